Context: an optimization exercise on an open-source flow, tuned for a short achievable clock period and few clock cycles. The choices shown serve that exercise and are no tape-out recipe.
At most, simulation tests tie the RTL to the original design; equivalence was not proved.
The runs stand in the order in which they began. Some may have run side by side, so a run need not build on the results above it, and the first need not be the original design.
Some runs may be left out. An edit can pass the tests and still lose a function that they never use.
No functional check of the RTL was part of runs 3 and 5.
No activity file was given, so power comes from the tool's default toggle rates.

**run.sh**
```bash
#!/bin/bash
# synth_recipe.tcl (not shown) runs the flow's synth.tcl, then flattens the netlist and writes it again
# the make line also repeats each setting of config.mk as NAME=value (left out here)
make -C /OpenROAD-flow-scripts/flow DESIGN_CONFIG=/design/flow/config.mk WORK_HOME=/design/flow/orfs CLKGATE_MAP_FILE= SYNTH_SCRIPT=/design/flow/synth_recipe.tcl finish
```
**config.mk**
```make
export PLATFORM = sky130hd
export DESIGN_NAME = mips_cpu
export DESIGN_NICKNAME = mips_cpu
export VERILOG_FILES = /design/flow/design.v
export SDC_FILE = /design/flow/constraint.sdc
export NUM_CORES = 4
export LEC_CHECK = 0
export ABC_CLOCK_PERIOD_IN_PS = 4000
export CAP_MARGIN = 20
export CORE_MARGIN = 2
export CORE_UTILIZATION = 40
export PLACE_DENSITY = 0.6
export SETUP_SLACK_MARGIN = 5
export SLEW_MARGIN = 20
```
**constraint.sdc**
```tcl
create_clock -name core_clock -period 15.0 [get_ports {clk}]
set_input_delay 3.0000 -clock core_clock [delete_from_list [all_inputs] [get_ports {clk}]]
set_output_delay 3.0000 -clock core_clock [all_outputs]
set_load 0.01 [all_outputs]
```
**design.v**
```verilog
module Registers_file (
		input clk,
		input rst,
		input [4:0] src1,
		input [4:0] src2,
		input [4:0] dest,
		input [31:0] Write_Val,
		input Write_EN,           
		output [31:0] reg1,
		output [31:0] reg2
);
	reg [31:0] regs [1:31];
	integer i;
	always @(posedge clk, posedge rst) begin
		if (rst) begin
			for (i = 1; i < 32; i = i + 1)
				regs[i] <= i;
		end else if (Write_EN)
			regs[dest] <= Write_Val;
	end
	wire [31:0] r1 = (src1 == 5'd0) ? 32'd0 : regs[src1];
	wire [31:0] r2 = (src2 == 5'd0) ? 32'd0 : regs[src2];
	assign reg1 = (Write_EN && dest == src1) ? Write_Val : r1;
	assign reg2 = (Write_EN && dest == src2) ? Write_Val : r2;
endmodule
module mips_cpu(
	input clk,
	input rst,
	output [31:0] imem_addr,
	input  [31:0] imem_data,
	output [17:0] sram_addr,
	output [15:0] sram_dq_out,
	input  [15:0] sram_dq_in,
	output sram_we_n
);
	localparam QD = 4;           
	localparam QB = 3;           
	localparam [5:0] OP_ADD = 6'b000001, OP_SUB = 6'b000011, OP_AND = 6'b000101,
		OP_OR = 6'b000110, OP_NOR = 6'b000111, OP_XOR = 6'b001000, OP_SLA = 6'b001001,
		OP_SLL = 6'b001010, OP_SRA = 6'b001011, OP_SRL = 6'b001100, OP_ADDI = 6'b100000,
		OP_SUBI = 6'b100001, OP_LD = 6'b100100, OP_ST = 6'b100101, OP_BEZ = 6'b101000,
		OP_BNE = 6'b101001, OP_JMP = 6'b101010;
	reg  [31:0] pc;
	reg  [31:0] d_ins;           
	reg  [31:0] d_pc4;
	reg         e_wen, e_load, e_store, e_bez, e_bne, e_jmp, e_brnz, e_pred;
	reg  [4:0]  e_dst;
	reg         e_sub, e_add, e_and, e_or, e_nor, e_xor, e_sll, e_srl, e_sra;
	reg  [31:0] e_a, e_b, e_rt, e_pc4, e_tgt;
	reg  [3:0]  e_fa, e_fb, e_ft;    
	reg         m1_wen, m1_load;
	reg  [4:0]  m1_dst;
	reg  [31:0] m1_res;
	reg         m2_wen, m2_load, m2_usedq;
	reg  [4:0]  m2_dst;
	reg  [31:0] m2_res;
	reg         w_wen;
	reg  [4:0]  w_dst;
	reg  [31:0] w_val;
	reg  [7:0]  q_w [0:QD-1];
	reg  [31:0] q_d [0:QD-1];
	reg  [QB-1:0] q_cnt;
	reg         q_ph;            
	reg  [8:0]  s_addr;
	reg  [15:0] s_dq;
	reg         s_we_n;
	assign imem_addr   = pc;
	assign sram_addr   = {9'd0, s_addr};
	assign sram_dq_out = s_dq;
	assign sram_we_n   = s_we_n;
	wire [5:0]  op  = d_ins[31:26];
	wire [4:0]  rs  = d_ins[25:21];
	wire [4:0]  rt  = d_ins[20:16];
	wire [4:0]  rd  = d_ins[15:11];
	wire [31:0] imm = {{16{d_ins[15]}}, d_ins[15:0]};
	wire        imm_nz = |d_ins[15:0];
	wire i_add  = op == OP_ADD,  i_sub  = op == OP_SUB,  i_and = op == OP_AND;
	wire i_or   = op == OP_OR,   i_nor  = op == OP_NOR,  i_xor = op == OP_XOR;
	wire i_sll  = op == OP_SLA || op == OP_SLL;
	wire i_sra  = op == OP_SRA,  i_srl  = op == OP_SRL;
	wire i_addi = op == OP_ADDI, i_subi = op == OP_SUBI;
	wire i_ld   = op == OP_LD,   i_st   = op == OP_ST;
	wire i_bez  = op == OP_BEZ,  i_bne  = op == OP_BNE,  i_jmp = op == OP_JMP;
	wire i_rtype = i_add | i_sub | i_and | i_or | i_nor | i_xor | i_sll | i_sra | i_srl;
	wire i_itype = i_addi | i_subi | i_ld;
	wire use_rs  = i_rtype | i_itype | i_st | i_bez | i_bne;
	wire use_rt  = i_rtype | i_st | i_bne;
	wire [4:0] dst = i_rtype ? rd : rt;
	wire wen = (i_rtype | i_itype) && dst != 5'd0;
	wire pred = (i_jmp | i_bne | (i_bez & d_ins[15])) & imm_nz;
	wire [31:0] rf_a, rf_b;
	Registers_file rf(.clk(clk), .rst(rst), .src1(rs), .src2(rt), .dest(w_dst),
		.Write_Val(w_val), .Write_EN(w_wen), .reg1(rf_a), .reg2(rf_b));
	wire rs_e  = e_wen  && e_dst  == rs;
	wire rs_m1 = m1_wen && m1_dst == rs;
	wire rs_m2 = m2_wen && m2_dst == rs;
	wire rt_e  = e_wen  && e_dst  == rt;
	wire rt_m1 = m1_wen && m1_dst == rt;
	wire rt_m2 = m2_wen && m2_dst == rt;
	wire [3:0] fa = rs_e ? 4'b0001 : rs_m1 ? 4'b0010 : rs_m2 ? 4'b0100 : 4'b1000;
	wire [3:0] ft = rt_e ? 4'b0001 : rt_m1 ? 4'b0010 : rt_m2 ? 4'b0100 : 4'b1000;
	wire ld_haz = (use_rs && ((rs_e && e_load) || (rs_m1 && m1_load))) ||
	              (use_rt && ((rt_e && e_load) || (rt_m1 && m1_load)));
	wire ld_ld  = i_ld && e_load;
	wire q_full = ({1'b0, q_cnt} + {{QB{1'b0}}, e_store}) >= QD;
	wire id_stall = ld_haz || ld_ld || (i_st && q_full);
	wire [31:0] d_tgt = d_pc4 + {imm[29:0], 2'b00};
	wire [31:0] fwd_a = ({32{e_fa[0]}} & m1_res) | ({32{e_fa[1]}} & m2_res) |
	                    ({32{e_fa[2]}} & w_val)  | ({32{e_fa[3]}} & e_a);
	wire [31:0] fwd_b = ({32{e_fb[0]}} & m1_res) | ({32{e_fb[1]}} & m2_res) |
	                    ({32{e_fb[2]}} & w_val)  | ({32{e_fb[3]}} & e_b);
	wire [31:0] fwd_t = ({32{e_ft[0]}} & m1_res) | ({32{e_ft[1]}} & m2_res) |
	                    ({32{e_ft[2]}} & w_val)  | ({32{e_ft[3]}} & e_rt);
	wire [31:0] sum = fwd_a + (e_sub ? ~fwd_b : fwd_b) + {31'd0, e_sub};
	wire        big = |fwd_b[31:5];
	wire [4:0]  sh  = fwd_b[4:0];
	wire [31:0] r_sll = big ? 32'd0 : (fwd_a << sh);
	wire [31:0] r_srl = big ? 32'd0 : (fwd_a >> sh);
	wire signed [31:0] sra_v = $signed(fwd_a) >>> sh;
	wire [31:0] r_sra = big ? {32{fwd_a[31]}} : sra_v;
	wire [31:0] alu = ({32{e_add}} & sum) |
	                  ({32{e_and}} & (fwd_a & fwd_b)) |
	                  ({32{e_or }} & (fwd_a | fwd_b)) |
	                  ({32{e_nor}} & ~(fwd_a | fwd_b)) |
	                  ({32{e_xor}} & (fwd_a ^ fwd_b)) |
	                  ({32{e_sll}} & r_sll) |
	                  ({32{e_srl}} & r_srl) |
	                  ({32{e_sra}} & r_sra);
	wire taken = e_jmp | (e_bez & (fwd_a == 32'd0)) | (e_bne & (fwd_a != fwd_t));
	wire mispredict = e_brnz & (taken != e_pred);
	wire [31:0] redirect = taken ? e_tgt : e_pc4;
	wire id_redirect = pred & ~id_stall;
	reg        qhit;
	reg [31:0] qdat;
	integer k;
	always @(*) begin
		qhit = 1'b0;
		qdat = 32'd0;
		for (k = 0; k < QD; k = k + 1)
			if (k < q_cnt && q_w[k] == m1_res[9:2]) begin
				qhit = 1'b1;
				qdat = q_d[k];
			end
	end
	wire q_push = e_store;
	wire q_wr   = !m1_load && !e_load && q_cnt != 0;
	wire q_pop  = q_wr && q_ph;
	integer j;
	always @(posedge clk or posedge rst) begin
		if (rst) begin
			s_addr <= 9'd0;
			s_dq   <= 16'd0;
			s_we_n <= 1'b1;
			q_cnt  <= {QB{1'b0}};
			q_ph   <= 1'b0;
		end else begin
			if (m1_load) begin
				s_addr <= {m1_res[9:2], 1'b0};
				s_we_n <= 1'b1;
			end else if (e_load) begin
				s_addr <= {sum[9:2], 1'b1};
				s_we_n <= 1'b1;
			end else if (q_cnt != 0) begin
				s_addr <= {q_w[0], q_ph};
				s_dq   <= q_ph ? q_d[0][31:16] : q_d[0][15:0];
				s_we_n <= 1'b0;
			end else
				s_we_n <= 1'b1;
			if (q_wr) q_ph <= ~q_ph;
			q_cnt <= q_cnt + {{QB-1{1'b0}}, q_push} - {{QB-1{1'b0}}, q_pop};
		end
	end
	always @(posedge clk) begin
		for (j = 0; j < QD; j = j + 1) begin
			if (q_push && j == q_cnt - {{QB-1{1'b0}}, q_pop}) begin
				q_w[j] <= sum[9:2];
				q_d[j] <= fwd_t;
			end else if (q_pop) begin
				if (j < QD - 1) begin
					q_w[j] <= q_w[j+1];
					q_d[j] <= q_d[j+1];
				end
			end
		end
	end
	always @(posedge clk or posedge rst) begin
		if (rst) begin
			pc <= 32'd0;
			d_ins <= 32'd0;
			{e_wen, e_load, e_store, e_bez, e_bne, e_jmp, e_brnz, e_pred} <= 8'd0;
			{m1_wen, m1_load} <= 2'b0;
			{m2_wen, m2_load, m2_usedq} <= 3'b0;
			w_wen <= 1'b0;
		end else begin
			if (mispredict)
				pc <= redirect;
			else if (id_redirect)
				pc <= d_tgt;
			else if (!id_stall)
				pc <= pc + 32'd4;
			if (mispredict || id_redirect)
				d_ins <= 32'd0;
			else if (!id_stall)
				d_ins <= imem_data;
			if (mispredict || id_stall)
				{e_wen, e_load, e_store, e_bez, e_bne, e_jmp, e_brnz, e_pred} <= 8'd0;
			else begin
				e_wen <= wen;
				e_load <= i_ld;
				e_store <= i_st;
				e_bez <= i_bez;
				e_bne <= i_bne;
				e_jmp <= i_jmp;
				e_brnz <= (i_bez | i_bne | i_jmp) & imm_nz;
				e_pred <= pred;
			end
			m1_wen <= e_wen;
			m1_load <= e_load;
			m2_wen <= m1_wen;
			m2_load <= m1_load;
			m2_usedq <= m1_load & ~qhit;
			w_wen <= m2_wen;
		end
	end
	always @(posedge clk) begin
		if (!mispredict && !id_redirect && !id_stall)
			d_pc4 <= pc + 32'd4;
		e_dst <= dst;
		e_sub <= i_sub | i_subi;
		e_add <= i_add | i_sub | i_addi | i_subi | i_ld | i_st;
		e_and <= i_and;
		e_or  <= i_or;
		e_nor <= i_nor;
		e_xor <= i_xor;
		e_sll <= i_sll;
		e_srl <= i_srl;
		e_sra <= i_sra;
		e_a   <= rf_a;
		e_b   <= (i_itype | i_st) ? imm : rf_b;
		e_rt  <= rf_b;
		e_fa  <= fa;
		e_fb  <= (i_itype | i_st) ? 4'b1000 : ft;
		e_ft  <= ft;
		e_pc4 <= d_pc4;
		e_tgt <= d_tgt;
		m1_dst <= e_dst;
		m1_res <= alu;
		m2_dst <= m1_dst;
		m2_res <= m1_load ? (qhit ? qdat : {sram_dq_in, 16'd0}) : m1_res;
		w_dst <= m2_dst;
		w_val <= {m2_res[31:16], m2_usedq ? sram_dq_in : m2_res[15:0]};
	end
endmodule
```
==> flow_summary.toml, run 1 <==
[synthesis]
yosys_register_bits = 1586
synthTopCellsByArea = "dfrtp_1 (31%), mux2_2 (15%), dfxtp_1 (7.1%)"
ys_types = 87
ys_warn_count = 5
synth.top_cell.area_share_pct = 30.6
seq_area_frac_synth_pct = 47.2
synth_edf_count = 192
syn-cell-area_um2 = 83200
synth_top_area_cell = "dfrtp_1"
postSynth.asyncResetShare_pct = 69.3
ys.flop_type = "dfrtp_1"
synth_cells = 7653
avgSynthCellArea_um2 = 10.9

[floorplanning]
die_height_um = 460
core_area_um2 = 207000
die_x_um = 460
design.portCount = 117
start_util_pct = 40.2
die_area_um2 = 212000
rows = 167

[cells_and_area]
mostFrequentLayoutCell = "mux2_2"
final_nets = 7625
area_delta_synth_final_pct = 12.4
largest_reg_flops = 992
top_register = "rf.regs"
fin_util_pct = 45.2
drive_gt1_share_pct = 24.8
fin_cells = 10309
final_cell_mix = "mux2_2 (1095), dfrtp_1 (1014), a22oi_1 (633), nand2_1 (423), a21oi_1 (295)"
reg_top3 = "rf.regs x992, q_d x128"
final_cell_area_um2 = 93500

[route]
first_pass_iters = 13
routed_via_density = 7.09
vias = 73051
ant_nets = 0
route.detailed.drc = 0
drt_iter0_markers = 13449
wl_um = 389000
wl_per_cell_um = 37.8

[sta]
tightestPinTransition_ps = 1350
fmax_mhz = 177
slew_violations = 0
max_slew_margin_pct = 9.35
period_minus_slack_ps = 5650
final.period_utilization_pct = 37.6
finalSetupViolCount = 0
rsz0062_at_grt = "false"
finalHoldViolCount = 0
fin_skew_ps = 57.2

[critical_path]
path_max_fanout = 62
end_kind = "register"
cp_slowest_cell = "dfxtp_2"
r2r_start = "w_val[3]"
critPathLaunchType = "register"
cp-startpoint = "w_val[3]"
critPathRequiredTime_ps = 15700
critical_path.cell_chain = "a22oi_1, nand2_2, buf_4, inv_1, buf_4, xnor2_1, ha_1, inv_1, a311oi_1, a311o_1, o211ai_1, nand3b_1, a31oi_1, a2111oi_0, or3_1"
rrSetupSlack_ps = 9350
worst-setup-path-type = "register to register"
max_stage_delay_ps = 810
cp.arrival_ps = 6340

[global_routing]
track_usage_pct = 35.7
first_global_vias = 69220
grt-ovfl-total = 0
grt_max_degree = 187
grt_antenna_before_repair = 25
grt_pass1_wl_um = 540000

[clock_network]
post_cts_resized = 0
clk_pin_slew_worst_paths_ps = 60
hold_buffers = 0
cts.sinks = 1586
cts_setup_buffers = 0
worstSkewPairLatency_ps = 870
clockRootBuffer = "clkbuf_16"
htreeDepth = 4
cts_made_buffers = 175
clock_path_buffers = 3
cts_tree = "yes"

[place]
port-buffer-count = 107
place.detailed.hpwl_um = 235000
postPlaceCellArea_um2 = 87400
place.gp.congestion = 0.995
place_inst = 9965

[outcome]
status = "no timing/DRC/antenna violations"

[power_and_ir_drop]
ir_worst_vdd_mv = 0.177
p_leak_nw = 40.3
cellPowerDensity_nw_per_um2 = 134

[worst_hold_path]
hp-class = "register to register"
min_from = "d_pc4[25]"

[run]
drv_cap = 0
==> report_power, final <==
part	total [mW]	switching, mW	internal (mW)
Clock	4.55	1.92	2.63
Combinational	2.46	1.54	0.914
Sequential	5.53	0.503	5.02
Total	12.5	3.97	8.57
==> metal layers <==
metal	GRT usage [%]	vias up	share of wire (%)
li1	-	28806	-
met1	44.2	36415	37
met2	50.6	6016	41
met3	14.3	1793	14
met4	24.4	21	8.6
met5	0	-	0.065
==> path summary, 6_finish.rpt <==
kind	depth (start not counted)	endpoint
setup / recovery	15	m1_res[29]
hold reg to reg	0	e_pc4[25]
min in group asynchronous	3	s_dq[12]
setup reg to reg	15	m1_res[29]
max in group asynchronous	6	rf.regs[14][29]
hold / removal	0	e_pc4[25]
==> kinds of logic after synthesis <==
family	Yosys count	synth area share [%]
AOI/OAI and AO/OA	2141	18.9
xor gates and xnor gates	174	1.83
adders and majority gates	135	2.06
buffers and inverters	890	4.13
DFF	1586	47.2
muxes	1332	17.7
other	1	0.00451
and+or+nand+nor	1394	8.15
==> stage by stage <==
stage | hold WS, ps | setup slack, ps | TNS (ps) | total power, mW
5_1_grt | 379 | 9140 | 0 | 12.9
3_5_place_dp | 356 | 8830 | 0 | 7.97
3_3_place_gp | 357 | 8880 | 0 | 7.91
2_1_floorplan | 348 | -3100 | -3152600 | 6.91
4_1_cts | 377 | 9250 | 0 | 12.5
6_report | 378 | 9350 | 0 | 12.5
==> worst max-delay path, delay by kind of cell, from the launching register on <==
family	cells	cell delay, ps
AO/OA/AOI/OAI	6	2050
XOR/XNOR	1	220
adder cells (fa/ha/maj)	1	350
buffers and inverters	4	1140
flip-flops	1	810
AND/OR/NAND/NOR	3	870
==> cell usage after synthesis, types with 68 or more instances <==
library cell  number
dfstp_2           81
a22o_1           280
nand3_1          138
ha_1             132
o21ai_0          237
mux2i_1          235
a222oi_1          68
o31ai_1           71
xor2_1            83
nand2_1          441
edfxtp_1         192
mux2_2          1095
nand4_1          192
nor2_1           262
a221oi_1         230
a21oi_1          295
xnor2_1           91
dfrtp_1         1018
a22oi_1          633
dfxtp_1          295
nor3_1            84
clkbuf_1         609
inv_1            149
buf_1             95
==> layout make-up <==
| cell class | count | area [um2] |
|---|---|---|
| Multi-Input combinational cell | 5185 | 41300 |
| Clock inverter | 71 | 932 |
| Clock buffer | 257 | 5090 |
| Fill cell | 19163 | 113000 |
| Sequential cell | 1586 | 39300 |
| Tap cell | 2704 | 3380 |
| Inverter | 152 | 574 |
| Antenna cell | 14 | 35.0 |
| Timing Repair Buffer | 340 | 2930 |
Testbench counts, summed over its fixed seeds: cycles 26,935.
==> inputs of run 2 (changes only) <==
==> flow/run.sh (new file) <==
#!/bin/bash
# Standard ORFS layout; timing repair aims at a margin below the clock period so that the
# achieved period (clock period less setup slack) is as short as the logic allows.
set -euo pipefail
bash standard.sh SETUP_SLACK_MARGIN=10.5 finish > orfs_finish.log 2>&1
==> standard.sh (new file) <==
#!/bin/bash
# synth_recipe.tcl (not shown) runs the flow's synth.tcl, then flattens the netlist and writes it again
# the make line also repeats each setting of config.mk as NAME=value (left out here)
make -C /OpenROAD-flow-scripts/flow DESIGN_CONFIG=/design/flow/config.mk WORK_HOME=/design/flow/orfs CLKGATE_MAP_FILE= SYNTH_SCRIPT=/design/flow/synth_recipe.tcl "${@:-finish}"
--- a/config.mk
+++ b/config.mk
@@ -10,5 +10,4 @@
 export CORE_MARGIN = 2
 export CORE_UTILIZATION = 40
 export PLACE_DENSITY = 0.6
-export SETUP_SLACK_MARGIN = 5
 export SLEW_MARGIN = 20
removed: run.sh
==> run 2 against run 1 <==
Compared with the run above: cell count rose by 0.50%; global-route usage shrank 0.12 points; register-to-register slack better by 930 ps; wire length fell by 0.30%; hold slack worse by 34 ps; final area rose by 0.92%; highest routed layer unchanged.
==> flow_summary.toml, run 2 <==
[critical_path]
worst-setup-path-type = "register to register"
path_max_fanout = 17
cp.arrival_ps = 5350
end_kind = "register"
cp_slowest_cell = "o31ai_1"
critPathRequiredTime_ps = 15630
r2r_start = "d_ins[25]"
max_stage_delay_ps = 970
critPathLaunchType = "register"
cp-startpoint = "d_ins[25]"
critical_path.cell_chain = "nand2b_1, nor2_4, buf_4, a222oi_1, nand3_1, nor4_1, o31ai_1"

[synthesis]
yosysMostFrequentCell = "mux2_2"
ys_warn_count = 5
synth_top_area_cell = "dfrtp_1"
yosys_register_bits = 1586
ys.flop_type = "dfrtp_1"
ys_types = 87
seq_area_frac_synth_pct = 47.2
synth.top_cell.area_share_pct = 30.6
synth_cells = 7653
synth_edf_count = 192
synthTopCellsByArea = "dfrtp_1 (31%), mux2_2 (15%), dfxtp_1 (7.1%)"
postSynth.asyncResetShare_pct = 69.3
synth_common_cells = "mux2_2 (1095), dfrtp_1 (1018), a22oi_1 (633), clkbuf_1 (609), nand2_1 (441)"
syn-cell-area_um2 = 83200
avgSynthCellArea_um2 = 10.9

[route]
drt_iter0_markers = 13360
routed_via_density = 7.05
route.detailed.drc = 0
first_pass_iters = 14
vias = 73033
wl_um = 388000
wl_per_cell_um = 37.5
ant_nets = 0

[floorplanning]
core_area_um2 = 207000
die_area_um2 = 212000
start_util_pct = 40.2
design.portCount = 117
die_height_um = 460
rows = 167
die_x_um = 460

[global_routing]
grtUsageMet3_pct = 14.0
met2_usage_pct = 50.6
grt_antenna_before_repair = 25
track_usage_pct = 35.5
first_global_vias = 69274
grt-ovfl-total = 0
gr-usage-met1_pct = 43.8
grt_max_degree = 91
busiest_layer = "met2"
grt_pass1_wl_um = 537000

[clock_network]
hold_buffers = 0
clk_pin_slew_worst_paths_ps = 60
htreeDepth = 4
clockRootBuffer = "clkbuf_16"
cts_tree = "yes"
cts_made_buffers = 173
clock_path_buffers = 3
cts.sinks = 1586
worstSkewPairLatency_ps = 880

[cells_and_area]
final_nets = 7682
final-seq-area_um2 = 39300
final_cell_mix = "mux2_2 (1095), dfrtp_1 (996), a22oi_1 (630), nand2_1 (420), a21oi_1 (293)"
drive_gt1_share_pct = 26.4
mostFrequentLayoutCell = "mux2_2"
fin_util_pct = 45.6
largest_reg_flops = 992
area_delta_synth_final_pct = 13.4
reg_top3 = "rf.regs x992, q_d x128"
top_register = "rf.regs"
multi_input_area_um2 = 41500
num-fill-cells = 19027

[place]
place.detailed.hpwl_um = 236000
place.gp.congestion = 0.998
port-buffer-count = 107

[sta]
finalSetupViolCount = 0
finalHoldViolCount = 0
rsz0062_at_grt = "true"
max_slew_margin_pct = 16.6
fin_skew_ps = 94.2
fmax_mhz = 212
slew_violations = 0
final.period_utilization_pct = 31.5
tightestPinTransition_ps = 1250
period_minus_slack_ps = 4720

[power_and_ir_drop]
p_leak_nw = 40.8
cellPowerDensity_nw_per_um2 = 133
ir_worst_vdd_mv = 0.149
total_power_mw = 12.6

[worst_hold_path]
hp-class = "register to register"
min_from = "m2_res[23]"

[outcome]
status = "no timing/DRC/antenna violations"

[run]
drv_cap = 0
==> run 2: cell types whose count changed in the layout (fill, tap and decap cells not counted), sizes merged <==
cell,before,now
bufbuf,0,3
clkdlybuf4s15,0,26
clkdlybuf4s50,107,49
clkbuf,257,266
buf,233,309
diode,14,12
bufinv,15,13
==> run 2: what timing repair did <==
action,4_1_cts,5_1_grt
buffers inserted,43,6
resized for setup,253,49
setup endpoints to repair,1296,404
pin swaps,7,6
cloned,8,2
==> run 2: critical path, delay by kind of cell (launching register included) <==
family,cells,cell delay (ps)
AO/OA/AOI/OAI,2,1200
buffers and inverters,1,670
flip-flops,1,780
AND/OR/NAND/NOR,4,1810
==> run 2: cell families (layout without fill, tap and decap cells) <==
family                   Yosys count  in the layout  synth area share (%)
adder cells (fa/ha/maj)          135            135                  2.06
other                              1             21               0.00451
flip-flops                      1586           1586                  47.2
AO/OA/AOI/OAI                   2141           2141                  18.9
multiplexers                    1332           1332                  17.7
AND/OR/NAND/NOR                 1394           1394                  8.15
XOR/XNOR                         174            174                  1.83
buffers and inverters            890            874                  4.13
==> run 2: path summary, 6_finish.rpt <==
check / to / slack, ps / cells after the start
min reg2reg: w_val[23] / 340 / 0
max: e_a[8] / 10280 / 7
min in group asynchronous: s_addr[0] / 2990 / 2
min: w_val[23] / 340 / 0
max in group asynchronous: rf.regs[20][27] / 10630 / 5
max reg2reg: e_a[8] / 10280 / 7
==> run 2: report_power, final <==
part / switching [mW] / internal [mW] / leakage [nW]
Sequential: 0.461 / 5.03 / 19.1
Combinational: 1.61 / 0.939 / 18.8
Clock: 1.94 / 2.58 / 2.91
Total: 4.01 / 8.55 / 40.8
==> run 2: metal layers <==
layer  vias to the layer above  share of wire [%]
met5                         -              0.050
met4                        14                8.6
met3                      1861                 13
met2                      6063                 41
met1                     36190                 37
li1                      28905                  -
==> run 2: layout make-up <==
type	instances	share of cell area, %
Multi-Input combinational cell	5185	43.9
Inverter	152	0.612
Clock inverter	68	1.01
Antenna cell	12	0.0318
Tap cell	2704	3.58
Timing Repair inverter	1	0.00530
Timing Repair Buffer	398	3.82
Clock buffer	255	5.34
Sequential cell	1586	41.7
==> run 2: per-stage QoR <==
| step | setup slack (ps) | std cells | hold WS [ps] | TNS [ps] | instance area, um2 |
|---|---|---|---|---|---|
| detailed placement | 8200 | 9965 | 365 | 0 | 87400 |
| CTS | 10480 | 10339 | 352 | 0 | 94100 |
| global placement | 8250 | 9965 | 357 | 0 | 87400 |
| floorplan | -3100 | 7661 | 348 | -3152600 | 83300 |
| finish | 10280 | 10361 | 344 | 0 | 94400 |
| global route | 10410 | 10353 | 364 | 0 | 94400 |
==> inputs of run 3 (changes only) <==
--- a/design.v
+++ b/design.v
@@ -1,3 +1,29 @@
+module ALU(
+    input  [31:0] a,
+    input  [31:0] b,
+    input         cin,
+    output [31:0] s
+);
+    wire [191:0] G, P;
+    wire [31:0] p0 = a ^ b;
+    assign G[31:0] = {a[31:1] & b[31:1], (a[0] & b[0]) | (p0[0] & cin)};
+    assign P[31:0] = p0;
+    genvar l, i;
+    generate
+        for (l = 1; l <= 5; l = l + 1) begin : lvl
+            for (i = 0; i < 32; i = i + 1) begin : col
+                if (i >= (1 << (l - 1))) begin : merge
+                    assign G[32*l+i] = G[32*(l-1)+i] | (P[32*(l-1)+i] & G[32*(l-1)+i-(1<<(l-1))]);
+                    assign P[32*l+i] = P[32*(l-1)+i] & P[32*(l-1)+i-(1<<(l-1))];
+                end else begin : pass
+                    assign G[32*l+i] = G[32*(l-1)+i];
+                    assign P[32*l+i] = P[32*(l-1)+i];
+                end
+            end
+        end
+    endgenerate
+    assign s = p0 ^ {G[32*5 +: 31], cin};
+endmodule
 module Registers_file (
 		input clk,
 		input rst,
@@ -35,6 +61,7 @@
 );
 	localparam QD = 4;           
 	localparam QB = 3;           
+	localparam BN = 8;           
 	localparam [5:0] OP_ADD = 6'b000001, OP_SUB = 6'b000011, OP_AND = 6'b000101,
 		OP_OR = 6'b000110, OP_NOR = 6'b000111, OP_XOR = 6'b001000, OP_SLA = 6'b001001,
 		OP_SLL = 6'b001010, OP_SRA = 6'b001011, OP_SRL = 6'b001100, OP_ADDI = 6'b100000,
@@ -43,6 +70,12 @@
 	reg  [31:0] pc;
 	reg  [31:0] d_ins;           
 	reg  [31:0] d_pc4;
+	reg  [29:0] d_pc;            
+	reg         d_btb;           
+	reg         bt_v  [0:BN-1];
+	reg  [29:0] bt_pc [0:BN-1];
+	reg  [29:0] bt_tg [0:BN-1];
+	reg  [2:0]  bt_ptr;
 	reg         e_wen, e_load, e_store, e_bez, e_bne, e_jmp, e_brnz, e_pred;
 	reg  [4:0]  e_dst;
 	reg         e_sub, e_add, e_and, e_or, e_nor, e_xor, e_sll, e_srl, e_sra;
@@ -111,7 +144,8 @@
 	                    ({32{e_fb[2]}} & w_val)  | ({32{e_fb[3]}} & e_b);
 	wire [31:0] fwd_t = ({32{e_ft[0]}} & m1_res) | ({32{e_ft[1]}} & m2_res) |
 	                    ({32{e_ft[2]}} & w_val)  | ({32{e_ft[3]}} & e_rt);
-	wire [31:0] sum = fwd_a + (e_sub ? ~fwd_b : fwd_b) + {31'd0, e_sub};
+	wire [31:0] sum;
+	ALU adder(.a(fwd_a), .b(e_sub ? ~fwd_b : fwd_b), .cin(e_sub), .s(sum));
 	wire        big = |fwd_b[31:5];
 	wire [4:0]  sh  = fwd_b[4:0];
 	wire [31:0] r_sll = big ? 32'd0 : (fwd_a << sh);
@@ -129,7 +163,37 @@
 	wire taken = e_jmp | (e_bez & (fwd_a == 32'd0)) | (e_bne & (fwd_a != fwd_t));
 	wire mispredict = e_brnz & (taken != e_pred);
 	wire [31:0] redirect = taken ? e_tgt : e_pc4;
-	wire id_redirect = pred & ~id_stall;
+	wire id_redirect = (pred != d_btb) & ~id_stall;
+	wire [31:0] id_target = pred ? d_tgt : d_pc4;
+	wire bt_install = pred & ~d_btb & ~id_stall;
+	reg        bt_hit;
+	reg [29:0] bt_nxt;
+	integer b;
+	always @(*) begin
+		bt_hit = 1'b0;
+		bt_nxt = 30'd0;
+		for (b = 0; b < BN; b = b + 1)
+			if (bt_v[b] && bt_pc[b] == pc[31:2]) begin
+				bt_hit = 1'b1;
+				bt_nxt = bt_tg[b];
+			end
+	end
+	integer bi;
+	always @(posedge clk or posedge rst) begin
+		if (rst) begin
+			for (bi = 0; bi < BN; bi = bi + 1)
+				bt_v[bi] <= 1'b0;
+			bt_ptr <= 3'd0;
+		end else if (bt_install) begin
+			bt_v[bt_ptr] <= 1'b1;
+			bt_ptr <= bt_ptr + 3'd1;
+		end
+	end
+	always @(posedge clk)
+		if (bt_install) begin
+			bt_pc[bt_ptr] <= d_pc;
+			bt_tg[bt_ptr] <= d_tgt[31:2];
+		end
 	reg        qhit;
 	reg [31:0] qdat;
 	integer k;
@@ -187,6 +251,7 @@
 		if (rst) begin
 			pc <= 32'd0;
 			d_ins <= 32'd0;
+			d_btb <= 1'b0;
 			{e_wen, e_load, e_store, e_bez, e_bne, e_jmp, e_brnz, e_pred} <= 8'd0;
 			{m1_wen, m1_load} <= 2'b0;
 			{m2_wen, m2_load, m2_usedq} <= 3'b0;
@@ -195,13 +260,16 @@
 			if (mispredict)
 				pc <= redirect;
 			else if (id_redirect)
-				pc <= d_tgt;
+				pc <= id_target;
 			else if (!id_stall)
-				pc <= pc + 32'd4;
-			if (mispredict || id_redirect)
+				pc <= bt_hit ? {bt_nxt, 2'b00} : pc + 32'd4;
+			if (mispredict || id_redirect) begin
 				d_ins <= 32'd0;
-			else if (!id_stall)
+				d_btb <= 1'b0;
+			end else if (!id_stall) begin
 				d_ins <= imem_data;
+				d_btb <= bt_hit;
+			end
 			if (mispredict || id_stall)
 				{e_wen, e_load, e_store, e_bez, e_bne, e_jmp, e_brnz, e_pred} <= 8'd0;
 			else begin
@@ -223,8 +291,10 @@
 		end
 	end
 	always @(posedge clk) begin
-		if (!mispredict && !id_redirect && !id_stall)
+		if (!mispredict && !id_redirect && !id_stall) begin
 			d_pc4 <= pc + 32'd4;
+			d_pc  <= pc[31:2];
+		end
 		e_dst <= dst;
 		e_sub <= i_sub | i_subi;
 		e_add <= i_add | i_sub | i_addi | i_subi | i_ld | i_st;
==> run 3 against run 2 <==
Compared with the run above: critical path type unchanged; critical endpoint is now e_b[14]; clock-buffer cell count increased by 78; wire length is 22% higher; still clean; fmax about the same.
==> flow_summary.toml, run 3 <==
[worst_hold_path]
hold_path_depth = 0
hp-class = "register to register"

[critical_path]
worst-setup-path-type = "register to register"
path_max_fanout = 23
end_kind = "register"
critPathLaunchType = "register"
reg2reg_depth = 12
cp.arrival_ps = 5510
critPathRequiredTime_ps = 15790

[cells_and_area]
final_cell_mix = "mux2_2 (1112), dfrtp_1 (1023), edfxtp_1 (702), a22oi_1 (692), nand2_1 (528)"
largest_reg_flops = 992
reg_top3 = "rf.regs x992, bt_pc x240, bt_tg x240"
drive_gt1_share_pct = 24.1
top_register = "rf.regs"
fin_cells = 12824
area_delta_synth_final_pct = 13.9
final_nets = 9294
mostFrequentLayoutCell = "mux2_2"

[power_and_ir_drop]
ir_worst_vdd_mv = 0.204
p_leak_nw = 48.8
cellPowerDensity_nw_per_um2 = 147
total_power_mw = 17.6

[synthesis]
ys_warn_count = 6
synthTopCellsByArea = "dfrtp_1 (25%), edfxtp_1 (20%), mux2_2 (12%)"
synth_common_cells = "mux2_2 (1112), dfrtp_1 (1030), edfxtp_1 (702), a22oi_1 (694), clkbuf_1 (612)"
postSynth.asyncResetShare_pct = 52.7
synth_edf_count = 702
yosys_register_bits = 2108
seq_area_frac_synth_pct = 52.2
synth_top_area_cell = "dfrtp_1"
yosysMostFrequentCell = "mux2_2"
synth.top_cell.area_share_pct = 24.5
avgSynthCellArea_um2 = 11.4
ys_types = 92
synth_cells = 9190
ys.flop_type = "dfrtp_1"
syn-cell-area_um2 = 105000

[clock_network]
htreeDepth = 4
worstSkewPairLatency_ps = 920
cts_tree = "yes"
clockRootBuffer = "clkbuf_16"
cts.sinks = 2108
cts_made_buffers = 226
clock_path_buffers = 4
clk_pin_slew_worst_paths_ps = 60
hold_buffers = 0

[global_routing]
grt_pass1_wl_um = 654000
grt_max_degree = 183
track_usage_pct = 34.4
grtUsageMet3_pct = 11.3
grt-ovfl-total = 0
gr-usage-met1_pct = 44.4
busiest_layer = "met2"
grt_antenna_before_repair = 33
met2_usage_pct = 49.7
first_global_vias = 83469

[route]
route.detailed.drc = 0
routed_via_density = 6.88
wl_per_cell_um = 37.0
vias = 88179
drt_iter0_markers = 16169
wl_um = 474000
ant_nets = 0
first_pass_iters = 14

[floorplanning]
core_area_um2 = 262000
die_area_um2 = 267000
die_height_um = 517
die_x_um = 517
design.portCount = 117
rows = 188
start_util_pct = 40.2

[sta]
fin_skew_ps = 113
final.period_utilization_pct = 31.5
whs_ps = 337
fin_ws_ps = 10280
slew_violations = 0
rsz0062_at_grt = "true"
tightestPinTransition_ps = 1290
period_minus_slack_ps = 4720
finalHoldViolCount = 0
finalSetupViolCount = 0
max_slew_margin_pct = 13.0
fmax_mhz = 212

[place]
place_inst = 12304
place.gp.congestion = 0.983
place.detailed.hpwl_um = 275000
port-buffer-count = 107
dpl_worst_slack_ps = 8080

[outcome]
status = "no timing/DRC/antenna violations"

[run]
drv_cap = 0
[run 3: area by class of cell]
class / instances / area (um2)
diodes: 21 / 52.6
clock buffers: 333 / 6610
clock inverters: 81 / 953
fillers: 23914 / 142000
inverters: 170 / 653
multi-input cells: 6102 / 47400
flip-flops and latches: 2108 / 54900
well taps: 3515 / 4400
repair buffers: 492 / 4750
repair inverters: 2 / 11.3
[run 3: kinds of logic (layout without fill, tap and decap cells)]
kind of cell / count (synthesis) / after routing / synth area share (%)
and+or+nand+nor: 1867 / 1869 / 8.75
muxes: 1338 / 1338 / 14.1
other: 1 / 30 / 0.00357
xor gates and xnor gates: 421 / 421 / 3.53
AOI/OAI and AO/OA: 2323 / 2323 / 16.0
adders and majority gates: 142 / 142 / 1.71
buffers and inverters: 990 / 1078 / 3.78
DFF: 2108 / 2108 / 52.2
[run 3: power by group]
part,switching [mW],internal [mW]
registers,0.687,7.03
logic,2.73,1.40
clock network,2.44,3.37
total,5.85,11.8
[run 3: repair_timing]
item	4_1_cts	5_1_grt
gates cloned	9	3
pin swaps	10	4
buffers inserted	71	2
gates resized for setup	460	60
setup endpoints to repair	1357	416
[run 3: critical path, cell delays in order, from the launching register on]
cell      delay (ps)
dfrtp_2          440
buf_4            370
buf_4            540
nand3b_1         430
nor2_4           170
buf_4            470
buf_4            580
a22oi_1          180
nand3_1          180
nor4_1            90
a21oi_1          480
mux2_2           420
mux2_2           190
[run 3: through the flow]
step	TNS [ps]	cell area, um2	utilization, %
after floorplan	-3362650	105000	-
after global placement	0	110000	42.2
after detailed placement	0	110000	42.2
after CTS	0	119000	45.6
after global routing	0	120000	45.7
final	0	120000	45.7
[run 3: final timing paths]
check	from	endpoint	slack, ps
max	d_ins[16]	e_b[14]	10280
min	m2_res[20]	w_val[20]	340
max reg2reg	d_ins[16]	e_b[14]	10280
min reg2reg	m2_res[20]	w_val[20]	340
max in group asynchronous	rst	rf.regs[17][30]	10590
min in group asynchronous	rst	rf.regs[28][10]	2720
[run 3: metal layers]
layer  vias up  wire, um
met4        31     36600
met5         -       483
met3      2049     63300
li1      34799         -
met1     44002    176000
met2      7298    198000
==> inputs of run 4 (changes only) <==
--- a/design.v
+++ b/design.v
@@ -29,6 +29,8 @@
 		input rst,
 		input [4:0] src1,
 		input [4:0] src2,
+		input [31:0] src1_oh,
+		input [31:0] src2_oh,
 		input [4:0] dest,
 		input [31:0] Write_Val,
 		input Write_EN,           
@@ -44,8 +46,16 @@
 		end else if (Write_EN)
 			regs[dest] <= Write_Val;
 	end
-	wire [31:0] r1 = (src1 == 5'd0) ? 32'd0 : regs[src1];
-	wire [31:0] r2 = (src2 == 5'd0) ? 32'd0 : regs[src2];
+	reg [31:0] r1, r2;
+	integer k;
+	always @(*) begin
+		r1 = 32'd0;
+		r2 = 32'd0;
+		for (k = 1; k < 32; k = k + 1) begin
+			r1 = r1 | ({32{src1_oh[k]}} & regs[k]);
+			r2 = r2 | ({32{src2_oh[k]}} & regs[k]);
+		end
+	end
 	assign reg1 = (Write_EN && dest == src1) ? Write_Val : r1;
 	assign reg2 = (Write_EN && dest == src2) ? Write_Val : r2;
 endmodule
@@ -72,6 +82,7 @@
 	reg  [31:0] d_pc4;
 	reg  [29:0] d_pc;            
 	reg         d_btb;           
+	reg  [31:0] d_rs_oh, d_rt_oh;    
 	reg         bt_v  [0:BN-1];
 	reg  [29:0] bt_pc [0:BN-1];
 	reg  [29:0] bt_tg [0:BN-1];
@@ -122,7 +133,8 @@
 	wire wen = (i_rtype | i_itype) && dst != 5'd0;
 	wire pred = (i_jmp | i_bne | (i_bez & d_ins[15])) & imm_nz;
 	wire [31:0] rf_a, rf_b;
-	Registers_file rf(.clk(clk), .rst(rst), .src1(rs), .src2(rt), .dest(w_dst),
+	Registers_file rf(.clk(clk), .rst(rst), .src1(rs), .src2(rt),
+		.src1_oh(d_rs_oh), .src2_oh(d_rt_oh), .dest(w_dst),
 		.Write_Val(w_val), .Write_EN(w_wen), .reg1(rf_a), .reg2(rf_b));
 	wire rs_e  = e_wen  && e_dst  == rs;
 	wire rs_m1 = m1_wen && m1_dst == rs;
@@ -252,6 +264,8 @@
 			pc <= 32'd0;
 			d_ins <= 32'd0;
 			d_btb <= 1'b0;
+			d_rs_oh <= 32'd1;
+			d_rt_oh <= 32'd1;
 			{e_wen, e_load, e_store, e_bez, e_bne, e_jmp, e_brnz, e_pred} <= 8'd0;
 			{m1_wen, m1_load} <= 2'b0;
 			{m2_wen, m2_load, m2_usedq} <= 3'b0;
@@ -266,9 +280,13 @@
 			if (mispredict || id_redirect) begin
 				d_ins <= 32'd0;
 				d_btb <= 1'b0;
+				d_rs_oh <= 32'd1;
+				d_rt_oh <= 32'd1;
 			end else if (!id_stall) begin
 				d_ins <= imem_data;
 				d_btb <= bt_hit;
+				d_rs_oh <= 32'd1 << imem_data[25:21];
+				d_rt_oh <= 32'd1 << imem_data[20:16];
 			end
 			if (mispredict || id_stall)
 				{e_wen, e_load, e_store, e_bez, e_bne, e_jmp, e_brnz, e_pred} <= 8'd0;
==> run 4 against run 3 <==
Compared with the run above: still clean on timing, DRC and antenna; sequential cell count increased by 62; critical path depth decreased by 10; non-clock buffer count decreased by 51; clock-buffer cell count decreased by 5; clock power increased by 3.6%; first-iteration DRC count decreased by 3.9%; hold slack improved by 32 ps; synthesized cell count decreased by 1.3%; critical path type is now register to primary output; largest cell class unchanged; largest power group unchanged.
==> flow_summary.toml, run 4 <==
[outcome]
status = "no timing/DRC/antenna violations"

[sta]
finalHoldViolCount = 0
final.period_utilization_pct = 30.6
period_minus_slack_ps = 4590
whs_ps = 370
tightestPinTransition_ps = 1310
tns_ps = 0
max_slew_margin_pct = 11.7
fmax_mhz = 218
finalSetupViolCount = 0
slew_violations = 0
fin_skew_ps = 139
fin_ws_ps = 10410
rsz0062_at_grt = "true"

[floorplanning]
rows = 188
die_area_um2 = 268000
core_area_um2 = 263000
die_height_um = 518
start_util_pct = 40.2
design.portCount = 117
die_x_um = 518

[global_routing]
first_global_vias = 82369
track_usage_pct = 33.0
grt_antenna_before_repair = 32
grt_max_degree = 183
grt-ovfl-total = 0
grt_pass1_wl_um = 640000

[synthesis]
synth_top_area_cell = "dfrtp_1"
synth_edf_count = 702
ys_types = 88
syn-cell-area_um2 = 106000
ys_warn_count = 6
synth.top_cell.area_share_pct = 25.8
ys.flop_type = "dfrtp_1"
yosysMostFrequentCell = "dfrtp_1"
yosys_register_bits = 2170
synth_common_cells = "dfrtp_1 (1092), mux2_2 (1056), edfxtp_1 (702), clkbuf_1 (609), nand2_1 (574)"
synth_cells = 9067
postSynth.asyncResetShare_pct = 54.1
avgSynthCellArea_um2 = 11.7
synthTopCellsByArea = "dfrtp_1 (26%), edfxtp_1 (20%), mux2_2 (11%)"
seq_area_frac_synth_pct = 53.4

[cells_and_area]
drive_gt1_share_pct = 23.6
top_register = "rf.regs"
final_cell_area_um2 = 120000
final_cell_mix = "mux2_2 (1055), dfrtp_1 (1017), edfxtp_1 (702), nand2_1 (552), a22oi_1 (538)"
area_delta_synth_final_pct = 13.7
largest_reg_flops = 992
reg_top3 = "rf.regs x992, bt_pc x240, bt_tg x240"
final_nets = 9154
mostFrequentLayoutCell = "mux2_2"
num-fill-cells = 23802

[critical_path]
worst-setup-path-type = "register to primary output"
reg2reg_depth = 16
end_kind = "primary output"
cp.arrival_ps = 1590
critPathLaunchType = "register"
rrSetupSlack_ps = 10470
r2r_start = "e_fa[2]"
critPathRequiredTime_ps = 12000
r2r_end = "pc[24]"
crit_path_end = "imem_addr[21]"
path_max_fanout = 2
cp-startpoint = "pc[21]"

[clock_network]
clk_pin_slew_worst_paths_ps = 60
htreeDepth = 4
cts_made_buffers = 234
hold_buffers = 0
cts.sinks = 2170
cts_tree = "yes"
clock_path_buffers = 4
worstSkewPairLatency_ps = 940
clockRootBuffer = "clkbuf_16"

[power_and_ir_drop]
cellPowerDensity_nw_per_um2 = 142
total_power_mw = 17.0
ir_worst_vdd_mv = 0.123
p_leak_nw = 50.2

[place]
port-buffer-count = 107
place.detailed.hpwl_um = 272000
dpl_worst_slack_ps = 8190
place.gp.congestion = 0.965
postPlaceCellArea_um2 = 111000

[worst_hold_path]
hp-class = "register to register"

[route]
ant_nets = 0
vias = 86408
wl_um = 463000
first_pass_iters = 13
routed_via_density = 6.81
route.detailed.drc = 0
wl_per_cell_um = 36.5
drt_iter0_markers = 15531

[run]
drv_cap = 0
-- run 4: where the power goes --
group / switching (mW) / total [mW] / internal (mW)
clock network: 2.51 / 6.01 / 3.50
registers: 0.595 / 7.72 / 7.12
logic: 2.14 / 3.29 / 1.15
-- run 4: kinds of logic (layout without fill, tap and decap cells) --
kind of cell	after synthesis	in the layout	synth area share [%]
AO/OA/AOI/OAI	2300	2300	16.3
multiplexers	1298	1298	13.5
other	1	27	0.00355
buffers and inverters	966	1044	3.56
adder cells (fa/ha/maj)	143	143	1.71
XOR/XNOR	426	426	3.53
flip-flops	2170	2170	53.4
AND/OR/NAND/NOR	1763	1769	7.99
-- run 4: timing repair --
item	4_1_cts	5_1_grt
endpoints found under the setup margin	1032	776
gates cloned	11	5
hold endpoints to repair	0	0
gates resized for setup	466	52
pin swaps	13	7
buffers inserted	45	10
-- run 4: how the worst min path moves through the flow --
stage / endpoint / from / cells after the start
detailed placement: e_tgt[1] / d_pc4[1] / 0
global route: w_val[23] / m2_res[23] / 0
global placement: e_tgt[0] / d_pc4[0] / 0
CTS: w_val[27] / m2_res[27] / 0
floorplan: e_tgt[0] / d_pc4[0] / 0
finish: w_val[23] / m2_res[23] / 0
-- run 4: per-layer routing --
metal | track usage [%] | share of wire (%)
met3 | 10.9 | 13
met5 | 0.142 | 0.045
met4 | 20.5 | 7.7
met1 | 42.7 | 37
met2 | 47.6 | 42
-- run 4: worst max-delay path, stage by stage, from the launching register on --
cell,delay (ps)
dfrtp_2,430
buf_12,140
buf_6,110
-- run 4: metrics by stage --
stage / utilization (%) / instances
floorplan: - / 9075
global placement: 42.1 / 12164
detailed placement: 42.1 / 12167
CTS: 45.6 / 12657
global route: 45.7 / 12681
finish: 45.8 / 12692
-- run 4: cell type report --
cell class	instances	area, um2	share of cell area [%]
antenna	18	45.0	0.0375
clock buffer	328	6730	5.59
clock inverter	106	1200	1.00
inverter	167	674	0.561
multi-input combinational	5945	46200	38.4
sequential	2170	56600	47.1
tap	3515	4400	3.66
timing repair buffer	441	4340	3.61
timing repair inverter	2	17.5	0.0146
Testbench counts for the RTL of run 4, summed over its fixed seeds: cycles 26,673.
==> inputs of run 5 (changes only) <==
--- a/design.v
+++ b/design.v
@@ -71,26 +71,25 @@
 );
 	localparam QD = 4;           
 	localparam QB = 3;           
-	localparam BN = 8;           
 	localparam [5:0] OP_ADD = 6'b000001, OP_SUB = 6'b000011, OP_AND = 6'b000101,
 		OP_OR = 6'b000110, OP_NOR = 6'b000111, OP_XOR = 6'b001000, OP_SLA = 6'b001001,
 		OP_SLL = 6'b001010, OP_SRA = 6'b001011, OP_SRL = 6'b001100, OP_ADDI = 6'b100000,
 		OP_SUBI = 6'b100001, OP_LD = 6'b100100, OP_ST = 6'b100101, OP_BEZ = 6'b101000,
 		OP_BNE = 6'b101001, OP_JMP = 6'b101010;
-	reg  [31:0] pc;
-	reg  [31:0] d_ins;           
+	reg  [31:0] pc;              
+	reg  [31:0] pcn;             
+	reg  [5:0]  d_op;            
+	reg  [25:0] d_fld;           
+	wire [31:0] d_ins = {d_op, d_fld};
 	reg  [31:0] d_pc4;
-	reg  [29:0] d_pc;            
-	reg         d_btb;           
+	reg  [31:0] d_pc8;           
+	reg         d_pred;          
 	reg  [31:0] d_rs_oh, d_rt_oh;    
-	reg         bt_v  [0:BN-1];
-	reg  [29:0] bt_pc [0:BN-1];
-	reg  [29:0] bt_tg [0:BN-1];
-	reg  [2:0]  bt_ptr;
 	reg         e_wen, e_load, e_store, e_bez, e_bne, e_jmp, e_brnz, e_pred;
 	reg  [4:0]  e_dst;
 	reg         e_sub, e_add, e_and, e_or, e_nor, e_xor, e_sll, e_srl, e_sra;
-	reg  [31:0] e_a, e_b, e_rt, e_pc4, e_tgt;
+	reg  [31:0] e_a, e_b, e_rt;
+	reg  [31:0] e_alt, e_alt4;
 	reg  [3:0]  e_fa, e_fb, e_ft;    
 	reg         m1_wen, m1_load;
 	reg  [4:0]  m1_dst;
@@ -107,11 +106,11 @@
 	reg         q_ph;            
 	reg  [8:0]  s_addr;
 	reg  [15:0] s_dq;
-	reg         s_we_n;
+	reg         s_we;            
 	assign imem_addr   = pc;
 	assign sram_addr   = {9'd0, s_addr};
 	assign sram_dq_out = s_dq;
-	assign sram_we_n   = s_we_n;
+	assign sram_we_n   = ~s_we;
 	wire [5:0]  op  = d_ins[31:26];
 	wire [4:0]  rs  = d_ins[25:21];
 	wire [4:0]  rt  = d_ins[20:16];
@@ -131,7 +130,6 @@
 	wire use_rt  = i_rtype | i_st | i_bne;
 	wire [4:0] dst = i_rtype ? rd : rt;
 	wire wen = (i_rtype | i_itype) && dst != 5'd0;
-	wire pred = (i_jmp | i_bne | (i_bez & d_ins[15])) & imm_nz;
 	wire [31:0] rf_a, rf_b;
 	Registers_file rf(.clk(clk), .rst(rst), .src1(rs), .src2(rt),
 		.src1_oh(d_rs_oh), .src2_oh(d_rt_oh), .dest(w_dst),
@@ -149,7 +147,6 @@
 	wire ld_ld  = i_ld && e_load;
 	wire q_full = ({1'b0, q_cnt} + {{QB{1'b0}}, e_store}) >= QD;
 	wire id_stall = ld_haz || ld_ld || (i_st && q_full);
-	wire [31:0] d_tgt = d_pc4 + {imm[29:0], 2'b00};
 	wire [31:0] fwd_a = ({32{e_fa[0]}} & m1_res) | ({32{e_fa[1]}} & m2_res) |
 	                    ({32{e_fa[2]}} & w_val)  | ({32{e_fa[3]}} & e_a);
 	wire [31:0] fwd_b = ({32{e_fb[0]}} & m1_res) | ({32{e_fb[1]}} & m2_res) |
@@ -158,7 +155,8 @@
 	                    ({32{e_ft[2]}} & w_val)  | ({32{e_ft[3]}} & e_rt);
 	wire [31:0] sum;
 	ALU adder(.a(fwd_a), .b(e_sub ? ~fwd_b : fwd_b), .cin(e_sub), .s(sum));
-	wire        big = |fwd_b[31:5];
+	wire        big = (e_fb[0] & (|m1_res[31:5])) | (e_fb[1] & (|m2_res[31:5])) |
+	                  (e_fb[2] & (|w_val[31:5]))  | (e_fb[3] & (|e_b[31:5]));
 	wire [4:0]  sh  = fwd_b[4:0];
 	wire [31:0] r_sll = big ? 32'd0 : (fwd_a << sh);
 	wire [31:0] r_srl = big ? 32'd0 : (fwd_a >> sh);
@@ -174,38 +172,25 @@
 	                  ({32{e_sra}} & r_sra);
 	wire taken = e_jmp | (e_bez & (fwd_a == 32'd0)) | (e_bne & (fwd_a != fwd_t));
 	wire mispredict = e_brnz & (taken != e_pred);
-	wire [31:0] redirect = taken ? e_tgt : e_pc4;
-	wire id_redirect = (pred != d_btb) & ~id_stall;
-	wire [31:0] id_target = pred ? d_tgt : d_pc4;
-	wire bt_install = pred & ~d_btb & ~id_stall;
-	reg        bt_hit;
-	reg [29:0] bt_nxt;
-	integer b;
-	always @(*) begin
-		bt_hit = 1'b0;
-		bt_nxt = 30'd0;
-		for (b = 0; b < BN; b = b + 1)
-			if (bt_v[b] && bt_pc[b] == pc[31:2]) begin
-				bt_hit = 1'b1;
-				bt_nxt = bt_tg[b];
-			end
-	end
-	integer bi;
-	always @(posedge clk or posedge rst) begin
-		if (rst) begin
-			for (bi = 0; bi < BN; bi = bi + 1)
-				bt_v[bi] <= 1'b0;
-			bt_ptr <= 3'd0;
-		end else if (bt_install) begin
-			bt_v[bt_ptr] <= 1'b1;
-			bt_ptr <= bt_ptr + 3'd1;
-		end
-	end
-	always @(posedge clk)
-		if (bt_install) begin
-			bt_pc[bt_ptr] <= d_pc;
-			bt_tg[bt_ptr] <= d_tgt[31:2];
-		end
+	wire [5:0]  f_op    = imem_data[31:26];
+	wire        f_short = (imem_data[15:8] == 8'h00) || (imem_data[15:8] == 8'hFF);
+	wire        f_br    = f_op == OP_JMP || f_op == OP_BNE || (f_op == OP_BEZ && imem_data[15]);
+	wire [10:0] f_off   = {imem_data[8:0], 2'b00};    
+	wire [31:0] f_pc8   = pcn + 32'd4;
+	wire [31:0] f_tgt, f_tgt4;
+	wire [11:0] f_lo    = {1'b0, pcn[10:0]}   + {1'b0, f_off};
+	wire [11:0] f_lo4   = {1'b0, f_pc8[10:0]} + {1'b0, f_off};
+	wire        f_same  = (f_lo[11] == f_off[10]) && (f_lo4[11] == f_off[10]) &&
+	                      (f_pc8[31:11] == pcn[31:11]);
+	wire        f_pred  = f_br && f_short && f_same;
+	assign f_tgt  = {pcn[31:11], f_lo[10:0]};
+	assign f_tgt4 = {pcn[31:11], f_lo4[10:0]};
+	wire [31:0] imm4 = {imm[29:0], 2'b00};
+	wire [31:0] d_tgt, d_tgt4;
+	ALU tgt_adder(.a(d_pc4), .b(imm4), .cin(1'b0), .s(d_tgt));
+	ALU tgt4_adder(.a(d_pc8), .b(imm4), .cin(1'b0), .s(d_tgt4));
+	wire pred = (i_jmp | i_bne | (i_bez & d_ins[15])) & imm_nz;
+	wire id_redirect = pred & ~d_pred & ~id_stall;
 	reg        qhit;
 	reg [31:0] qdat;
 	integer k;
@@ -222,26 +207,23 @@
 	wire q_wr   = !m1_load && !e_load && q_cnt != 0;
 	wire q_pop  = q_wr && q_ph;
 	integer j;
+	always @(posedge clk) begin
+		if (m1_load)
+			s_addr <= {m1_res[9:2], 1'b0};
+		else if (e_load)
+			s_addr <= {sum[9:2], 1'b1};
+		else if (q_cnt != 0) begin
+			s_addr <= {q_w[0], q_ph};
+			s_dq   <= q_ph ? q_d[0][31:16] : q_d[0][15:0];
+		end
+	end
 	always @(posedge clk or posedge rst) begin
 		if (rst) begin
-			s_addr <= 9'd0;
-			s_dq   <= 16'd0;
-			s_we_n <= 1'b1;
+			s_we <= 1'b0;
 			q_cnt  <= {QB{1'b0}};
 			q_ph   <= 1'b0;
 		end else begin
-			if (m1_load) begin
-				s_addr <= {m1_res[9:2], 1'b0};
-				s_we_n <= 1'b1;
-			end else if (e_load) begin
-				s_addr <= {sum[9:2], 1'b1};
-				s_we_n <= 1'b1;
-			end else if (q_cnt != 0) begin
-				s_addr <= {q_w[0], q_ph};
-				s_dq   <= q_ph ? q_d[0][31:16] : q_d[0][15:0];
-				s_we_n <= 1'b0;
-			end else
-				s_we_n <= 1'b1;
+			s_we <= q_wr;
 			if (q_wr) q_ph <= ~q_ph;
 			q_cnt <= q_cnt + {{QB-1{1'b0}}, q_push} - {{QB-1{1'b0}}, q_pop};
 		end
@@ -262,31 +244,30 @@
 	always @(posedge clk or posedge rst) begin
 		if (rst) begin
 			pc <= 32'd0;
-			d_ins <= 32'd0;
-			d_btb <= 1'b0;
-			d_rs_oh <= 32'd1;
-			d_rt_oh <= 32'd1;
+			pcn <= 32'd4;
+			d_op <= 6'd0;
+			d_pred <= 1'b0;
 			{e_wen, e_load, e_store, e_bez, e_bne, e_jmp, e_brnz, e_pred} <= 8'd0;
 			{m1_wen, m1_load} <= 2'b0;
 			{m2_wen, m2_load, m2_usedq} <= 3'b0;
 			w_wen <= 1'b0;
 		end else begin
-			if (mispredict)
-				pc <= redirect;
-			else if (id_redirect)
-				pc <= id_target;
-			else if (!id_stall)
-				pc <= bt_hit ? {bt_nxt, 2'b00} : pc + 32'd4;
+			if (mispredict) begin
+				pc  <= e_alt;
+				pcn <= e_alt4;
+			end else if (id_redirect) begin
+				pc  <= d_tgt;
+				pcn <= d_tgt4;
+			end else if (!id_stall) begin
+				pc  <= f_pred ? f_tgt  : pcn;
+				pcn <= f_pred ? f_tgt4 : f_pc8;
+			end
 			if (mispredict || id_redirect) begin
-				d_ins <= 32'd0;
-				d_btb <= 1'b0;
-				d_rs_oh <= 32'd1;
-				d_rt_oh <= 32'd1;
+				d_op <= 6'd0;
+				d_pred <= 1'b0;
 			end else if (!id_stall) begin
-				d_ins <= imem_data;
-				d_btb <= bt_hit;
-				d_rs_oh <= 32'd1 << imem_data[25:21];
-				d_rt_oh <= 32'd1 << imem_data[20:16];
+				d_op <= imem_data[31:26];
+				d_pred <= f_pred;
 			end
 			if (mispredict || id_stall)
 				{e_wen, e_load, e_store, e_bez, e_bne, e_jmp, e_brnz, e_pred} <= 8'd0;
@@ -309,9 +290,12 @@
 		end
 	end
 	always @(posedge clk) begin
-		if (!mispredict && !id_redirect && !id_stall) begin
-			d_pc4 <= pc + 32'd4;
-			d_pc  <= pc[31:2];
+		if (!id_stall) begin
+			d_fld <= imem_data[25:0];
+			d_rs_oh <= 32'd1 << imem_data[25:21];
+			d_rt_oh <= 32'd1 << imem_data[20:16];
+			d_pc4 <= pcn;
+			d_pc8 <= f_pc8;
 		end
 		e_dst <= dst;
 		e_sub <= i_sub | i_subi;
@@ -329,8 +313,8 @@
 		e_fa  <= fa;
 		e_fb  <= (i_itype | i_st) ? 4'b1000 : ft;
 		e_ft  <= ft;
-		e_pc4 <= d_pc4;
-		e_tgt <= d_tgt;
+		e_alt  <= pred ? d_pc4 : d_tgt;
+		e_alt4 <= pred ? d_pc8 : d_tgt4;
 		m1_dst <= e_dst;
 		m1_res <= alu;
 		m2_dst <= m1_dst;
==> flow/run.sh (replaced) <==
#!/bin/bash
# Standard ORFS layout; timing repair aims at a margin below the clock period so that the
# achieved period (clock period less setup slack) is as short as the logic allows.
set -euo pipefail
bash standard.sh SETUP_SLACK_MARGIN=10.8 finish > orfs_finish.log 2>&1
==> run 5 against run 4 <==
Compared with the run above: first-iteration DRC count down 9.9%; combinational power shrank 1%; worst setup slack lost 64 ps; wire length fell by 11%; clock-buffer cell count shrank 56; critical endpoint is now pc[7]; largest power group unchanged.
==> flow_summary.toml, run 5 <==
[sta]
slew_violations = 0
tightestPinTransition_ps = 1380
fmax_mhz = 215
final.period_utilization_pct = 31.0
period_minus_slack_ps = 4660
max_slew_margin_pct = 7.06
fin_skew_ps = 76.1
rsz0062_at_grt = "true"
finalHoldViolCount = 0
finalSetupViolCount = 0

[critical_path]
worst-setup-path-type = "input port to register"
r2r_start = "pcn[2]"
crit_path_end = "pc[7]"
rrSetupSlack_ps = 10700
critPathRequiredTime_ps = 15710
path_max_fanout = 7
critPathLaunchType = "input port"
reg2reg_depth = 15
cp-startpoint = "imem_data[1]"
cp.arrival_ps = 5370
r2r_end = "pc[7]"
end_kind = "register"

[floorplanning]
core_area_um2 = 223000
rows = 173
die_area_um2 = 228000
start_util_pct = 40.3
die_height_um = 478
design.portCount = 117
die_x_um = 478

[synthesis]
ys_types = 89
avgSynthCellArea_um2 = 10.8
synthTopCellsByArea = "dfrtp_1 (28%), mux2_2 (14%), edfxtp_1 (11%)"
ys.flop_type = "dfrtp_1"
seq_area_frac_synth_pct = 48.0
synth_cells = 8323
synth_edf_count = 334
yosysMostFrequentCell = "mux2_2"
synth_top_area_cell = "dfrtp_1"
postSynth.asyncResetShare_pct = 63.2
ys_warn_count = 5
synth_common_cells = "mux2_2 (1083), dfrtp_1 (1000), nand2_1 (593), clkbuf_1 (542), a22oi_1 (541)"
syn-cell-area_um2 = 89700
yosys_register_bits = 1711
synth.top_cell.area_share_pct = 27.9

[clock_network]
htreeDepth = 4
hold_buffers = 0
cts_tree = "yes"
clock_path_buffers = 3
cts.sinks = 1711
worstSkewPairLatency_ps = 870
clockRootBuffer = "clkbuf_16"
cts_made_buffers = 185
clk_pin_slew_worst_paths_ps = 60

[place]
place.detailed.hpwl_um = 240000
port-buffer-count = 107
place.gp.congestion = 0.995
postPlaceCellArea_um2 = 93900
place_inst = 10939

[cells_and_area]
final_cell_mix = "mux2_2 (1082), dfrtp_1 (993), nand2_1 (564), a22oi_1 (534), nor2_1 (418)"
drive_gt1_share_pct = 25.5
reg_top3 = "rf.regs x992, q_d x128"
largest_reg_flops = 992
final_cell_area_um2 = 103000
final_nets = 8486
area_delta_synth_final_pct = 14.4
fin_util_pct = 46.1
mostFrequentLayoutCell = "mux2_2"
fin_cells = 11398
top_register = "rf.regs"

[global_routing]
first_global_vias = 75202
track_usage_pct = 34.6
grt_pass1_wl_um = 572000
grt_antenna_before_repair = 29
grt-ovfl-total = 0
grt_max_degree = 88

[run]
drv_cap = 0

[route]
routed_via_density = 6.92
route.detailed.drc = 0
vias = 78902
wl_um = 410000
drt_iter0_markers = 13997
ant_nets = 0
wl_per_cell_um = 35.9
first_pass_iters = 11

[worst_hold_path]
hp-class = "register to register"

[power_and_ir_drop]
cellPowerDensity_nw_per_um2 = 137
p_leak_nw = 44.8
total_power_mw = 14.0
ir_worst_vdd_mv = 0.121

[outcome]
status = "no timing/DRC/antenna violations"
[run 5: cell types whose count changed after synthesis, sizes merged, moves of 32 or more]
cell	previous run	this run
edfxtp	702	334
ha	140	180
dfrtp	1092	1000
nand4	205	163
xnor2	276	124
mux2i	242	147
mux2	1056	1092
nor2	353	440
a32o	39	0
a21oi	281	355
a22o	382	333
clkbuf	609	542
xor2	150	101
nand3	185	153
[run 5: kinds of logic after synthesis]
logic type / after synthesis / share of synthesized area [%]
xor gates and xnor gates: 226 / 2.23
other: 1 / 0.00418
AOI/OAI and AO/OA: 2289 / 18.6
adders and majority gates: 186 / 2.64
buffers and inverters: 912 / 4.01
muxes: 1240 / 15.4
DFF: 1711 / 48.0
and+or+nand+nor: 1758 / 9.09
[run 5: final cells by class]
| type | count | area [um2] |
|---|---|---|
| antenna | 14 | 35.0 |
| multi-input combinational | 5708 | 44300 |
| fill | 20430 | 120000 |
| inverter | 186 | 717 |
| clock inverter | 74 | 882 |
| clock buffer | 272 | 5480 |
| sequential | 1711 | 43100 |
| timing repair inverter | 1 | 5.00 |
| timing repair buffer | 457 | 4460 |
| tap | 2975 | 3720 |
[run 5: worst min path at each step]
stage,endpoint,slack [ps],from,depth (start not counted)
final,m2_dst[4],390,m1_dst[4],0
after global routing,m2_dst[4],400,m1_dst[4],0
after CTS,m2_dst[4],390,m1_dst[4],0
after detailed placement,w_dst[3],380,m2_dst[3],0
after global placement,m2_dst[4],380,m1_dst[4],0
after floorplan,m1_load,350,e_load,0
[run 5: what timing repair did]
action / CTS / global route
pin swaps: 59 / 55
endpoints found under the hold margin: 0 / 0
buffers inserted: 42 / 34
resized for setup: 528 / 94
gates cloned: 14 / 7
setup endpoints to repair: 995 / 353
[run 5: routing by layer]
metal	global-route usage [%]	wire, um	part of all wire, %	up-vias
met5	0	342	0.084	-
met4	18.8	28100	6.9	28
met3	13.6	59100	14	1734
met2	48.4	165000	40	6413
met1	45.5	157000	38	39337
li1	-	-	-	31390
[run 5: worst max-delay path: stages]
cell	delay [ps]
buf_12	110
ha_4	210
a21oi_4	150
o2111ai_2	180
a41o_1	260
or3_4	400
a21oi_4	180
buf_6	150
buf_12	110
buf_16	120
and3_4	180
o31ai_2	70
mux2_4	250
[run 5: power breakdown]
part	internal, mW	leakage (nW)	switching (mW)
clock	2.68	3.11	2.09
combinational	1.28	21.2	1.98
sequential	5.48	20.5	0.517
[run 5: stage by stage]
stage | hold WS, ps | TNS (ps) | setup slack, ps
floorplan | 352 | -2845090 | -2850
global placement | 381 | 0 | 8140
detailed placement | 383 | 0 | 8120
CTS | 391 | 0 | 10410
global route | 398 | 0 | 10270
finish | 392 | 0 | 10340
==> inputs of run 6 (changes only) <==
--- a/design.v
+++ b/design.v
@@ -180,9 +180,7 @@
 	wire [31:0] f_tgt, f_tgt4;
 	wire [11:0] f_lo    = {1'b0, pcn[10:0]}   + {1'b0, f_off};
 	wire [11:0] f_lo4   = {1'b0, f_pc8[10:0]} + {1'b0, f_off};
-	wire        f_same  = (f_lo[11] == f_off[10]) && (f_lo4[11] == f_off[10]) &&
-	                      (f_pc8[31:11] == pcn[31:11]);
-	wire        f_pred  = f_br && f_short && f_same;
+	wire        f_pred  = f_br && f_short;
 	assign f_tgt  = {pcn[31:11], f_lo[10:0]};
 	assign f_tgt4 = {pcn[31:11], f_lo4[10:0]};
 	wire [31:0] imm4 = {imm[29:0], 2'b00};
@@ -190,7 +188,12 @@
 	ALU tgt_adder(.a(d_pc4), .b(imm4), .cin(1'b0), .s(d_tgt));
 	ALU tgt4_adder(.a(d_pc8), .b(imm4), .cin(1'b0), .s(d_tgt4));
 	wire pred = (i_jmp | i_bne | (i_bez & d_ins[15])) & imm_nz;
-	wire id_redirect = pred & ~d_pred & ~id_stall;
+	wire [10:0] d_off  = {d_ins[8:0], 2'b00};
+	wire [11:0] d_lo   = {1'b0, d_pc4[10:0]} + {1'b0, d_off};
+	wire [11:0] d_lo4  = {1'b0, d_pc8[10:0]} + {1'b0, d_off};
+	wire        d_same = (d_lo[11] == d_off[10]) && (d_lo4[11] == d_off[10]) &&
+	                     (d_pc8[31:11] == d_pc4[31:11]);
+	wire id_redirect = pred & ~(d_pred & d_same) & ~id_stall;
 	reg        qhit;
 	reg [31:0] qdat;
 	integer k;
@@ -212,10 +215,9 @@
 			s_addr <= {m1_res[9:2], 1'b0};
 		else if (e_load)
 			s_addr <= {sum[9:2], 1'b1};
-		else if (q_cnt != 0) begin
+		else
 			s_addr <= {q_w[0], q_ph};
-			s_dq   <= q_ph ? q_d[0][31:16] : q_d[0][15:0];
-		end
+		s_dq <= q_ph ? q_d[0][31:16] : q_d[0][15:0];
 	end
 	always @(posedge clk or posedge rst) begin
 		if (rst) begin
@@ -259,8 +261,8 @@
 				pc  <= d_tgt;
 				pcn <= d_tgt4;
 			end else if (!id_stall) begin
-				pc  <= f_pred ? f_tgt  : pcn;
-				pcn <= f_pred ? f_tgt4 : f_pc8;
+				pc  <= {pcn[31:11],   f_pred ? f_tgt[10:0]  : pcn[10:0]};
+				pcn <= {f_pc8[31:11], f_pred ? f_tgt4[10:0] : f_pc8[10:0]};
 			end
 			if (mispredict || id_redirect) begin
 				d_op <= 6'd0;
==> flow/run.sh (replaced) <==
#!/bin/bash
# Standard ORFS layout, with two changes to how it is made:
# - timing repair aims at a margin below the clock period, so that the achieved period
#   (clock period less setup slack) is as short as the logic allows;
# - every input and output port still gets its buffer, but a buf_8 rather than the
#   slow delay cell buffer_ports picks by default.
# The make output goes to orfs_finish.log; ORFS keeps each step's log under orfs/logs/.
set -euo pipefail
bash standard.sh SETUP_SLACK_MARGIN=10.8 "BUFFER_PORTS_ARGS=-buffer_cell sky130_fd_sc_hd__buf_8" finish > orfs_finish.log 2>&1
==> run 6 against run 5 <==
Compared with the run above: still clean on timing, DRC and antenna; hold slack worse by 22 ps; core utilization up 0.26 points; area after synthesis down 0.23%; critical path depth unchanged; largest cell class unchanged.
==> flow_summary.toml, run 6 <==
[critical_path]
critPathLaunchType = "input port"
end_kind = "register"
cp.arrival_ps = 5300
worst-setup-path-type = "input port to register"
critical_path.cell_chain = "buf_8, ha_4, fa_2, a21o_1, a21oi_2, o21ai_2, nor4_2, nor3_2, mux2_2, xnor2_1, mux2i_1, o21ai_1, mux2_4"
path_max_fanout = 3
path_buf_inv = 1
cp_top_family = "multiplexers"
critPathRequiredTime_ps = 15740
cp.depth = 13
max_stage_delay_ps = 370
reg2reg_depth = 17
cp_slowest_cell = "fa_2"

[power_and_ir_drop]
ir_worst_vdd_mv = 0.100
pwr-share-seq_pct = 41.8
p_comb_share_pct = 23.5
p_leak_nw = 45.5
p_int_mw = 9.79
cellPowerDensity_nw_per_um2 = 140
p_switching_mw = 4.65
power.share.clock_pct = 34.7
p_sw_share_pct = 32.2

[sta]
fmax_mhz = 219
finalHoldViolCount = 0
whs_ps = 370
max_slew_margin_pct = 7.72
fin_ws_ps = 10440
final.period_utilization_pct = 30.4
period_minus_slack_ps = 4560
tightestPinTransition_ps = 1370
fin_skew_ps = 28.3
finalSetupViolCount = 0
rsz0062_at_grt = "true"
tns_ps = 0
slew_violations = 0

[clock_network]
clk_pin_slew_worst_paths_ps = 60
clock_path_buffers = 3
htreeDepth = 4
hold_buffers = 0
cts.sinks = 1711
worstSkewPairLatency_ps = 870
cts_tree = "yes"
clockRootBuffer = "clkbuf_16"
cts_made_buffers = 189

[floorplanning]
die_x_um = 477
start_util_pct = 40.3
die_height_um = 477
die_area_um2 = 228000
design.portCount = 117
core_area_um2 = 222000
rows = 173

[cells_and_area]
final_nets = 8420
top_register = "rf.regs"
drive_gt1_share_pct = 26.3
num-fill-cells = 20213
largest_reg_flops = 992
multi_input_area_um2 = 44000
reg_top3 = "rf.regs x992, q_d x128"
area_delta_synth_final_pct = 15.1
mostFrequentLayoutCell = "mux2_2"
final-seq-area_um2 = 43000
final_cell_mix = "mux2_2 (1105), dfrtp_1 (984), nand2_1 (534), a22oi_1 (522), nor2_1 (446)"
fin_cells = 11342

[synthesis]
avgSynthCellArea_um2 = 10.8
yosysMostFrequentCell = "mux2_2"
ys.flop_type = "dfrtp_1"
ys_types = 97
postSynth.asyncResetShare_pct = 63.2
seq_area_frac_synth_pct = 47.9
synth_cells = 8252
ys_warn_count = 5
synth_edf_count = 310
synth_top_area_cell = "dfrtp_1"
synth.top_cell.area_share_pct = 28.0
synthTopCellsByArea = "dfrtp_1 (28%), mux2_2 (14%), edfxtp_1 (10%)"
synth_common_cells = "mux2_2 (1109), dfrtp_1 (1000), clkbuf_1 (559), nand2_1 (556), a22oi_1 (528)"
yosys_register_bits = 1711
syn-cell-area_um2 = 89500

[global_routing]
grt_antenna_before_repair = 21
grt_max_degree = 172
track_usage_pct = 34.4
grt-ovfl-total = 0
first_global_vias = 74275
grt_pass1_wl_um = 568000

[route]
wl_per_cell_um = 36.1
wl_um = 410000
drt_iter0_markers = 15249
route.detailed.drc = 0
vias = 78641
ant_nets = 0
first_pass_iters = 11
routed_via_density = 6.93

[worst_hold_path]
hp-class = "register to register"
hold_path_depth = 0

[outcome]
status = "no timing/DRC/antenna violations"

[place]
place.detailed.hpwl_um = 241000
place_inst = 10872
dpl_worst_slack_ps = 8650
place.gp.congestion = 0.967
port-buffer-count = 107

[run]
drv_cap = 0
run 6: cell count changes after synthesis, sizes merged, moves of 26 or more:
cell	previous run	this run
mux2i	147	186
mux2	1092	1118
a21oi	355	296
o211ai	87	47
o21ai	277	242
nand2	594	557
run 6: repair_timing:
action / 4_1_cts / 5_1_grt
gates resized for setup: 154 / 105
setup endpoints to repair: 944 / 586
pin swaps: 28 / 37
cloned: 6 / 12
setup buffers: 23 / 56
run 6: logic make-up after synthesis:
logic type | after synthesis | synth area share [%]
mux | 1305 | 16.2
simple gates | 1737 | 9.08
buf+inv | 888 | 3.82
other cells | 1 | 0.00419
compound gates | 2182 | 18.0
xor+xnor | 245 | 2.40
fa+ha+maj | 183 | 2.61
flops | 1711 | 47.9
run 6: power groups by stage:
stage	Combinational [mW]	Clock, mW	Sequential (mW)
after global routing	3.63	5.22	6.09
after global placement	3.10	0	6.07
final	3.40	5.01	6.03
after floorplan	2.02	0	5.87
after CTS	3.25	5.03	6.01
after detailed placement	3.14	0	6.08
run 6: routing by layer:
metal,track usage (%),vias to the layer above,share of wire (%)
li1,-,31180,-
met1,45.6,39029,38
met2,47.5,6636,40
met3,13.6,1772,15
met4,19.1,24,7.3
met5,1.41,-,0.14
run 6: stage by stage:
stage	utilization (%)	total power, mW	instance area, um2
3_5_place_dp	42.4	9.22	94400
5_1_grt	46.4	14.9	103000
4_1_cts	45.8	14.3	102000
6_report	46.4	14.4	103000
3_3_place_gp	42.4	9.17	94400
2_1_floorplan	-	7.89	89600
run 6: path summary, 6_finish.rpt:
check                             startpoint              end  slack [ps]
worst max-delay path            imem_data[0]          pcn[10]       10440
worst min register to register      d_pc4[0]        e_alt4[0]         370
worst min-delay path                d_pc4[0]        e_alt4[0]         370
worst max register to register       e_fb[2]       m1_res[30]       10840
max in group asynchronous                rst  rf.regs[24][26]       11030
min in group asynchronous                rst    rf.regs[8][8]        2130
run 6: area by class of cell:
class | instances | area share, %
multi-input cells | 5663 | 42.7
repair buffers | 454 | 4.87
clock buffers | 269 | 5.33
diodes | 13 | 0.0316
inverters | 168 | 0.641
clock inverters | 89 | 1.10
well taps | 2975 | 3.61
flip-flops and latches | 1711 | 41.7
run 6: worst reg2reg max path: cells and delay by family (launching register included):
| kind | cells | cell delay [ps] |
|---|---|---|
| compound gates | 9 | 2080 |
| buf+inv | 3 | 500 |
| simple gates | 3 | 470 |
| fa+ha+maj | 1 | 420 |
| flops | 1 | 370 |
| xor+xnor | 1 | 190 |
Testbench counts for the RTL of run 6, summed over its fixed seeds: cycles 26,150.
==> inputs of run 7 (changes only) <==
--- a/design.v
+++ b/design.v
@@ -24,6 +24,33 @@
     endgenerate
     assign s = p0 ^ {G[32*5 +: 31], cin};
 endmodule
+module PrefixAdder #(parameter W = 11, parameter L = 4) (
+    input  [W-1:0] a,
+    input  [W-1:0] b,
+    output [W-1:0] s,
+    output         co
+);
+    wire [W*(L+1)-1:0] G, P;
+    wire [W-1:0] p0 = a ^ b;
+    assign G[W-1:0] = a & b;
+    assign P[W-1:0] = p0;
+    genvar l, i;
+    generate
+        for (l = 1; l <= L; l = l + 1) begin : lvl
+            for (i = 0; i < W; i = i + 1) begin : col
+                if (i >= (1 << (l - 1))) begin : merge
+                    assign G[W*l+i] = G[W*(l-1)+i] | (P[W*(l-1)+i] & G[W*(l-1)+i-(1<<(l-1))]);
+                    assign P[W*l+i] = P[W*(l-1)+i] & P[W*(l-1)+i-(1<<(l-1))];
+                end else begin : pass
+                    assign G[W*l+i] = G[W*(l-1)+i];
+                    assign P[W*l+i] = P[W*(l-1)+i];
+                end
+            end
+        end
+    endgenerate
+    assign s  = p0 ^ {G[W*L +: W-1], 1'b0};
+    assign co = G[W*L + W-1];
+endmodule
 module Registers_file (
 		input clk,
 		input rst,
@@ -178,8 +205,9 @@
 	wire [10:0] f_off   = {imem_data[8:0], 2'b00};    
 	wire [31:0] f_pc8   = pcn + 32'd4;
 	wire [31:0] f_tgt, f_tgt4;
-	wire [11:0] f_lo    = {1'b0, pcn[10:0]}   + {1'b0, f_off};
-	wire [11:0] f_lo4   = {1'b0, f_pc8[10:0]} + {1'b0, f_off};
+	wire [11:0] f_lo, f_lo4;
+	PrefixAdder #(.W(11), .L(4)) f_lo_add(.a(pcn[10:0]), .b(f_off), .s(f_lo[10:0]), .co(f_lo[11]));
+	PrefixAdder #(.W(11), .L(4)) f_lo4_add(.a(f_pc8[10:0]), .b(f_off), .s(f_lo4[10:0]), .co(f_lo4[11]));
 	wire        f_pred  = f_br && f_short;
 	assign f_tgt  = {pcn[31:11], f_lo[10:0]};
 	assign f_tgt4 = {pcn[31:11], f_lo4[10:0]};
==> run 7 against run 6 <==
Compared with the run above: still clean on timing, DRC and antenna; wire length increased by 0.34%; non-clock buffer count decreased by 41; sequential share of layout area increased by 0.18 points; sequential power about the same; power decreased by 1.9%; first-iteration DRC count decreased by 6.0%; final area decreased by 0.45%; synthesized cell count increased by 1.4%; critical path type unchanged; largest cell class unchanged; largest power group unchanged.
==> flow_summary.toml, run 7 <==
[outcome]
status = "no timing/DRC/antenna violations"

[global_routing]
track_usage_pct = 34.4
grt_max_degree = 167
grt_pass1_wl_um = 569000
grt_antenna_before_repair = 19
grt-ovfl-total = 0
first_global_vias = 75135

[clock_network]
clock_path_buffers = 3
clk_pin_slew_worst_paths_ps = 60
cts_tree = "yes"
clockRootBuffer = "clkbuf_16"
cts.sinks = 1711
htreeDepth = 4
worstSkewPairLatency_ps = 890
cts_made_buffers = 185

[route]
ant_nets = 0
routed_via_density = 6.97
wl_per_cell_um = 36.0
wl_um = 411000
drt_iter0_markers = 14331
route.detailed.drc = 0
vias = 79491
first_pass_iters = 14

[cells_and_area]
largest_reg_flops = 992
reg_top3 = "rf.regs x992, q_d x128"
mostFrequentLayoutCell = "mux2_2"
final_nets = 8474
fin_util_pct = 45.7
fin_cells = 11404
top_register = "rf.regs"
area_delta_synth_final_pct = 13.8
drive_gt1_share_pct = 25.2
num-fill-cells = 20592
final_cell_mix = "mux2_2 (1094), dfrtp_1 (991), nand2_1 (554), a22oi_1 (554), nor2_1 (409)"

[place]
port-buffer-count = 107
place.detailed.hpwl_um = 246000
place.gp.congestion = 1.01
place_inst = 10981

[synthesis]
synth-compound-area-share_pct = 18.5
synth.top_cell.area_share_pct = 27.8
yosys_register_bits = 1711
avgSynthCellArea_um2 = 10.8
synth-simple-area-share_pct = 9.14
synth_edf_count = 310
synth_common_cells = "mux2_2 (1096), dfrtp_1 (1000), clkbuf_1 (584), nand2_1 (577), a22oi_1 (560)"
synthXorXnorAreaFrac_pct = 2.36
synth_top_family_by_area = "compound AO/OA/AOI/OAI gates"
postSynth.asyncResetShare_pct = 63.2
syn-cell-area_um2 = 90200
ys.flop_type = "dfrtp_1"
synth_fa_ha_area_share_pct = 2.59
muxShareOfSynthArea_pct = 16.0
yosysMostFrequentCell = "mux2_2"
ys_warn_count = 5
synth_cells = 8365
synth_top_area_cell = "dfrtp_1"
synthTopCellsByArea = "dfrtp_1 (28%), mux2_2 (14%), edfxtp_1 (10%)"
seq_area_frac_synth_pct = 47.5
ys_types = 91

[critical_path]
cp.arrival_ps = 5340
critPathRequiredTime_ps = 15700
critPathLaunchType = "input port"
cp_top_family = "compound AO/OA/AOI/OAI gates"
path_max_fanout = 2
cp.depth = 12
r2r_end = "m1_res[31]"
max_stage_delay_ps = 360
cp_slowest_cell = "fa_2"
critical_path.cell_chain = "buf_8, ha_4, fa_2, a21o_1, a221o_1, o41ai_2, xnor2_1, nand2_1, xnor2_1, mux2i_1, o21ai_1, mux2_4"
end_kind = "register"
path_buf_inv = 1
cpMostUsedCell = "xnor2_1"
worst-setup-path-type = "input port to register"
rrSetupSlack_ps = 10680
r2r_start = "e_fa[0]"
reg2reg_depth = 13

[power_and_ir_drop]
p_int_mw = 9.48
p_leak_nw = 44.9
pwr-share-seq_pct = 42.6
ir_worst_vdd_mv = 0.131
p_sw_share_pct = 33.1
power.share.clock_pct = 33.5
p_switching_mw = 4.68
cellPowerDensity_nw_per_um2 = 138
p_comb_share_pct = 23.9

[floorplanning]
rows = 174
start_util_pct = 40.2
die_x_um = 479
design.portCount = 117
die_height_um = 479
die_area_um2 = 229000
core_area_um2 = 224000

[sta]
fmax_mhz = 215
rsz0062_at_grt = "true"
tightestPinTransition_ps = 1440
max_slew_margin_pct = 2.95
fin_skew_ps = 79.3
slew_violations = 0
finalSetupViolCount = 0
final.period_utilization_pct = 30.9
period_minus_slack_ps = 4640
finalHoldViolCount = 0

[run]
drv_cap = 0

[worst_hold_path]
worstHoldEndpoint = "m2_dst[4]"
min_from = "m1_dst[4]"
hp-class = "register to register"
hold_path_depth = 0
## run 7: changes by cell type in the layout (fill, tap and decap cells not counted), moves of 26 or more
cell / change
a211oi_1: +26
a21oi_1: +29
a22oi_1: +32
o21ai_0: +36
nor2_1: -37
## run 7: power groups by stage
stage	clock, mW	sequential (mW)	combinational [mW]
5_1_grt	4.95	6.08	3.63
6_report	4.74	6.03	3.39
2_1_floorplan	0	5.86	2.05
3_3_place_gp	0	6.07	3.14
4_1_cts	4.77	6.01	3.25
3_5_place_dp	0	6.08	3.18
## run 7: area by class of cell
type                       instances  area [um2]  share of cell area, %
multi-input combinational       5768       44500                   43.4
clock buffer                     270        5390                   5.25
sequential                      1711       43000                   41.9
clock inverter                    73         927                  0.904
inverter                         160         614                  0.599
antenna                           15        37.5                 0.0366
tap                             2992        3740                   3.65
timing repair buffer             413        4430                   4.32
timing repair inverter             2        10.0                0.00975
## run 7: layer usage
layer  global-route usage [%]  wire, um  up-vias
met1                     45.2    155000    39605
met4                     19.9     30600       10
met2                     47.7    164000     6535
li1                         -         -    31525
met3                     13.4     60600     1816
met5                        0        93        -
## run 7: worst max path at each step
stage	slack [ps]	end	startpoint
after floorplan	-2850	d_op[0]	rst
after global placement	8740	rf.regs[10][17]	rst
after detailed placement	8670	rf.regs[10][6]	rst
after CTS	10390	pcn[10]	imem_data[0]
after global routing	10320	pcn[10]	imem_data[0]
final	10360	pcn[10]	imem_data[0]
## run 7: timing repair
item / 4_1_cts / 5_1_grt
buffers inserted: 13 / 35
hold buffers: 0 / 0
gates cloned: 6 / 9
endpoints found under the hold margin: 0 / 0
endpoints found under the setup margin: 1115 / 736
resized for setup: 117 / 86
pin swaps: 7 / 26
## run 7: logic make-up after synthesis
kind of cell,after synthesis
AO/OA/AOI/OAI,2276
XOR/XNOR,243
adder cells (fa/ha/maj),183
buffers and inverters,897
flip-flops,1711
multiplexers,1301
other,1
AND/OR/NAND/NOR,1753
## run 7: per-stage QoR
| step | power, mW | worst slack (ps) | TNS, ps | instance area, um2 | hold slack (ps) |
|---|---|---|---|---|---|
| finish | 14.2 | 10360 | 0 | 103000 | 351 |
| global route | 14.7 | 10320 | 0 | 103000 | 363 |
| CTS | 14.0 | 10390 | 0 | 102000 | 351 |
| detailed placement | 9.26 | 8670 | 0 | 94900 | 362 |
| global placement | 9.21 | 8740 | 0 | 94900 | 356 |
| floorplan | 7.91 | -2850 | -2845090 | 90300 | 342 |
Testbench counts for the RTL of run 7, summed over its fixed seeds: cycles 26,150.
==> inputs of run 8 (changes only) <==
==> flow/run.sh (replaced) <==
#!/bin/bash
# Standard ORFS layout, with three changes to how it is made:
# - timing repair aims at a margin below the clock period, so that the achieved period
#   (clock period less setup slack) is as short as the logic allows;
# - repair may resize a cell to any drive strength, not only to one of the same footprint;
# - every input and output port still gets its buffer, but a buf_8 rather than the
#   slow delay cell buffer_ports picks by default.
# The make output goes to orfs_finish.log; ORFS keeps each step's log under orfs/logs/.
set -euo pipefail
bash standard.sh SETUP_SLACK_MARGIN=10.8 MATCH_CELL_FOOTPRINT=0 "BUFFER_PORTS_ARGS=-buffer_cell sky130_fd_sc_hd__buf_8" finish > orfs_finish.log 2>&1
==> run 8 against run 7 <==
Compared with the run above: via count is 0.49% higher; still clean on timing, DRC and antenna; fmax barely moved; sequential power is essentially flat; non-clock buffer count fell by 24; sequential share of layout area barely moved; largest cell class unchanged; clock power is 4.4% higher.
==> flow_summary.toml, run 8 <==
[cells_and_area]
final_cell_area_um2 = 103000
reg_top3 = "rf.regs x992, q_d x128"
num-fill-cells = 20473
top_register = "rf.regs"
fin_util_pct = 45.7
fin_cells = 11397
final-seq-area_um2 = 42900
multi_input_area_um2 = 44500
largest_reg_flops = 992
area_delta_synth_final_pct = 13.8
final_nets = 8451
final_cell_mix = "mux2_2 (1095), dfrtp_1 (990), nand2_1 (556), a22oi_1 (556), nor2_1 (412)"
mostFrequentLayoutCell = "mux2_2"
drive_gt1_share_pct = 25.1

[sta]
fmax_mhz = 215
rsz0062_at_grt = "true"
finalHoldViolCount = 0
tns_ps = 0
fin_ws_ps = 10350
fin_skew_ps = 57.7
whs_ps = 378
slew_violations = 0
max_slew_margin_pct = 9.72
tightestPinTransition_ps = 1340
final.period_utilization_pct = 31.0
finalSetupViolCount = 0
period_minus_slack_ps = 4650

[critical_path]
critPathRequiredTime_ps = 15730
path_max_fanout = 2
end_kind = "register"
critPathLaunchType = "input port"
cp.arrival_ps = 5380
worst-setup-path-type = "input port to register"

[floorplanning]
design.portCount = 117
die_area_um2 = 229000
die_height_um = 479
die_x_um = 479
start_util_pct = 40.2
rows = 174
core_area_um2 = 224000

[synthesis]
yosysMostFrequentCell = "mux2_2"
ys_types = 91
seq_area_frac_synth_pct = 47.5
syn-cell-area_um2 = 90200
synth.top_cell.area_share_pct = 27.8
avgSynthCellArea_um2 = 10.8
synth_edf_count = 310
yosys_register_bits = 1711
synth_cells = 8365
synth_common_cells = "mux2_2 (1096), dfrtp_1 (1000), clkbuf_1 (584), nand2_1 (577), a22oi_1 (560)"
postSynth.asyncResetShare_pct = 63.2
synth_top_area_cell = "dfrtp_1"
ys_warn_count = 5
ys.flop_type = "dfrtp_1"
synthTopCellsByArea = "dfrtp_1 (28%), mux2_2 (14%), edfxtp_1 (10%)"

[route]
vias = 79880
met1_length_um = 159000
top_layer = "met5"
route.detailed.drc = 0
drt_iter0_markers = 15410
ant_nets = 0
route.met3.wl_um = 61000
wl_per_cell_um = 36.7
routed_via_density = 7.01
wl_met2_um = 168000
wl_um = 418000
first_pass_iters = 12

[power_and_ir_drop]
p_leak_nw = 44.8
ir_worst_vdd_mv = 0.107
cellPowerDensity_nw_per_um2 = 140
total_power_mw = 14.4

[clock_network]
cts.sinks = 1711
worstSkewPairLatency_ps = 890
clock_path_buffers = 3
cts_made_buffers = 187
cts_tree = "yes"
clockRootBuffer = "clkbuf_16"
clk_pin_slew_worst_paths_ps = 60
hold_buffers = 0
htreeDepth = 4

[global_routing]
first_global_vias = 75286
grt_pass1_wl_um = 582000
grt-ovfl-total = 0
track_usage_pct = 35.2
grt_max_degree = 170
grt_antenna_before_repair = 18

[place]
postPlaceCellArea_um2 = 95000
place_inst = 10990
dpl_worst_slack_ps = 8790
place.gp.congestion = 1.02
port-buffer-count = 107
place.detailed.hpwl_um = 250000

[worst_hold_path]
hp-class = "register to register"

[run]
drv_cap = 0

[outcome]
status = "no timing/DRC/antenna violations"
## run 8: path summary, 6_finish.rpt
path	end	cells after the start	slack, ps	startpoint
setup / recovery	pcn[10]	12	10350	imem_data[0]
hold / removal	m2_dst[2]	0	380	m1_dst[2]
setup reg to reg	pc[28]	11	10710	e_ft[1]
hold reg to reg	m2_dst[2]	0	380	m1_dst[2]
max in group asynchronous	rf.regs[25][0]	5	11040	rst
min in group asynchronous	rf.regs[27][11]	2	2130	rst
## run 8: layout make-up
cell class	count	share of cell area [%]
clock inverters	88	1.05
clock buffers	266	5.39
multi-input cells	5768	43.4
well taps	2992	3.65
inverters	160	0.600
repair inverters	1	0.00488
flip-flops and latches	1711	41.8
diodes	22	0.0537
repair buffers	389	4.03
## run 8: cell families (layout without fill, tap and decap cells)
| kind of cell | count (synthesis) | after routing | synth area share [%] |
|---|---|---|---|
| xor+xnor | 243 | 243 | 2.36 |
| fa+ha+maj | 183 | 183 | 2.59 |
| compound gates | 2276 | 2276 | 18.5 |
| other cells | 1 | 31 | 0.00416 |
| flops | 1711 | 1711 | 47.5 |
| mux | 1301 | 1301 | 16.0 |
| simple gates | 1753 | 1756 | 9.14 |
| buf+inv | 897 | 904 | 3.88 |
## run 8: per-layer routing
metal / vias to the layer above / GRT usage [%]
met3: 1851 / 14.0
met1: 39746 / 46.3
li1: 31477 / -
met2: 6790 / 49.1
met4: 16 / 19.5
met5: - / 0.228
## run 8: report_power, final
group / internal (mW) / switching, mW
Combinational: 1.35 / 2.04
Sequential: 5.45 / 0.579
Clock: 2.83 / 2.12
Total: 9.64 / 4.74
## run 8: critical path, stage by stage
cell     delay (ps)
buf_8           100
ha_4            160
fa_2            400
a21o_1          190
a221o_1         330
o41ai_2         260
xnor2_1         160
nand2_1         120
xnor2_1         140
mux2i_1         160
o21ai_1          70
mux2_4          280
## run 8: timing repair
action / in CTS / in global routing
pin swaps: 9 / 24
endpoints found under the setup margin: 959 / 649
gates cloned: 5 / 3
buffers inserted: 8 / 15
gates resized for setup: 129 / 75
==> inputs of run 9 (changes only) <==
--- a/design.v
+++ b/design.v
@@ -24,33 +24,6 @@
     endgenerate
     assign s = p0 ^ {G[32*5 +: 31], cin};
 endmodule
-module PrefixAdder #(parameter W = 11, parameter L = 4) (
-    input  [W-1:0] a,
-    input  [W-1:0] b,
-    output [W-1:0] s,
-    output         co
-);
-    wire [W*(L+1)-1:0] G, P;
-    wire [W-1:0] p0 = a ^ b;
-    assign G[W-1:0] = a & b;
-    assign P[W-1:0] = p0;
-    genvar l, i;
-    generate
-        for (l = 1; l <= L; l = l + 1) begin : lvl
-            for (i = 0; i < W; i = i + 1) begin : col
-                if (i >= (1 << (l - 1))) begin : merge
-                    assign G[W*l+i] = G[W*(l-1)+i] | (P[W*(l-1)+i] & G[W*(l-1)+i-(1<<(l-1))]);
-                    assign P[W*l+i] = P[W*(l-1)+i] & P[W*(l-1)+i-(1<<(l-1))];
-                end else begin : pass
-                    assign G[W*l+i] = G[W*(l-1)+i];
-                    assign P[W*l+i] = P[W*(l-1)+i];
-                end
-            end
-        end
-    endgenerate
-    assign s  = p0 ^ {G[W*L +: W-1], 1'b0};
-    assign co = G[W*L + W-1];
-endmodule
 module Registers_file (
 		input clk,
 		input rst,
@@ -205,9 +178,8 @@
 	wire [10:0] f_off   = {imem_data[8:0], 2'b00};    
 	wire [31:0] f_pc8   = pcn + 32'd4;
 	wire [31:0] f_tgt, f_tgt4;
-	wire [11:0] f_lo, f_lo4;
-	PrefixAdder #(.W(11), .L(4)) f_lo_add(.a(pcn[10:0]), .b(f_off), .s(f_lo[10:0]), .co(f_lo[11]));
-	PrefixAdder #(.W(11), .L(4)) f_lo4_add(.a(f_pc8[10:0]), .b(f_off), .s(f_lo4[10:0]), .co(f_lo4[11]));
+	wire [11:0] f_lo    = {1'b0, pcn[10:0]}   + {1'b0, f_off};
+	wire [11:0] f_lo4   = {1'b0, f_pc8[10:0]} + {1'b0, f_off};
 	wire        f_pred  = f_br && f_short;
 	assign f_tgt  = {pcn[31:11], f_lo[10:0]};
 	assign f_tgt4 = {pcn[31:11], f_lo4[10:0]};
==> run 9 against run 8 <==
Compared with the run above: critical path type unchanged; highest routed layer unchanged; hold slack got worse by 1.4 ps; final area about the same; clock power shrank 4%; sequential share of layout area is essentially flat; critical endpoint unchanged; area after synthesis shrank 0.72%; first-iteration DRC count up 3.5%; clock-buffer cell count up 23.
==> flow_summary.toml, run 9 <==
[outcome]
status = "no timing/DRC/antenna violations"

[global_routing]
first_global_vias = 75093
grt_pass1_wl_um = 566000
grt-ovfl-total = 0
grt_max_degree = 149
grt_antenna_before_repair = 25
track_usage_pct = 34.2

[synthesis]
postSynth.asyncResetShare_pct = 63.2
synth_cells = 8252
seq_area_frac_synth_pct = 47.9
yosys_register_bits = 1711
synthTopCellsByArea = "dfrtp_1 (28%), mux2_2 (14%), edfxtp_1 (10%)"
synth_edf_count = 310
syn-cell-area_um2 = 89500
synth_common_cells = "mux2_2 (1109), dfrtp_1 (1000), clkbuf_1 (559), nand2_1 (556), a22oi_1 (528)"
synth.top_cell.area_share_pct = 28.0
yosysMostFrequentCell = "mux2_2"
ys_types = 97
ys_warn_count = 5
ys.flop_type = "dfrtp_1"
synth_top_area_cell = "dfrtp_1"
avgSynthCellArea_um2 = 10.8

[sta]
tightestPinTransition_ps = 1250
fmax_mhz = 222
finalSetupViolCount = 0
whs_ps = 376
final.period_utilization_pct = 30.1
rsz0062_at_grt = "true"
period_minus_slack_ps = 4510
max_slew_margin_pct = 15.8
slew_violations = 0
finalHoldViolCount = 0
fin_skew_ps = 66.0

[critical_path]
path_max_fanout = 2
end_kind = "register"
cp.arrival_ps = 5260
critPathLaunchType = "input port"
reg2reg_depth = 12
worst-setup-path-type = "input port to register"
r2r_end = "m1_res[24]"
r2r_start = "e_b[8]"
critPathRequiredTime_ps = 15750
rrSetupSlack_ps = 10620

[power_and_ir_drop]
p_int_mw = 9.55
pwr-share-seq_pct = 42.5
p_sw_share_pct = 32.6
cellPowerDensity_nw_per_um2 = 138
total_power_mw = 14.2
ir_worst_vdd_mv = 0.120
p_comb_share_pct = 23.8
power.share.clock_pct = 33.6
p_switching_mw = 4.62
p_leak_nw = 45.2

[cells_and_area]
drive_gt1_share_pct = 25.8
largest_reg_flops = 992
num-fill-cells = 20286
reg_top3 = "rf.regs x992, q_d x128"
area_delta_synth_final_pct = 14.6
mostFrequentLayoutCell = "mux2_2"
final_nets = 8411
top_register = "rf.regs"
final_cell_mix = "mux2_2 (1107), dfrtp_1 (988), nand2_1 (536), a22oi_1 (520), nor2_1 (445)"

[route]
first_pass_iters = 14
wl_per_cell_um = 36.0
route.detailed.drc = 0
ant_nets = 0
drt_iter0_markers = 15949
routed_via_density = 7.01
wl_um = 408000
vias = 79426

[floorplanning]
core_area_um2 = 222000
design.portCount = 117
die_x_um = 477
rows = 173
die_height_um = 477
start_util_pct = 40.3
die_area_um2 = 228000

[clock_network]
htreeDepth = 4
clockRootBuffer = "clkbuf_16"
cts_tree = "yes"
cts.sinks = 1711
hold_buffers = 0
clk_pin_slew_worst_paths_ps = 60
clock_path_buffers = 3
cts_made_buffers = 188
worstSkewPairLatency_ps = 870

[place]
place.gp.congestion = 1.01
port-buffer-count = 107
place.detailed.hpwl_um = 241000

[worst_hold_path]
min_from = "d_pc4[0]"
worstHoldEndpoint = "e_alt4[0]"
hold_path_depth = 0
hp-class = "register to register"

[run]
drv_cap = 0
[run 9: cell count changes in the layout (fill, tap and decap cells not counted), moves of 24 or more]
cell,delta
a211oi_1,-27
a21oi_1,-28
a221oi_1,+24
a22oi_1,-36
buf_4,+27
nor2_1,+33
o21ai_0,-34
[run 9: final cells by class]
cell class,instances,area (um2),area share (%)
repair inverters,1,5.00,0.00488
repair buffers,443,4890,4.77
multi-input cells,5665,44000,42.9
clock inverters,58,717,0.698
clock buffers,289,5580,5.44
diodes,28,70.1,0.0683
well taps,2975,3720,3.63
inverters,168,652,0.635
flip-flops and latches,1711,43000,41.9
[run 9: power by group through the flow]
| stage | sequential (mW) | clock (mW) | combinational [mW] |
|---|---|---|---|
| floorplan | 5.87 | 0 | 2.02 |
| global placement | 6.06 | 0 | 3.09 |
| detailed placement | 6.08 | 0 | 3.13 |
| CTS | 6.01 | 4.78 | 3.23 |
| global route | 6.08 | 4.97 | 3.61 |
| finish | 6.02 | 4.76 | 3.38 |
[run 9: metal layers]
metal / share of wire (%) / vias to the layer above / GRT usage [%]
li1: - / 31145 / -
met1: 38 / 39323 / 44.8
met2: 40 / 7021 / 46.7
met3: 15 / 1909 / 14.3
met4: 7.3 / 28 / 19.9
met5: 0.13 / - / 1.07
[run 9: cell families after synthesis]
kind of cell | after synthesis | synth area share (%)
AO/OA/AOI/OAI | 2182 | 18.0
AND/OR/NAND/NOR | 1737 | 9.08
flip-flops | 1711 | 47.9
multiplexers | 1305 | 16.2
buffers and inverters | 888 | 3.82
XOR/XNOR | 245 | 2.40
adder cells (fa/ha/maj) | 183 | 2.61
other | 1 | 0.00419
[run 9: metrics by stage]
stage                     instances  utilization [%]  instance area (um2)  setup slack [ps]  setup TNS, ps
after global placement        10879             42.5                94400              8800              0
after floorplan                8260                -                89600             -2850       -2845090
after global routing          11312             46.1               103000             10390              0
after CTS                     11266             45.8               102000             10390              0
final                         11338             46.2               103000             10490              0
after detailed placement      10881             42.5                94400              8680              0
[run 9: how the worst max path moves through the flow]
stage | start | endpoint | slack, ps | cells past startpoint
6_report | imem_data[0] | pcn[10] | 10490 | 13
5_1_grt | imem_data[0] | pcn[10] | 10390 | 13
4_1_cts | imem_data[0] | pcn[10] | 10390 | 13
3_5_place_dp | rst | rf.regs[10][28] | 8680 | 5
3_3_place_gp | rst | rf.regs[25][28] | 8800 | 5
2_1_floorplan | rst | d_op[0] | -2850 | 1
[run 9: timing repair]
action	4_1_cts	5_1_grt
pin swaps	32	41
setup endpoints to repair	1032	650
resized for setup	177	88
gates cloned	9	11
buffers inserted	29	33
[run 9: critical path, cell delays in order]
cell and delay (ps):
buf_8 100, ha_4 160, fa_2 370, a21o_1 180, a21oi_2 170, o21ai_2 90, nor4_2 150, nor3_1 110
mux2_2 290, xnor2_1 120, mux2i_1 160, o21ai_1 80, mux2_4 280
Testbench counts for the RTL of run 9, summed over its fixed seeds: cycles 26,150.

==> what the ideal ports hide <==
The flow's constraints put no driver on any port. The routed layouts listed below were extracted and timed again, unchanged, in two steps. Step 1 assumes that a clkbuf_16 drives the clock port and a buf_2 every other input. Step 2 also shifts input and output timing later by t, the mid clock arrival at the registers, as if the neighbouring blocks saw the same clock. Slacks: no drivers / after step 1 / after step 2; pairs: no drivers / after step 1.
| run | shift t [ns] | setup slack, ns | worst setup path at the end | slew at the worst register clock pin (ns) |
|---|---|---|---|---|
| run 1 | 0.930 | 9.353 / 9.353 / 8.909 | input, reset recovery | 0.07 / 0.07 |
| run 2 | 0.922 | 10.280 / 10.280 / 9.780 | input, reset recovery | 0.08 / 0.08 |
| run 3 | 0.956 | 10.281 / 10.281 / 9.705 | input, reset recovery | 0.08 / 0.08 |
| run 4 | 0.957 | 10.408 / 10.318 / 9.672 | input to register | 0.07 / 0.07 |
| run 5 | 0.930 | 10.345 / 10.352 / 9.422 | input to register | 0.07 / 0.07 |
| run 6 | 0.955 | 10.437 / 10.428 / 9.538 | input to register | 0.07 / 0.07 |
| run 7 | 0.948 | 10.358 / 10.418 / 9.472 | input to register | 0.07 / 0.07 |
| run 8 | 0.953 | 10.355 / 10.401 / 9.451 | input to register | 0.07 / 0.07 |
| run 9 | 0.940 | 10.488 / 10.406 / 9.604 | input to register | 0.07 / 0.07 |
After both steps every run listed still meets setup and hold. The setup slack of run 5, which loses most, moves by +0.007 ns with the drivers and by -0.923 ns with both steps. Setup slack includes reset recovery checks.
